Context: an optimization exercise on an open-source flow, tuned for small area. The choices shown serve that exercise and are no tape-out recipe. In this exercise RTL edits were held to simulation tests only and were not proved equivalent to the original. Runs are listed by start time; runs that overlapped did not see each other's results, and the first one shown may already differ from the original design. Some runs may be left out. An edit can pass the tests and still lose a function that they never use. Power figures rest on the tool's default switching activity, not on a simulated workload.

File: design/flow/config.mk
export PLATFORM = sky130hd
export DESIGN_NAME = top
export DESIGN_NICKNAME = top
export VERILOG_FILES = /design/flow/design.v
export SDC_FILE = /design/flow/constraint.sdc
export NUM_CORES = 4
export LEC_CHECK = 0
export CAP_MARGIN = 20
export CORE_MARGIN = 2
export CORE_UTILIZATION = 35
export GPL_ROUTABILITY_DRIVEN = 1
export PLACE_DENSITY = 0.55
export SLEW_MARGIN = 20
File: design/flow/constraint.sdc
create_clock -name core_clock -period 18.0 [get_ports {sys_clk}]
set_input_delay 3.6000 -clock core_clock [delete_from_list [all_inputs] [get_ports {sys_clk}]]
set_output_delay 3.6000 -clock core_clock [all_outputs]
set_load 0.01 [all_outputs]
File: design/flow/design.v
`timescale 1ns/1ps
module top(
	input		sys_clk,
	input		sys_rst_n,
	input		[9:0]		i_adc,
	input		[9:0]		i_adc_dds,
	output		[9:0]		o_dac,
	output		[9:0]		o_dacP,
	input		phaseUpA,
	input		phaseDownA
);
wire	phaseClrA;
assign phaseClrA =1'b0;
wire	 	[9:0]	adc_data;
wire	 	[9:0]	adc_dds_data;
wire		[9:0]	la_filter_data;
wire		[9:0]	dacP_data;
wire		[9:0]	dacPMM_data;
wire		[63:0]	sum;
adc	adc_dutO(
	.clk			(sys_clk),
	.i_data			(i_adc),
	.o_data			(adc_data)
);
adc	adc_dutDds(
	.clk			(sys_clk),
	.i_data			(i_adc_dds),
	.o_data			(adc_dds_data)
);
dac	dac_dut(
	.clk			(sys_clk),
	.i_data			(la_filter_data),
	.o_data			(o_dac)
);
la_filter la_filter_dut(
	.clk			(sys_clk),
	.sys_rst_n		(sys_rst_n),
	.input_signal	(adc_data),
	.sigmaS_out		(la_filter_data),
	.sum			(sum)
);
dac	dac_dutPhase(
	.clk			(sys_clk),
	.i_data			(dacPMM_data),
	.o_data			(o_dacP)
);
phase_adjust phase_adjust_dut(
	.clk			(sys_clk),
	.sys_rst_n		(sys_rst_n),
	.input_signal	(adc_data),
	.output_signal	(dacP_data),
	.butt_phase_down(phaseUpA),
	.butt_phase_up	(phaseDownA),
	.butt_phase_clr	(phaseClrA)
);
b_rescue b_rescue_dut(
	.clk			(sys_clk),
	.sys_rst_n		(sys_rst_n),
	.rv_signal		(la_filter_data),
	.input_signalA	(dacP_data),
	.dds_input		(adc_dds_data),
	.dds_shift		(dacPMM_data)
);
endmodule
module adc(
	input			clk,
	input	[9:0]	i_data,
	output	[9:0]	o_data
);
parameter	DC_BIAS =10'd380;
assign o_data =i_data -DC_BIAS;
endmodule
module dac(
	input			clk,
	input	[9:0]	i_data,
	output	[9:0]	o_data
);
assign o_data =i_data;
endmodule
module la_filter(
	input			clk,
	input			sys_rst_n,
	input			[9:0]	input_signal,
	output			[9:0]	sigmaS_out,
	output reg		[63:0]	sum
);
reg	[9:0]	xi[0:127];
reg	[31:0]	sum128_to_16[0:15];
reg	[31:0]	sum16_to_4[0:3];
reg	[3:0]	delay_cnt;							 
integer	reg_index;
always @(posedge clk or negedge sys_rst_n)
	if(!sys_rst_n) begin
		for(reg_index =0;reg_index <128;reg_index =reg_index +1) begin
			xi[reg_index] <='d0;
		end
		delay_cnt <=3'd0;
	end
	else begin
		if(delay_cnt ==3'd2) begin
			delay_cnt <=3'd0;
			xi[0] <=input_signal;
			for(reg_index =0;reg_index <127;reg_index =reg_index +1) begin
				xi[reg_index +1] <=xi[reg_index];
			end
		end
		else
			delay_cnt <=delay_cnt +1'b1;
	end
always @(posedge clk or negedge sys_rst_n)		 
	if(!sys_rst_n) begin
		for(reg_index =0;reg_index <16;reg_index =reg_index +1) begin
			sum128_to_16[reg_index] <='d0;
		end
	end
	else begin
		for(reg_index =0;reg_index <16;reg_index =reg_index +1) begin
			sum128_to_16[reg_index] <=xi[reg_index*8]+xi[reg_index*8+1]+xi[reg_index*8+2]+xi[reg_index*8+3]
				+xi[reg_index*8+4]+xi[reg_index*8+5]+xi[reg_index*8+6]+xi[reg_index*8+7];
		end
	end
always @(posedge clk or negedge sys_rst_n)		 
	if(!sys_rst_n) begin
		for(reg_index =0;reg_index <4;reg_index =reg_index +1) begin
			sum16_to_4[reg_index] <='d0;
		end
	end
	else begin
		for(reg_index =0;reg_index <4;reg_index =reg_index +1) begin
			sum16_to_4[reg_index] <=sum128_to_16[4*reg_index] +sum128_to_16[4*reg_index+1] 
				+sum128_to_16[4*reg_index+2] +sum128_to_16[4*reg_index+3];
		end
	end
always @(posedge clk or negedge sys_rst_n)
	if(!sys_rst_n)
		sum <='d0;
	else 
		sum <=sum16_to_4[0]+sum16_to_4[1]+sum16_to_4[2]+sum16_to_4[3];
assign 		sigmaS_out =sum[10:1];				 
endmodule
module phase_adjust(
	input		clk,
	input		sys_rst_n,
	input		[9:0]	input_signal,
	output		[9:0]	output_signal,
	input		butt_phase_down,
	input		butt_phase_up,
	input		butt_phase_clr					 
);
wire	butt_phase_down_o;
wire	butt_phase_up_o;
reg			butt_phase_up_1,butt_phase_up_2;	
reg			butt_phase_down_1,butt_phase_down_2;	
reg	[8:0]		OUTPHASE;
parameter		PHASEFACTER		=16'd365;
integer			index;
reg	[9:0]	signal_shiftR[PHASEFACTER-1:0];
always @(posedge clk or negedge sys_rst_n)
	if(!sys_rst_n) begin
		for(index =0;index <PHASEFACTER;index =index +1) begin
			signal_shiftR[index] <='d0;
		end
	end
	else begin
		signal_shiftR[0] <=input_signal;
		for(index =0;index <PHASEFACTER -1;index =index +1) begin
			signal_shiftR[index +1] <=signal_shiftR[index];
		end
	end
wire	[PHASEFACTER*10-1:0]	signal_flat;
wire	[8:0]	rd_index =OUTPHASE -9'd1;
genvar	gi;
generate
	for(gi =0;gi <PHASEFACTER;gi =gi +1) begin : g_flat
		assign signal_flat[gi*10 +:10] =signal_shiftR[gi];
	end
endgenerate
assign output_signal =(OUTPHASE !=9'd0 &&OUTPHASE <=PHASEFACTER) ?signal_flat[rd_index*10 +:10] :10'd0;
always @(posedge clk or negedge sys_rst_n)
	if(!sys_rst_n) begin
		OUTPHASE <='d256;
	end
	else begin
		if(~butt_phase_down_o &&butt_phase_up_o && !butt_phase_clr)
			OUTPHASE <=OUTPHASE +'d2; 
		else if(butt_phase_down_o &&~butt_phase_up_o && !butt_phase_clr)
			OUTPHASE <=OUTPHASE -'d2;  
		else if (butt_phase_clr)
			OUTPHASE <='d256;
		else begin
			OUTPHASE <=OUTPHASE;
		end
	end
always @(posedge clk or negedge sys_rst_n) 
if(!sys_rst_n)begin
	butt_phase_down_1 <=1'b0;
	butt_phase_down_2 <=1'b0;
	butt_phase_up_1 <=1'b0;
	butt_phase_up_2 <=1'b0;
end
else begin
	butt_phase_down_1 <=butt_phase_down;
	butt_phase_down_2 <=butt_phase_down_1;
	butt_phase_up_1 <=butt_phase_up;
	butt_phase_up_2 <=butt_phase_up_1;
end
assign butt_phase_down_o =(butt_phase_down_2 &&~butt_phase_down_1);
assign butt_phase_up_o =(butt_phase_up_2 &&~butt_phase_up_1);	
endmodule
module b_rescue(
	input		clk,
	input		sys_rst_n,
	input		[9:0]	rv_signal,
	input		[9:0]	input_signalA,
	input		[9:0]	dds_input,
	output		[9:0]	dds_shift
);
reg	[9:0]	dds_input_shift	[255:0];
reg	[7:0]	shift_reg;
reg	[7:0]	tim_delay;
wire	signed [15:0]	R_error;
wire	signed [15:0]	N_error;
wire	signed [15:0]	L_error;
wire	 [15:0]	AbsR_error;
wire	 [15:0]	AbsN_error;
wire	 [15:0]	AbsL_error;
wire	[2559:0]	dds_flat;
wire	[7:0]	shift_up =shift_reg +8'd1;
wire	[7:0]	shift_dn =shift_reg -8'd1;
genvar	gi;
generate
	for(gi =0;gi <256;gi =gi +1) begin : g_flat
		assign dds_flat[gi*10 +:10] =dds_input_shift[gi];
	end
endgenerate
assign R_error =dds_flat[shift_up*10 +:10]+rv_signal		-input_signalA;
assign N_error =dds_flat[shift_reg*10 +:10] +rv_signal		-input_signalA;
assign L_error =dds_flat[shift_dn*10 +:10] +rv_signal  	-input_signalA;
assign AbsR_error=R_error[15] ==1'b1 ?~R_error+1'b1:R_error;
assign AbsN_error=N_error[15] ==1'b1 ?~N_error+1'b1:N_error;
assign AbsL_error=L_error[15] ==1'b1 ?~L_error+1'b1:L_error;
localparam	THOLD	='d11;				 
integer	reg_index;
always @(posedge clk or negedge sys_rst_n)
	if(!sys_rst_n) begin
		for(reg_index =0;reg_index <256;reg_index =reg_index +1) begin
			dds_input_shift[reg_index] <='d0;
		end
	end
	else begin
		dds_input_shift[0] <=dds_input;
		for(reg_index =0;reg_index <255;reg_index =reg_index +1) begin
			dds_input_shift[reg_index +1] <=dds_input_shift[reg_index];
		end
	end
always @(posedge clk or negedge sys_rst_n) 
	if(!sys_rst_n)
		tim_delay <='d0;
	else if(tim_delay !=240) begin
		tim_delay <=tim_delay +1'b1;
	end
	else begin
		tim_delay <=tim_delay;
	end
always @(posedge clk or negedge sys_rst_n) 
	if(!sys_rst_n)
		shift_reg <=8'h00;
	else if(tim_delay ==240) begin
		if(AbsR_error <AbsN_error  &&AbsN_error -AbsR_error >THOLD)
			shift_reg <=shift_reg +'d1;
		else if(AbsL_error <AbsN_error  &&AbsN_error -AbsL_error >THOLD)
			shift_reg <=shift_reg -'d1;
		else begin
			shift_reg <=shift_reg;
		end
	end
	else begin
		shift_reg <=8'h00;
	end
assign dds_shift =dds_flat[shift_reg*10 +:10];
endmodule
File: design/flow/run.sh
#!/bin/bash
# synth_recipe.tcl (not shown) runs the flow's synth.tcl, then flattens the netlist and writes it again
# the make line also repeats each setting of config.mk as NAME=value (left out here)
make -C /OpenROAD-flow-scripts/flow DESIGN_CONFIG=/design/flow/config.mk WORK_HOME=/design/flow/orfs CLKGATE_MAP_FILE= SYNTH_SCRIPT=/design/flow/synth_recipe.tcl finish
==> results of run 1 <==
## cells in the mapped netlist (all sizes together) (12+ instances only)
library cell	number	share of area [%]
dfrtp	7741	60
xnor2	292	0.80
o21a	19	0.045
nor2b	30	0.059
inv	1371	1.6
xor2	88	0.24
nor2	110	0.13
ha	337	1.3
clkbuf	669	0.78
o21bai	50	0.12
nand4	13	0.025
a31oi	14	0.027
o21ai	629	0.98
a21o	67	0.16
nand2b	29	0.057
mux4	3098	22
a211oi	24	0.056
nand2	3018	3.5
fa	1021	6.4
nor3	18	0.028
buf	347	0.50
a21oi	205	0.32
mux2i	27	0.084
nand3	52	0.081
mux2	34	0.12
o211ai	12	0.028
## final cells by class
class	instances	share of cell area, %
clock buffers	1122	6.33
flip-flops and latches	7742	53.3
diodes	7	0.00482
well taps	12200	4.19
repair buffers	312	0.895
inverters	1372	1.42
clock inverters	371	1.44
multi-input cells	9324	32.4
## worst max-delay path: cells and delay by family, from the launching register on
kind	cells	cell delay (ps)
AOI/OAI and AO/OA	12	3040
xor gates and xnor gates	1	130
adders and majority gates	5	2280
buffers and inverters	5	1950
DFF	1	980
muxes	5	2570
and+or+nand+nor	5	1200
## final timing paths
check,from,endpoint,slack [ps],cells past startpoint
worst max-delay path,b_rescue_dut.shift_reg[1],b_rescue_dut.shift_reg[7],5650,33
worst min-delay path,phase_adjust_dut.signal_shiftR[52][3],phase_adjust_dut.signal_shiftR[53][3],220,0
worst max register to register,b_rescue_dut.shift_reg[1],b_rescue_dut.shift_reg[7],5650,33
worst min register to register,phase_adjust_dut.signal_shiftR[52][3],phase_adjust_dut.signal_shiftR[53][3],220,0
max in group asynchronous,sys_rst_n,phase_adjust_dut.signal_shiftR[326][7],11600,5
min in group asynchronous,sys_rst_n,b_rescue_dut.dds_input_shift[253][2],2380,1
## logic make-up after synthesis
family,synth area share [%]
other cells,0.00234
mux,22.0
compound gates,1.92
buf+inv,2.89
xor+xnor,1.04
fa+ha+maj,7.69
flops,60.5
simple gates,4.03
## routing by layer
| layer | track usage [%] | vias to the layer above | wire length, microns |
|---|---|---|---|
| met5 | 0 | - | 69 |
| met4 | 3.28 | 12 | 15700 |
| met3 | 2.23 | 957 | 30100 |
| met2 | 22.7 | 3135 | 310000 |
| met1 | 21.5 | 88500 | 301000 |
| li1 | - | 68700 | - |
## where the power goes
| group | switching (mW) | total (mW) | internal, mW |
|---|---|---|---|
| combinational | 7.49 | 12.2 | 4.67 |
| sequential | 0.255 | 18.0 | 17.7 |
| clock | 7.10 | 17.5 | 10.4 |
| total | 14.8 | 47.6 | 32.8 |
## per-stage QoR
| step | util [%] | hold slack [ps] | instances | setup WS (ps) | total power [mW] |
|---|---|---|---|---|---|
| final | 39.8 | 222 | 32400 | 5650 | 47.6 |
| after global placement | 36.7 | 331 | 30900 | 5070 | 30.5 |
| after CTS | 39.8 | 217 | 32400 | 5180 | 48.3 |
| after floorplan | - | 331 | 19500 | 8090 | 26.6 |
| after global routing | 39.8 | 217 | 32400 | 4590 | 50.2 |
| after detailed placement | 36.7 | 335 | 30900 | 5180 | 30.5 |
==> run notes, run 1 <==
- Fin nets: 20900
- Initial Utilization: 35.1%
- Htree depth: 6
- Maximum VDD drop: 0.510 mV
- # setup viols final: 0
- Critical path class: reg -> reg
- Worst-path maximum fanout: 59
- Flops & latches, synth: 7742
- Vias in the first global route: 176000
- Largest regs: phase_adjust_dut.signal_shiftR (3640), b_rescue_dut.dds_input_shift (2560), la_filter_dut.xi (1280)
- Via count: 161000
- Area growth syn-to-layout: 13.4%
- Port buffer count: 43
- Setup crit end kind: flop
- Worst skew pair latency: 1170 ps
- CP peak stage delay: 980 ps
- Netlist cell types: 72
- Initial antenna violation count: 29
- Slew margin rel.: 22.9%
- Number of synthesized flops with an enable pin: 0
- CP max stage cell: dfrtp_4
- Startpoint Class: flop
- I/O pin total: 44
- Pwr/cell area: 131 mW/mm^2
- Fin Setup TNS: 0 ps
- Design Area, Final: 0.364 sq mm
- Largest net degree at the start of global routing: 231
- Fillers: 82400
- WP data required: 19010 ps
- Fin crit period: 12350 ps
- Ys flop type: dfrtp_1
- Reg area: 0.194 sq mm
- TritonCTS clock tree: done
- Commonest non-fill, non-tap cells in the layout: dfrtp_1, mux4_2, nand2_1, inv_1, fa_1
- Clock Root Buffer: clkbuf_16
- Maxcap violations: 0
- Number of CTS-inserted buffers: 795
- First-pass GRT wire length: 1070000 microns
- Asr flop ratio synth: 100%
- Layout cells sized above 1: 23.7%
- Max Slew Vio Count: 0
- Core Footprint: 0.913 sq mm
- Routed wire length: 658000 microns
- Layout Skew: 129 ps
- Drt pass-1 iters: 6
- Drt via density: 4.97
- Status: complete, no violations
- PostCTS Resize Cnt: 0
- Die X: 961 microns
- Initial drt markers: 11400
- Setup bufs post-CTS: 0
- Max Freq: 0.0809 GHz
- DR DRC count: 0
- Average size of a mapped cell: 16.5 sq um
- Clock Path Buffers: 4
- RSZ-0062 raised after global routing: no
- Lkg Pwr: 164 nW
- CTS Hold Bufs: 0
- Final ANT Viol Nets: 0
- Reg with most FFs: phase_adjust_dut.signal_shiftR
- CTS sink count: 7742
- Post-Synthesis Cells: 19400
- Worst slew pin tran: 1150 ps
- Most common cell after layout, fill and taps aside: dfrtp_1
- HPWL after DPL: 399000 microns
- Row count: 351
- Die ar.: 0.923 sq mm
- Max FFs per register: 3640
- DP Area: 0.335 sq mm
- Height of the die: 961 microns
- Critical path arrival: 13360 ps
- Gp weighted congestion: 0.791
- Grt ovf: 0
- Seq/Total Area, Yosys: 60.5%
- Clock-pin slew of the registers on the worst-case setup and hold paths: 60 ps
- Synthesized cell area: 0.320 sq mm
- Final hold violation count: 0
- Fin crit share: 68.6%
- Syn. warnings: 8
- GRT Overall Usage: 14.5%
- Post-DR wirelength/cell: 20.3 microns
- Critical Path Most Common Cell: mux4_2
- HP Class: reg -> reg
- Area of the multi-input gates: 0.118 sq mm
==> run 2, diff against run 1 <==
==> design/flow/design.v (replaced) <==
`timescale 1ns/1ps
module top(
	input		sys_clk,
	input		sys_rst_n,
	input		[9:0]		i_adc,
	input		[9:0]		i_adc_dds,
	output		[9:0]		o_dac,
	output		[9:0]		o_dacP,
	input		phaseUpA,
	input		phaseDownA
);
wire	[9:0]	adc_data;
wire	[9:0]	adc_dds_data;
wire	[9:0]	la_filter_data;
wire	[9:0]	dacP_data;
wire	[9:0]	dacPMM_data;
wire	[9:0]	tap2;		 
wire	[9:0]	tap_tail;	 
reg		[8:0]	cnt;
reg		[1:0]	dcnt;
always @(posedge sys_clk or negedge sys_rst_n)
	if(!sys_rst_n) begin
		cnt  <=9'd0;
		dcnt <=2'd0;
	end
	else begin
		if(cnt !=9'd511)
			cnt <=cnt +9'd1;
		dcnt <=(dcnt ==2'd2) ?2'd0 :dcnt +2'd1;
	end
adc	adc_dutO(
	.clk			(sys_clk),
	.i_data			(i_adc),
	.o_data			(adc_data)
);
adc	adc_dutDds(
	.clk			(sys_clk),
	.i_data			(i_adc_dds),
	.o_data			(adc_dds_data)
);
dac	dac_dut(
	.clk			(sys_clk),
	.i_data			(la_filter_data),
	.o_data			(o_dac)
);
phase_adjust phase_adjust_dut(
	.clk			(sys_clk),
	.sys_rst_n		(sys_rst_n),
	.cnt			(cnt),
	.input_signal	(adc_data),
	.output_signal	(dacP_data),
	.tap2			(tap2),
	.tap_tail		(tap_tail),
	.butt_phase_down(phaseUpA),
	.butt_phase_up	(phaseDownA)
);
la_filter la_filter_dut(
	.clk			(sys_clk),
	.sys_rst_n		(sys_rst_n),
	.cnt			(cnt),
	.dcnt			(dcnt),
	.tap2			(tap2),
	.tap_tail		(tap_tail),
	.sigmaS_out		(la_filter_data)
);
dac	dac_dutPhase(
	.clk			(sys_clk),
	.i_data			(dacPMM_data),
	.o_data			(o_dacP)
);
b_rescue b_rescue_dut(
	.clk			(sys_clk),
	.sys_rst_n		(sys_rst_n),
	.cnt			(cnt),
	.rv_signal		(la_filter_data),
	.input_signalA	(dacP_data),
	.dds_input		(adc_dds_data),
	.dds_shift		(dacPMM_data)
);
endmodule
module adc(
	input			clk,
	input	[9:0]	i_data,
	output	[9:0]	o_data
);
parameter	DC_BIAS =10'd380;
assign o_data =i_data -DC_BIAS;
endmodule
module dac(
	input			clk,
	input	[9:0]	i_data,
	output	[9:0]	o_data
);
assign o_data =i_data;
endmodule
module la_filter(
	input			clk,
	input			sys_rst_n,
	input			[8:0]	cnt,
	input			[1:0]	dcnt,
	input			[9:0]	tap2,
	input			[9:0]	tap_tail,
	output			[9:0]	sigmaS_out
);
reg		[79:0]	tail;
always @(posedge clk)
	if(dcnt ==2'd0)
		tail <={tail[69:0],tap_tail};
wire	[9:0]	x_in  =(cnt >9'd2)   ?tap2 :10'd0;
wire	[9:0]	x_out =(cnt >9'd386) ?tail[79:70] :10'd0;
reg		[10:0]	sum;
always @(posedge clk or negedge sys_rst_n)
	if(!sys_rst_n)
		sum <=11'd0;
	else if(dcnt ==2'd2)
		sum <=sum +{1'b0,x_in} -{1'b0,x_out};
assign 		sigmaS_out =sum[10:1];
endmodule
module phase_adjust(
	input		clk,
	input		sys_rst_n,
	input		[8:0]	cnt,
	input		[9:0]	input_signal,
	output	reg	[9:0]	output_signal,
	output		[9:0]	tap2,
	output		[9:0]	tap_tail,
	input		butt_phase_down,
	input		butt_phase_up
);
localparam	LEN	=364;
reg		[LEN*10-1:0]	sr;
always @(posedge clk)
	sr <={sr[LEN*10-11:0],input_signal};
assign tap2     =sr[2*10 +:10];
assign tap_tail =sr[(LEN-1)*10 +:10];
reg			butt_phase_up_1,butt_phase_up_2;
reg			butt_phase_down_1,butt_phase_down_2;
wire		butt_phase_down_o =butt_phase_down_2 &~butt_phase_down_1;
wire		butt_phase_up_o   =butt_phase_up_2 &~butt_phase_up_1;
reg		[7:0]	ph;
always @(posedge clk or negedge sys_rst_n)
	if(!sys_rst_n) begin
		butt_phase_down_1 <=1'b0;
		butt_phase_down_2 <=1'b0;
		butt_phase_up_1 <=1'b0;
		butt_phase_up_2 <=1'b0;
		ph <=8'd128;
	end
	else begin
		butt_phase_down_1 <=butt_phase_down;
		butt_phase_down_2 <=butt_phase_down_1;
		butt_phase_up_1 <=butt_phase_up;
		butt_phase_up_2 <=butt_phase_up_1;
		if(~butt_phase_down_o &butt_phase_up_o)
			ph <=ph +8'd1;
		else if(butt_phase_down_o &~butt_phase_up_o)
			ph <=ph -8'd1;
	end
wire	rd_ok =(ph !=8'd0) &&(ph <=8'd182) &&({ph,1'b0} <=cnt);
integer	k;
always @* begin
	output_signal =10'd0;
	for(k =0;k <182;k =k +1)
		output_signal =output_signal |({10{rd_ok &&(ph ==k+1)}} &sr[(2*k+1)*10 +:10]);
end
endmodule
module b_rescue(
	input		clk,
	input		sys_rst_n,
	input		[8:0]	cnt,
	input		[9:0]	rv_signal,
	input		[9:0]	input_signalA,
	input		[9:0]	dds_input,
	output		[9:0]	dds_shift
);
localparam	THOLD	=11;
reg		[2559:0]	dl;
always @(posedge clk)
	dl <={dl[2549:0],dds_input};
reg		[7:0]	shift_reg;
reg		[9:0]	w_l,w_n,w_r;
wire	[12:0]	b   ={3'b0,rv_signal} -{3'b0,input_signalA};
wire	[12:0]	e_r ={3'b0,w_r} +b;
wire	[12:0]	e_n ={3'b0,w_n} +b;
wire	[12:0]	e_l ={3'b0,w_l} +b;
wire	[11:0]	abs_r =e_r[12] ?-e_r[11:0] :e_r[11:0];
wire	[11:0]	abs_n =e_n[12] ?-e_n[11:0] :e_n[11:0];
wire	[11:0]	abs_l =e_l[12] ?-e_l[11:0] :e_l[11:0];
wire	run =(cnt >=9'd240);
wire	up  =run &&({1'b0,abs_n} >{1'b0,abs_r} +13'd11);
wire	dn  =run &&!up &&({1'b0,abs_n} >{1'b0,abs_l} +13'd11);
wire	[7:0]	i2 =shift_reg -8'd2;
wire	[7:0]	i3 =shift_reg -8'd3;
wire	[6:0]	ke =shift_reg[7:1] -7'd1;
wire	[6:0]	ko =shift_reg[0] ?ke :ke -7'd1;
reg		[9:0]	rd_e,rd_o;
integer	k;
always @* begin
	rd_e =10'd0;
	rd_o =10'd0;
	for(k =0;k <128;k =k +1) begin
		rd_e =rd_e |({10{ke ==k}} &dl[(2*k)*10 +:10]);
		rd_o =rd_o |({10{ko ==k}} &dl[(2*k+1)*10 +:10]);
	end
end
wire	[9:0]	x2 =({1'b0,i2} <cnt) ?(shift_reg[0] ?rd_o :rd_e) :10'd0;
wire	[9:0]	x3 =({1'b0,i3} <cnt) ?(shift_reg[0] ?rd_e :rd_o) :10'd0;
wire	[7:0]	s_nx =up ?shift_reg +8'd1 :dn ?shift_reg -8'd1 :shift_reg;
wire	[9:0]	nx_r =(s_nx ==8'd255) ?dds_input :up ?w_r :dn ?w_l :w_n;
wire	[9:0]	nx_n =(s_nx ==8'd0)   ?dds_input :up ?w_n :dn ?x2  :w_l;
wire	[9:0]	nx_l =(s_nx ==8'd1)   ?dds_input :up ?w_l :dn ?x3  :x2;
always @(posedge clk or negedge sys_rst_n)
	if(!sys_rst_n) begin
		shift_reg <=8'd0;
		w_l <=10'd0;
		w_n <=10'd0;
		w_r <=10'd0;
	end
	else begin
		shift_reg <=s_nx;
		w_l <=nx_l;
		w_n <=nx_n;
		w_r <=nx_r;
	end
assign dds_shift =w_n;
endmodule
==> run 2 against run 1 <==
  * Still clean on timing, DRC and antenna
  * Non-clock buffer count up 218
  * Count of clock-buffer cells in the layout down 300
  * Clock skew down 82 ps
  * Setup slack worse by 2000 ps
  * Critical path depth up 10
  * Fmax down 14%
  * First-iteration DRC count up 92%
  * Register-to-register slack worse by 2000 ps
  * Via count down 24%
  * Worst hold slack better by 82 ps
  * Flip-flop and latch count down 1390
  * Critical path type unchanged
  * Critical endpoint is now b_rescue_dut.w_n[6]
  * Largest cell class unchanged
  * Largest power group unchanged
==> run notes, run 2 <==
- Status: complete, no violations
- Dpl cells: 18700
- Average size of a mapped cell: 13.5 sq um
- Clock-pin slew of the registers on the worst-case setup and hold paths: 60 ps
- DP Area: 0.179 sq mm
- Initial drt markers: 21900
- Reg with most FFs: phase_adjust_dut.sr
- Htree depth: 6
- Fillers: 44300
- Height of the die: 696 microns
- Fin crit share: 79.5%
- Vias in the first global route: 112000
- Worst-path maximum fanout: 21
- Grt ovf: 0
- Setup crit end kind: flop
- Maxcap violations: 0
- Die ar.: 0.485 sq mm
- Max Slew Vio Count: 0
- Layout cells sized above 1: 12.9%
- Area share of the largest cell type after synthesis: 74.0%
- Worst skew pair latency: 1130 ps
- Critical path class: reg -> reg
- CP max stage cell: dfrtp_1
- Number of synthesized flops with an enable pin: 80
- CTS Hold Bufs: 0
- Fin crit period: 14310 ps
- Core Footprint: 0.478 sq mm
- Final ANT Viol Nets: 0
- Worst slack, placed: 3960 ps
- Synthesized cell area: 0.168 sq mm
- Netlist cell types: 103
- Slew margin rel.: 8.62%
- Die X: 696 microns
- Layout Skew: 46.5 ps
- Clock Root Buffer: clkbuf_16
- Max Freq: 0.0699 GHz
- Routed wire length: 830000 microns
- Initial antenna violation count: 135
- CTS sink count: 6352
- CP peak stage delay: 1010 ps
- Post-synth top area cell: dfxtp_1
- Fin nets: 13100
- Critical path arrival: 15280 ps
- Port buffer count: 43
- Flops & latches, synth: 6352
- Final cell count without fillers: 19900
- Area growth syn-to-layout: 18.5%
- Crit-path leading delay family: simple AND/OR/NAND/NOR gates
- DR DRC count: 0
- Max FFs per register: 3640
- PostCTS Resize Cnt: 0
- Pwr/cell area: 160 mW/mm^2
- Drt via density: 6.12
- Final hold violation count: 0
- Worst Hold Margin: 304 ps
- Clock Path Buffers: 4
- Setup bufs post-CTS: 0
- TritonCTS clock tree: done
- Initial Utilization: 35.1%
- Maximum VDD drop: 0.145 mV
- Via count: 122000
- Fin Setup TNS: 0 ps
- Post-DR wirelength/cell: 41.7 microns
- Startpoint Class: flop
- Ys flop type: dfxtp_1
- Lkg Pwr: 74.4 nW
- Seq/Total Area, Yosys: 76.5%
- Row count: 254
- Final worst slack: 3690 ps
- Asr flop ratio synth: 1.13%
- RSZ-0062 raised after global routing: no
- GRT Overall Usage: 33.2%
- Worst slew pin tran: 1370 ps
- First-pass GRT wire length: 1070000 microns
- Largest net degree at the start of global routing: 92
- Final core area utilization: 41.6%
- Commonest non-fill, non-tap cells in the layout: dfxtp_1, a22oi_1, clkbuf_16, nand3_1, buf_4
- Most common cell in the netlist: dfxtp_1
- Post-Synthesis Cells: 12400
- Largest regs: phase_adjust_dut.sr (3640), b_rescue_dut.dl (2560), la_filter_dut.tail (80)
- Design Area, Final: 0.199 sq mm
- Gp weighted congestion: 1.05
- I/O pin total: 44
- HPWL after DPL: 570000 microns
- # setup viols final: 0
- Drt pass-1 iters: 10
- HP Class: reg -> reg
- Area contributors post-synth: dfxtp_1, a22oi_1, nand3_1, a32oi_1, edfxtp_1
- Overall Power: 31.8 mW
- Syn. warnings: 4
- Buf/Inv on CP: 1
- Most common cell after layout, fill and taps aside: dfxtp_1
- Number of CTS-inserted buffers: 578
- WP data required: 18970 ps
- Post-synth top cells: dfxtp_1, a22oi_1, nand3_1, clkbuf_1, nand2_1
## run 2: cell types whose count changed in the layout (fill, tap and decap cells not counted), moves of 212 or more
cell / before / now
dfrtp_1: 7733 / 68
dfxtp_1: 0 / 6200
mux4_2: 3098 / 0
nand2_1: 3018 / 425
inv_1: 1371 / 89
fa_1: 1021 / 14
a22oi_1: 2 / 826
nand3_1: 52 / 582
o21ai_0: 627 / 178
a32oi_1: 0 / 283
buf_4: 205 / 469
a22o_1: 0 / 223
ha_1: 335 / 120
clkbuf_16: 802 / 590
## run 2: cells by family (layout without fill, tap and decap cells)
group | Yosys count | after routing | share of synthesized area, %
simple gates | 2150 | 2150 | 6.55
other cells | 0 | 171 | 0
flops | 6352 | 6352 | 76.5
buf+inv | 753 | 1652 | 1.75
xor+xnor | 130 | 130 | 0.688
mux | 72 | 72 | 0.452
fa+ha+maj | 135 | 135 | 1.07
compound gates | 2851 | 2851 | 13.0
## run 2: final timing paths
| kind | endpoint | start | cells past startpoint | slack (ps) |
|---|---|---|---|---|
| setup reg to reg | b_rescue_dut.w_n[6] | phase_adjust_dut.ph[6] | 43 | 3690 |
| hold reg to reg | phase_adjust_dut.sr[2818] | phase_adjust_dut.sr[2808] | 0 | 300 |
| hold / removal | phase_adjust_dut.sr[2818] | phase_adjust_dut.sr[2808] | 0 | 300 |
| min in group asynchronous | b_rescue_dut.w_n[8] | sys_rst_n | 1 | 2560 |
| max in group asynchronous | phase_adjust_dut.ph[5] | sys_rst_n | 2 | 14290 |
| setup / recovery | b_rescue_dut.w_n[6] | phase_adjust_dut.ph[6] | 43 | 3690 |
## run 2: worst register-to-register path: cells and delay by family (launching register included)
| family | cells | cell delay [ps] |
|---|---|---|
| AO/OA/AOI/OAI | 16 | 4500 |
| XOR/XNOR | 3 | 700 |
| adder cells (fa/ha/maj) | 6 | 2280 |
| buffers and inverters | 1 | 650 |
| flip-flops | 1 | 1010 |
| AND/OR/NAND/NOR | 17 | 5010 |
## run 2: where the power goes
part           internal (mW)  leakage [nW]  total, mW  switching, mW
registers               14.3          51.9       14.5          0.231
clock network           7.10          9.55       12.6           5.55
logic                   1.41          12.9       4.64           3.24
total                   22.8          74.4       31.8           9.02
## run 2: final cells by class
type / instances / area [sq um] / area share (%)
Multi-Input combinational cell: 5338 / 37900 / 19.1
Clock inverter: 204 / 2600 / 1.31
Tap cell: 6400 / 8010 / 4.03
Antenna cell: 171 / 428 / 0.215
Timing Repair Buffer: 530 / 4300 / 2.16
Clock buffer: 822 / 16900 / 8.49
Sequential cell: 6352 / 128000 / 64.5
Inverter: 96 / 360 / 0.181
## run 2: routing by layer
layer  track usage, %  wire length, microns  up-vias
met4             29.8                 92000       44
met2             46.0                331000    11500
met3             12.7                107000     3867
met5           0.0693                   351        -
met1             39.6                300000    59600
li1                 -                     -    46900
==> run 3: too many edits to list; what changed since run 2 <==
design/flow/design.v: 226 -> 1837 lines; modules unchanged: 4
  c_aoi222: new, 3 lines
  c_nand4: new, 3 lines
  c_nand3: new, 3 lines
  c_nand2: new, 3 lines
  c_nor2: new, 3 lines
  c_inv: new, 3 lines
  phase_adjust: edited, 48 -> 64 lines
  rdmux_182: new, 906 lines, shown in part
  b_rescue: edited, 60 -> 75 lines
  rdmux_128: new, 656 lines, not shown
==> module c_aoi222 as of run 3 <==
module c_aoi222(input a1,a2,b1,b2,c1,c2, output y);
assign y =~((a1&a2)|(b1&b2)|(c1&c2));
endmodule
==> module c_nand4 as of run 3 <==
module c_nand4(input a,b,c,d, output y);
assign y =~(a&b&c&d);
endmodule
==> module c_nand3 as of run 3 <==
module c_nand3(input a,b,c, output y);
assign y =~(a&b&c);
endmodule
==> module c_nand2 as of run 3 <==
module c_nand2(input a,b, output y);
assign y =~(a&b);
endmodule
==> module c_nor2 as of run 3 <==
module c_nor2(input a,b, output y);
assign y =~(a|b);
endmodule
==> module c_inv as of run 3 <==
module c_inv(input a, output y);
assign y =~a;
endmodule
==> module phase_adjust, changes in run 3 <==
@@ -3,7 +3,7 @@
 	input		sys_rst_n,
 	input		[8:0]	cnt,
 	input		[9:0]	input_signal,
-	output	reg	[9:0]	output_signal,
+	output		[9:0]	output_signal,
 	output		[9:0]	tap2,
 	output		[9:0]	tap_tail,
 	input		butt_phase_down,
@@ -38,11 +38,27 @@
 		else if(butt_phase_down_o &~butt_phase_up_o)
 			ph <=ph -8'd1;
 	end
-wire	rd_ok =(ph !=8'd0) &&(ph <=8'd182) &&({ph,1'b0} <=cnt);
-integer	k;
-always @* begin
-	output_signal =10'd0;
-	for(k =0;k <182;k =k +1)
-		output_signal =output_signal |({10{rd_ok &&(ph ==k+1)}} &sr[(2*k+1)*10 +:10]);
-end
+wire	rd_en =({ph,1'b0} <=cnt);
+wire	[22:0]	hi_n;
+wire	[7:0]	lo_n;
+wire	[181:0]	sel;
+wire	[1819:0]	odd;
+genvar	gi;
+generate
+	for(gi =0;gi <23;gi =gi +1) begin : g_hi
+		assign hi_n[gi] =~(rd_en &&(ph[7:3] ==gi));
+	end
+	for(gi =0;gi <8;gi =gi +1) begin : g_lo
+		assign lo_n[gi] =~(ph[2:0] ==gi);
+	end
+	for(gi =0;gi <182;gi =gi +1) begin : g_sel
+		c_nor2 u_sel(.a(hi_n[(gi+1)>>3]),.b(lo_n[(gi+1)&7]),.y(sel[gi]));
+		assign odd[gi*10 +:10] =sr[(2*gi+1)*10 +:10];
+	end
+endgenerate
+rdmux_182 u_rd(
+	.data	(odd),
+	.sel	(sel),
+	.q		(output_signal)
+);
 endmodule
==> module rdmux_182 as of run 3, first 18 of 906 lines <==
module rdmux_182(
	input	[1819:0]	data,
	input	[181:0]	sel,
	output	[9:0]	q
);
	wire b0_p0; c_aoi222 b0_p0_u(.a1(sel[0]),.a2(data[0]),.b1(sel[1]),.b2(data[10]),.c1(sel[2]),.c2(data[20]),.y(b0_p0));
	wire b0_p1; c_aoi222 b0_p1_u(.a1(sel[3]),.a2(data[30]),.b1(sel[4]),.b2(data[40]),.c1(sel[5]),.c2(data[50]),.y(b0_p1));
	wire b0_p2; c_aoi222 b0_p2_u(.a1(sel[6]),.a2(data[60]),.b1(sel[7]),.b2(data[70]),.c1(sel[8]),.c2(data[80]),.y(b0_p2));
	wire b0_p3; c_aoi222 b0_p3_u(.a1(sel[9]),.a2(data[90]),.b1(sel[10]),.b2(data[100]),.c1(sel[11]),.c2(data[110]),.y(b0_p3));
	wire b0_p4; c_aoi222 b0_p4_u(.a1(sel[12]),.a2(data[120]),.b1(sel[13]),.b2(data[130]),.c1(sel[14]),.c2(data[140]),.y(b0_p4));
	wire b0_p5; c_aoi222 b0_p5_u(.a1(sel[15]),.a2(data[150]),.b1(sel[16]),.b2(data[160]),.c1(sel[17]),.c2(data[170]),.y(b0_p5));
	wire b0_p6; c_aoi222 b0_p6_u(.a1(sel[18]),.a2(data[180]),.b1(sel[19]),.b2(data[190]),.c1(sel[20]),.c2(data[200]),.y(b0_p6));
	wire b0_p7; c_aoi222 b0_p7_u(.a1(sel[21]),.a2(data[210]),.b1(sel[22]),.b2(data[220]),.c1(sel[23]),.c2(data[230]),.y(b0_p7));
	wire b0_p8; c_aoi222 b0_p8_u(.a1(sel[24]),.a2(data[240]),.b1(sel[25]),.b2(data[250]),.c1(sel[26]),.c2(data[260]),.y(b0_p8));
	wire b0_p9; c_aoi222 b0_p9_u(.a1(sel[27]),.a2(data[270]),.b1(sel[28]),.b2(data[280]),.c1(sel[29]),.c2(data[290]),.y(b0_p9));
	wire b0_p10; c_aoi222 b0_p10_u(.a1(sel[30]),.a2(data[300]),.b1(sel[31]),.b2(data[310]),.c1(sel[32]),.c2(data[320]),.y(b0_p10));
	wire b0_p11; c_aoi222 b0_p11_u(.a1(sel[33]),.a2(data[330]),.b1(sel[34]),.b2(data[340]),.c1(sel[35]),.c2(data[350]),.y(b0_p11));
	wire b0_p12; c_aoi222 b0_p12_u(.a1(sel[36]),.a2(data[360]),.b1(sel[37]),.b2(data[370]),.c1(sel[38]),.c2(data[380]),.y(b0_p12));
==> module b_rescue as of run 3 <==
module b_rescue(
	input		clk,
	input		sys_rst_n,
	input		[8:0]	cnt,
	input		[9:0]	rv_signal,
	input		[9:0]	input_signalA,
	input		[9:0]	dds_input,
	output		[9:0]	dds_shift
);
reg		[2559:0]	dl;
always @(posedge clk)
	dl <={dl[2549:0],dds_input};
reg		[7:0]	shift_reg;
reg		[9:0]	w_l,w_n,w_r;
wire	[12:0]	b   ={3'b0,rv_signal} -{3'b0,input_signalA};
wire	[12:0]	e_r ={3'b0,w_r} +b;
wire	[12:0]	e_n ={3'b0,w_n} +b;
wire	[12:0]	e_l ={3'b0,w_l} +b;
wire	[11:0]	abs_r =e_r[12] ?-e_r[11:0] :e_r[11:0];
wire	[11:0]	abs_n =e_n[12] ?-e_n[11:0] :e_n[11:0];
wire	[11:0]	abs_l =e_l[12] ?-e_l[11:0] :e_l[11:0];
wire	run =(cnt >=9'd240);
wire	up  =run &&({1'b0,abs_n} >{1'b0,abs_r} +13'd11);
wire	dn  =run &&!up &&({1'b0,abs_n} >{1'b0,abs_l} +13'd11);
wire	[7:0]	i2 =shift_reg -8'd2;
wire	[7:0]	i3 =shift_reg -8'd3;
wire	[6:0]	ke =i2[7:1];
wire	[6:0]	ko =i3[7:1];
wire	en_e =({1'b0,ke,1'b0} <cnt);
wire	en_o =({1'b0,ko,1'b1} <cnt);
wire	[15:0]	hie_n,hio_n;
wire	[7:0]	loe_n,loo_n;
wire	[127:0]	sel_e,sel_o;
wire	[1279:0]	d_e,d_o;
genvar	gi;
generate
	for(gi =0;gi <16;gi =gi +1) begin : g_hi
		assign hie_n[gi] =~(en_e &&(ke[6:3] ==gi));
		assign hio_n[gi] =~(en_o &&(ko[6:3] ==gi));
	end
	for(gi =0;gi <8;gi =gi +1) begin : g_lo
		assign loe_n[gi] =~(ke[2:0] ==gi);
		assign loo_n[gi] =~(ko[2:0] ==gi);
	end
	for(gi =0;gi <128;gi =gi +1) begin : g_sel
		c_nor2 u_sele(.a(hie_n[gi>>3]),.b(loe_n[gi&7]),.y(sel_e[gi]));
		c_nor2 u_selo(.a(hio_n[gi>>3]),.b(loo_n[gi&7]),.y(sel_o[gi]));
		assign d_e[gi*10 +:10] =dl[(2*gi)*10 +:10];
		assign d_o[gi*10 +:10] =dl[(2*gi+1)*10 +:10];
	end
endgenerate
wire	[9:0]	rd_e,rd_o;
rdmux_128 u_rde(.data(d_e),.sel(sel_e),.q(rd_e));
rdmux_128 u_rdo(.data(d_o),.sel(sel_o),.q(rd_o));
wire	[9:0]	x2 =shift_reg[0] ?rd_o :rd_e;
wire	[9:0]	x3 =shift_reg[0] ?rd_e :rd_o;
wire	[7:0]	s_nx =up ?shift_reg +8'd1 :dn ?shift_reg -8'd1 :shift_reg;
wire	[9:0]	nx_r =(s_nx ==8'd255) ?dds_input :up ?w_r :dn ?w_l :w_n;
wire	[9:0]	nx_n =(s_nx ==8'd0)   ?dds_input :up ?w_n :dn ?x2  :w_l;
wire	[9:0]	nx_l =(s_nx ==8'd1)   ?dds_input :up ?w_l :dn ?x3  :x2;
always @(posedge clk or negedge sys_rst_n)
	if(!sys_rst_n) begin
		shift_reg <=8'd0;
		w_l <=10'd0;
		w_n <=10'd0;
		w_r <=10'd0;
	end
	else begin
		shift_reg <=s_nx;
		w_l <=nx_l;
		w_n <=nx_n;
		w_r <=nx_r;
	end
assign dds_shift =w_n;
endmodule
--- a/design/flow/config.mk
+++ b/design/flow/config.mk
@@ -7,7 +7,12 @@
 export LEC_CHECK = 0
 export CAP_MARGIN = 20
 export CORE_MARGIN = 2
-export CORE_UTILIZATION = 35
+export CORE_UTILIZATION = 60
+export CTS_BUF_LIST = sky130_fd_sc_hd__clkbuf_8 sky130_fd_sc_hd__clkbuf_16
+export CTS_CLUSTER_DIAMETER = 60
+export CTS_CLUSTER_SIZE = 30
 export GPL_ROUTABILITY_DRIVEN = 1
-export PLACE_DENSITY = 0.55
+export PLACE_DENSITY = 0.7
 export SLEW_MARGIN = 20
+export SYNTH_HIERARCHICAL = 1
+export SYNTH_MINIMUM_KEEP_SIZE = 0
==> run 3 against run 2 <==
  * Highest routed layer unchanged
  * First-iteration DRC count is 31% lower
  * Flip-flop and latch count stayed put
  * Routed wire length is 53% lower
  * Core utilization is 24 points higher
  * Total power is 15% lower
  * Cell area is 14% lower
==> run notes, run 3 <==
- Startpoint Class: flop
- Clock Root Buffer: clkbuf_16
- First-pass GRT wire length: 568000 microns
- Worst r2r path cells: 51
- Die ar.: 0.267 sq mm
- Gp weighted congestion: 1.01
- Fin nets: 10800
- Setup crit end kind: flop
- Post-synth top area cell: dfxtp_1
- Final worst slack: 3900 ps
- Worst slack, placed: 3880 ps
- Max FFs per register: 3640
- Area growth syn-to-layout: 8.86%
- Fin crit share: 78.3%
- Final cell count without fillers: 14300
- DP Area: 0.162 sq mm
- GRT Overall Usage: 28.4%
- Main combinational cell family by area after synthesis: compound AO/OA/AOI/OAI gates
- Dpl cells: 13800
- Asr flop ratio synth: 1.13%
- Clock Path Buffers: 4
- TritonCTS clock tree: done
- CP peak stage delay: 770 ps
- Most common cell in the netlist: dfxtp_1
- Drt via density: 6.22
- Layout cells sized above 1: 5.64%
- Slew margin rel.: 14.8%
- Maximum VDD drop: 0.201 mV
- Critical path arrival: 14900 ps
- Compound-Gate Fraction of Synth Area: 10.8%
- Final ANT Viol Nets: 0
- Area share of the largest cell type after synthesis: 78.8%
- Largest net degree at the start of global routing: 81
- Final hold violation count: 0
- Post-synthesis mux area share: 0.380%
- Max Freq: 0.0709 GHz
- Synthesized cell area: 0.157 sq mm
- Design Area, Final: 0.171 sq mm
- Worst skew pair latency: 970 ps
- Hold path depth: 0
- Initial drt markers: 15200
- Row count: 188
- CTS sink count: 6352
- CTS Hold Bufs: 0
- DR DRC count: 0
- Lkg Pwr: 65.0 nW
- Drt pass-1 iters: 12
- Fillers: 18400
- Status: complete, no violations
- Most common cell after layout, fill and taps aside: dfxtp_1
- Largest regs: phase_adjust_dut.sr (3640), b_rescue_dut.dl (2560), la_filter_dut.tail (80)
- Worst-path maximum fanout: 23
- Die X: 516 microns
- Pwr/cell area: 157 mW/mm^2
- # setup viols final: 0
- Commonest non-fill, non-tap cells in the layout: dfxtp_1, a222oi_1, nor2_1, nand4_1, clkbuf_16
- Post-Synth Adder-Cell Area: 1.14%
- Fin Setup TNS: 0 ps
- Final core area utilization: 65.5%
- Area contributors post-synth: dfxtp_1, a222oi_1, nor2_1, nand4_1, edfxtp_1
- Number of CTS-inserted buffers: 290
- Average size of a mapped cell: 15.4 sq um
- Worst Hold Margin: 309 ps
- Ys flop type: dfxtp_1
- Max Slew Vio Count: 0
- Post-synth top cells: dfxtp_1, a222oi_1, nor2_1, nand4_1, nand2_1
- Reg with most FFs: phase_adjust_dut.sr
- Post-Synth Simple-Gate Area: 4.68%
- Routed wire length: 391000 microns
- Initial antenna violation count: 10
- Netlist cell types: 98
- Post-DR wirelength/cell: 27.4 microns
- Port buffer count: 43
- Initial Utilization: 60.2%
- Worst slew pin tran: 1270 ps
- Post-synthesis xor/xnor area fraction: 0.594%
- Height of the die: 516 microns
- CP max stage cell: and4b_1
- Maxcap violations: 0
- Vias in the first global route: 86600
- HPWL after DPL: 270000 microns
- HP Class: reg -> reg
- Htree depth: 5
- Layout Skew: 80.3 ps
- Syn. warnings: 10
- Flops & latches, synth: 6352
- PostCTS Resize Cnt: 0
- WP data required: 18800 ps
- Via count: 88700
- Number of synthesized flops with an enable pin: 80
- Post-Synthesis Cells: 10300
- Core Footprint: 0.262 sq mm
- Overall Power: 26.9 mW
- Seq/Total Area, Yosys: 81.5%
- I/O pin total: 44
- Clock-pin slew of the registers on the worst-case setup and hold paths: 110 ps
- Critical path class: reg -> reg
- Setup bufs post-CTS: 0
- RSZ-0062 raised after global routing: no
- Fin crit period: 14100 ps
- Grt ovf: 0
run 3: layer usage:
metal / wire length [microns] / global-route usage (%) / share of wire (%)
met1: 160000 / 38.1 / 41
met2: 177000 / 44.9 / 45
met3: 31700 / 4.97 / 8.1
met4: 21500 / 13.9 / 5.5
met5: 7 / 0 / 0.0018
run 3: critical path: cells and delay by family, from the launching register on:
family | cells | cell delay [ps]
buf+inv | 4 | 680
compound gates | 22 | 5380
mux | 1 | 350
fa+ha+maj | 5 | 1490
simple gates | 17 | 4970
xor+xnor | 2 | 500
flops | 1 | 500
run 3: worst paths after layout:
check	to	start	slack, ps
worst min-delay path	phase_adjust_dut.sr[2776]	phase_adjust_dut.sr[2766]	310
min in group asynchronous	phase_adjust_dut.butt_phase_down_1	sys_rst_n	2670
max in group asynchronous	b_rescue_dut.shift_reg[5]	sys_rst_n	14670
worst max-delay path	b_rescue_dut.w_n[4]	cnt[4]	3900
worst max register to register	b_rescue_dut.w_n[4]	cnt[4]	3900
worst min register to register	phase_adjust_dut.sr[2776]	phase_adjust_dut.sr[2766]	310
run 3: cells by family after synthesis:
family	count (synthesis)
AOI/OAI and AO/OA	1793
and+or+nand+nor	1532
xor gates and xnor gates	106
buffers and inverters	284
other	4
adders and majority gates	135
DFF	6352
muxes	52
run 3: cell type report:
class / count / area, sq um / area share [%]
flip-flops and latches: 6352 / 128000 / 74.8
multi-input cells: 3680 / 28100 / 16.4
clock buffers: 305 / 7550 / 4.41
well taps: 3515 / 4400 / 2.57
clock inverters: 115 / 1380 / 0.803
repair buffers: 136 / 1130 / 0.658
inverters: 151 / 567 / 0.331
diodes: 3 / 7.51 / 0.00438
run 3: power by group:
part / total, mW / switching (mW) / internal, mW
registers: 14.5 / 0.193 / 14.3
logic: 4.83 / 3.11 / 1.72
clock network: 7.58 / 4.32 / 3.26
run 3: per-module statistics from Yosys, one instance, submodules excluded:
module,cell area (sq um),flip-flops and latches,copies in the design,cells inside
c_nand3,5.00,0,20,1
c_nor2,3.75,0,648,1
c_inv,3.75,0,60,1
adc,164,0,2,23
rdmux_182,78.8,0,1,11
rdmux_128,78.8,0,2,11
la_filter,3770,91,1,246
c_nand4,6.26,0,390,1
c_nand2,3.75,0,20,1
c_aoi222,10.0,0,1470,1
phase_adjust,74300,3652,1,3811
dac,75.1,0,2,10
top,468,11,1,36
b_rescue,58300,2598,1,3458
==> run 4, diff against run 3 <==
--- a/design/flow/config.mk
+++ b/design/flow/config.mk
@@ -8,8 +8,8 @@
 export CAP_MARGIN = 20
 export CORE_MARGIN = 2
 export CORE_UTILIZATION = 60
-export CTS_BUF_LIST = sky130_fd_sc_hd__clkbuf_8 sky130_fd_sc_hd__clkbuf_16
-export CTS_CLUSTER_DIAMETER = 60
+export CTS_BUF_LIST = sky130_fd_sc_hd__clkbuf_16
+export CTS_CLUSTER_DIAMETER = 80
 export CTS_CLUSTER_SIZE = 30
 export GPL_ROUTABILITY_DRIVEN = 1
 export PLACE_DENSITY = 0.7
==> run 4 against run 3 <==
  * Clock skew up 21 ps
  * Synthesized cell count stayed put
  * Largest power group unchanged
  * Fmax decreased by 0.96%
  * Sequential share of layout area is 1.1 points higher
  * Non-clock buffer count unchanged
  * Area after synthesis is the same
  * Clock power decreased by 15%
  * Critical path depth decreased by 4
  * Register-to-register slack worse by 140 ps
  * Worst hold slack worse by 31 ps
  * Global-route usage fell by 0.22 points
  * Count of clock-buffer cells in the layout shrank 60
  * Highest routed layer unchanged
==> run notes, run 4 <==
- Post-DR wirelength/cell: 27.5 microns
- Synthesized cell area: 0.157 sq mm
- HPWL after DPL: 270000 microns
- Final ANT Viol Nets: 0
- Post-synthesis xor/xnor area fraction: 0.594%
- Die X: 516 microns
- Netlist cell types: 98
- Worst-path maximum fanout: 23
- Critical path arrival: 15010 ps
- Setup bufs post-CTS: 0
- Final hold violation count: 0
- Area share of the largest cell type after synthesis: 78.8%
- HP Class: reg -> reg
- Row count: 188
- Lkg Pwr: 63.7 nW
- Grt ovf: 0
- RSZ-0062 raised after global routing: no
- Maxcap violations: 0
- Layout cells sized above 1: 4.47%
- Seq/Total Area, Yosys: 81.5%
- Most common cell in the netlist: dfxtp_1
- Design Area, Final: 0.169 sq mm
- Final worst slack: 3760 ps
- I/O pin total: 44
- Dpl cells: 13800
- Buf/Inv on CP: 4
- Initial drt markers: 15300
- Routed wire length: 388000 microns
- Flops & latches, synth: 6352
- Number of synthesized flops with an enable pin: 80
- Fin crit period: 14240 ps
- Fin Setup TNS: 0 ps
- Post-Synthesis Cells: 10300
- Flop pwr share: 56.2%
- Largest regs: phase_adjust_dut.sr (3640), b_rescue_dut.dl (2560), la_filter_dut.tail (80)
- Number of CTS-inserted buffers: 243
- Clock-pin slew of the registers on the worst-case setup and hold paths: 110 ps
- Asr flop ratio synth: 1.13%
- Max Slew Vio Count: 0
- Via count: 88000
- DR DRC count: 0
- Compound-Gate Fraction of Synth Area: 10.8%
- Area growth syn-to-layout: 7.30%
- CTS Hold Bufs: 0
- Port buffer count: 43
- Die ar.: 0.267 sq mm
- Int Pwr: 18.5 mW
- Area contributors post-synth: dfxtp_1, a222oi_1, nor2_1, nand4_1, edfxtp_1
- Largest net degree at the start of global routing: 81
- CP peak stage delay: 790 ps
- Status: complete, no violations
- Max Freq: 0.0702 GHz
- GRT Overall Usage: 28.2%
- Initial antenna violation count: 13
- Clock Path Buffers: 4
- CTS sink count: 6352
- Final core area utilization: 64.5%
- Sw Ratio: 28.2%
- TritonCTS clock tree: done
- Average size of a mapped cell: 15.4 sq um
- Fin nets: 10700
- Layout Skew: 101 ps
- WP data required: 18770 ps
- Post-Synth Simple-Gate Area: 4.68%
- Crit-path leading delay family: simple AND/OR/NAND/NOR gates
- Combinational Power Share: 18.7%
- Core Footprint: 0.262 sq mm
- Vias in the first global route: 86000
- Overall Power: 25.8 mW
- # setup viols final: 0
- Clock power frac: 25.0%
- Critical path class: reg -> reg
- Syn. warnings: 10
- Worst slack, placed: 3880 ps
- Commonest non-fill, non-tap cells in the layout: dfxtp_1, a222oi_1, nor2_1, nand4_1, clkbuf_16
- Max FFs per register: 3640
- Fin crit share: 79.1%
- Reg with most FFs: phase_adjust_dut.sr
- Main combinational cell family by area after synthesis: compound AO/OA/AOI/OAI gates
- Post-synth top cells: dfxtp_1, a222oi_1, nor2_1, nand4_1, nand2_1
- CP max stage cell: and4b_1
- Slew margin rel.: 16.4%
- Ys flop type: dfxtp_1
- Htree depth: 4
- Initial Utilization: 60.2%
- NetSw: 7.28 mW
- Final cell count without fillers: 14100
- Pwr/cell area: 153 mW/mm^2
- Clock Root Buffer: clkbuf_16
- Post-Synth Adder-Cell Area: 1.14%
- PostCTS Resize Cnt: 0
- Maximum VDD drop: 0.203 mV
- Drt pass-1 iters: 11
- Worst slew pin tran: 1250 ps
- Drt via density: 6.23
- Startpoint Class: flop
- First-pass GRT wire length: 565000 microns
- Height of the die: 516 microns
- Setup crit end kind: flop
- Worst Hold Margin: 278 ps
- Worst skew pair latency: 980 ps
- Post-synth top area cell: dfxtp_1
- Most common cell after layout, fill and taps aside: dfxtp_1
- Gp weighted congestion: 1.01
- Post-synthesis mux area share: 0.380%
- DP Area: 0.162 sq mm
[run 4: per-layer routing]
metal / vias to the layer above / track usage [%] / wire, microns
li1: 39200 / - / -
met1: 43600 / 38.0 / 160000
met2: 4326 / 44.3 / 175000
met3: 882 / 4.99 / 31200
met4: 4 / 13.6 / 21500
met5: - / 0 / 42
[run 4: cells by family after synthesis]
group	Yosys count
fa+ha+maj	135
other cells	4
compound gates	1793
mux	52
flops	6352
buf+inv	284
xor+xnor	106
simple gates	1532
[run 4: final cells by class]
cell class              count  area [sq um]
inverters                 151           567
clock buffers             245          6130
multi-input cells        3680         28100
well taps                3515          4400
clock inverters            34           324
diodes                      8          20.0
flip-flops and latches   6352        128000
repair buffers            136          1130
fillers                 18700         92800
[run 4: power groups by stage]
stage | combinational [mW] | sequential (mW) | clock, mW
detailed placement | 4.77 | 14.8 | 0
global placement | 4.77 | 14.8 | 0
finish | 4.83 | 14.5 | 6.46
floorplan | 3.40 | 14.7 | 0
global route | 5.31 | 14.5 | 6.99
CTS | 4.80 | 14.5 | 6.52
[run 4: Yosys stat by module, one instance, submodules excluded, excerpt]
module        area [sq um]  cells inside  flip-flops and latches
c_nor2                3.75             1                       0
c_nand3               5.00             1                       0
phase_adjust         74300          3811                    3652
adc                    164            23                       0
c_inv                 3.75             1                       0
c_nand2               3.75             1                       0
top                    468            36                      11
[run 4: worst paths after layout]
kind	cells past startpoint	from	end	slack, ps
max in group asynchronous	1	sys_rst_n	b_rescue_dut.shift_reg[5]	14670
worst min register to register	0	phase_adjust_dut.sr[2540]	phase_adjust_dut.sr[2550]	280
worst min-delay path	0	phase_adjust_dut.sr[2540]	phase_adjust_dut.sr[2550]	280
worst max register to register	47	cnt[4]	b_rescue_dut.w_n[4]	3760
worst max-delay path	47	cnt[4]	b_rescue_dut.w_n[4]	3760
min in group asynchronous	1	sys_rst_n	la_filter_dut.sum[3]	2670
==> run 5, diff against run 4 <==
--- a/design/flow/design.v
+++ b/design/flow/design.v
@@ -192,16 +192,18 @@
 		assign odd[gi*10 +:10] =sr[(2*gi+1)*10 +:10];
 	end
 endgenerate
+wire	[9:0]	rd_n;
 rdmux_182 u_rd(
 	.data	(odd),
 	.sel	(sel),
-	.q		(output_signal)
+	.q_n	(rd_n)
 );
+assign output_signal =~rd_n;
 endmodule
 module rdmux_182(
 	input	[1819:0]	data,
 	input	[181:0]	sel,
-	output	[9:0]	q
+	output	[9:0]	q_n
 );
 	wire b0_p0; c_aoi222 b0_p0_u(.a1(sel[0]),.a2(data[0]),.b1(sel[1]),.b2(data[10]),.c1(sel[2]),.c2(data[20]),.y(b0_p0));
 	wire b0_p1; c_aoi222 b0_p1_u(.a1(sel[3]),.a2(data[30]),.b1(sel[4]),.b2(data[40]),.c1(sel[5]),.c2(data[50]),.y(b0_p1));
@@ -263,7 +265,7 @@
 	wire b0_p57; c_aoi222 b0_p57_u(.a1(sel[171]),.a2(data[1710]),.b1(sel[172]),.b2(data[1720]),.c1(sel[173]),.c2(data[1730]),.y(b0_p57));
 	wire b0_p58; c_aoi222 b0_p58_u(.a1(sel[174]),.a2(data[1740]),.b1(sel[175]),.b2(data[1750]),.c1(sel[176]),.c2(data[1760]),.y(b0_p58));
 	wire b0_p59; c_aoi222 b0_p59_u(.a1(sel[177]),.a2(data[1770]),.b1(sel[178]),.b2(data[1780]),.c1(sel[179]),.c2(data[1790]),.y(b0_p59));
-	wire b0_p60; c_aoi222 b0_p60_u(.a1(sel[180]),.a2(data[1800]),.b1(sel[181]),.b2(data[1810]),.c1(1'b0),.c2(1'b0),.y(b0_p60));
+	wire b0_p60; c_aoi222 b0_p60_u(.a1(sel[180]),.a2(data[1800]),.b1(sel[181]),.b2(data[1810]),.c1(sel[180]),.c2(data[1800]),.y(b0_p60));
 	wire b0_l0_0; c_nand4 b0_l0_0_u(.a(b0_p0),.b(b0_p1),.c(b0_p2),.d(b0_p3),.y(b0_l0_0));
 	wire b0_l0_1; c_nand4 b0_l0_1_u(.a(b0_p4),.b(b0_p5),.c(b0_p6),.d(b0_p7),.y(b0_l0_1));
 	wire b0_l0_2; c_nand4 b0_l0_2_u(.a(b0_p8),.b(b0_p9),.c(b0_p10),.d(b0_p11),.y(b0_l0_2));
@@ -278,8 +280,8 @@
 	wire b0_l0_11; c_nand4 b0_l0_11_u(.a(b0_p44),.b(b0_p45),.c(b0_p46),.d(b0_p47),.y(b0_l0_11));
 	wire b0_l0_12; c_nand4 b0_l0_12_u(.a(b0_p48),.b(b0_p49),.c(b0_p50),.d(b0_p51),.y(b0_l0_12));
 	wire b0_l0_13; c_nand4 b0_l0_13_u(.a(b0_p52),.b(b0_p53),.c(b0_p54),.d(b0_p55),.y(b0_l0_13));
-	wire b0_l0_14; c_nand4 b0_l0_14_u(.a(b0_p56),.b(b0_p57),.c(b0_p58),.d(b0_p59),.y(b0_l0_14));
-	wire b0_l0_15; c_inv b0_l0_15_u(.a(b0_p60),.y(b0_l0_15));
+	wire b0_l0_14; c_nand3 b0_l0_14_u(.a(b0_p56),.b(b0_p57),.c(b0_p58),.y(b0_l0_14));
+	wire b0_l0_15; c_nand2 b0_l0_15_u(.a(b0_p59),.b(b0_p60),.y(b0_l0_15));
 	wire b0_l1_0; c_nor2 b0_l1_0_u(.a(b0_l0_0),.b(b0_l0_1),.y(b0_l1_0));
 	wire b0_l1_1; c_nor2 b0_l1_1_u(.a(b0_l0_2),.b(b0_l0_3),.y(b0_l1_1));
 	wire b0_l1_2; c_nor2 b0_l1_2_u(.a(b0_l0_4),.b(b0_l0_5),.y(b0_l1_2));
@@ -291,8 +293,7 @@
 	wire b0_l2_0; c_nand4 b0_l2_0_u(.a(b0_l1_0),.b(b0_l1_1),.c(b0_l1_2),.d(b0_l1_3),.y(b0_l2_0));
 	wire b0_l2_1; c_nand4 b0_l2_1_u(.a(b0_l1_4),.b(b0_l1_5),.c(b0_l1_6),.d(b0_l1_7),.y(b0_l2_1));
 	wire b0_l3_0; c_nor2 b0_l3_0_u(.a(b0_l2_0),.b(b0_l2_1),.y(b0_l3_0));
-	wire b0_o; c_inv b0_iv(.a(b0_l3_0),.y(b0_o));
-	assign q[0] =b0_o;
+	assign q_n[0] =b0_l3_0;
 	wire b1_p0; c_aoi222 b1_p0_u(.a1(sel[0]),.a2(data[1]),.b1(sel[1]),.b2(data[11]),.c1(sel[2]),.c2(data[21]),.y(b1_p0));
 	wire b1_p1; c_aoi222 b1_p1_u(.a1(sel[3]),.a2(data[31]),.b1(sel[4]),.b2(data[41]),.c1(sel[5]),.c2(data[51]),.y(b1_p1));
 	wire b1_p2; c_aoi222 b1_p2_u(.a1(sel[6]),.a2(data[61]),.b1(sel[7]),.b2(data[71]),.c1(sel[8]),.c2(data[81]),.y(b1_p2));
@@ -353,7 +354,7 @@
 	wire b1_p57; c_aoi222 b1_p57_u(.a1(sel[171]),.a2(data[1711]),.b1(sel[172]),.b2(data[1721]),.c1(sel[173]),.c2(data[1731]),.y(b1_p57));
 	wire b1_p58; c_aoi222 b1_p58_u(.a1(sel[174]),.a2(data[1741]),.b1(sel[175]),.b2(data[1751]),.c1(sel[176]),.c2(data[1761]),.y(b1_p58));
 	wire b1_p59; c_aoi222 b1_p59_u(.a1(sel[177]),.a2(data[1771]),.b1(sel[178]),.b2(data[1781]),.c1(sel[179]),.c2(data[1791]),.y(b1_p59));
-	wire b1_p60; c_aoi222 b1_p60_u(.a1(sel[180]),.a2(data[1801]),.b1(sel[181]),.b2(data[1811]),.c1(1'b0),.c2(1'b0),.y(b1_p60));
+	wire b1_p60; c_aoi222 b1_p60_u(.a1(sel[180]),.a2(data[1801]),.b1(sel[181]),.b2(data[1811]),.c1(sel[180]),.c2(data[1801]),.y(b1_p60));
 	wire b1_l0_0; c_nand4 b1_l0_0_u(.a(b1_p0),.b(b1_p1),.c(b1_p2),.d(b1_p3),.y(b1_l0_0));
 	wire b1_l0_1; c_nand4 b1_l0_1_u(.a(b1_p4),.b(b1_p5),.c(b1_p6),.d(b1_p7),.y(b1_l0_1));
 	wire b1_l0_2; c_nand4 b1_l0_2_u(.a(b1_p8),.b(b1_p9),.c(b1_p10),.d(b1_p11),.y(b1_l0_2));
@@ -368,8 +369,8 @@
 	wire b1_l0_11; c_nand4 b1_l0_11_u(.a(b1_p44),.b(b1_p45),.c(b1_p46),.d(b1_p47),.y(b1_l0_11));
 	wire b1_l0_12; c_nand4 b1_l0_12_u(.a(b1_p48),.b(b1_p49),.c(b1_p50),.d(b1_p51),.y(b1_l0_12));
 	wire b1_l0_13; c_nand4 b1_l0_13_u(.a(b1_p52),.b(b1_p53),.c(b1_p54),.d(b1_p55),.y(b1_l0_13));
-	wire b1_l0_14; c_nand4 b1_l0_14_u(.a(b1_p56),.b(b1_p57),.c(b1_p58),.d(b1_p59),.y(b1_l0_14));
-	wire b1_l0_15; c_inv b1_l0_15_u(.a(b1_p60),.y(b1_l0_15));
+	wire b1_l0_14; c_nand3 b1_l0_14_u(.a(b1_p56),.b(b1_p57),.c(b1_p58),.y(b1_l0_14));
+	wire b1_l0_15; c_nand2 b1_l0_15_u(.a(b1_p59),.b(b1_p60),.y(b1_l0_15));
 	wire b1_l1_0; c_nor2 b1_l1_0_u(.a(b1_l0_0),.b(b1_l0_1),.y(b1_l1_0));
 	wire b1_l1_1; c_nor2 b1_l1_1_u(.a(b1_l0_2),.b(b1_l0_3),.y(b1_l1_1));
 	wire b1_l1_2; c_nor2 b1_l1_2_u(.a(b1_l0_4),.b(b1_l0_5),.y(b1_l1_2));
@@ -381,8 +382,7 @@
 	wire b1_l2_0; c_nand4 b1_l2_0_u(.a(b1_l1_0),.b(b1_l1_1),.c(b1_l1_2),.d(b1_l1_3),.y(b1_l2_0));
 	wire b1_l2_1; c_nand4 b1_l2_1_u(.a(b1_l1_4),.b(b1_l1_5),.c(b1_l1_6),.d(b1_l1_7),.y(b1_l2_1));
 	wire b1_l3_0; c_nor2 b1_l3_0_u(.a(b1_l2_0),.b(b1_l2_1),.y(b1_l3_0));
-	wire b1_o; c_inv b1_iv(.a(b1_l3_0),.y(b1_o));
-	assign q[1] =b1_o;
+	assign q_n[1] =b1_l3_0;
 	wire b2_p0; c_aoi222 b2_p0_u(.a1(sel[0]),.a2(data[2]),.b1(sel[1]),.b2(data[12]),.c1(sel[2]),.c2(data[22]),.y(b2_p0));
 	wire b2_p1; c_aoi222 b2_p1_u(.a1(sel[3]),.a2(data[32]),.b1(sel[4]),.b2(data[42]),.c1(sel[5]),.c2(data[52]),.y(b2_p1));
 	wire b2_p2; c_aoi222 b2_p2_u(.a1(sel[6]),.a2(data[62]),.b1(sel[7]),.b2(data[72]),.c1(sel[8]),.c2(data[82]),.y(b2_p2));
@@ -443,7 +443,7 @@
 	wire b2_p57; c_aoi222 b2_p57_u(.a1(sel[171]),.a2(data[1712]),.b1(sel[172]),.b2(data[1722]),.c1(sel[173]),.c2(data[1732]),.y(b2_p57));
 	wire b2_p58; c_aoi222 b2_p58_u(.a1(sel[174]),.a2(data[1742]),.b1(sel[175]),.b2(data[1752]),.c1(sel[176]),.c2(data[1762]),.y(b2_p58));
 	wire b2_p59; c_aoi222 b2_p59_u(.a1(sel[177]),.a2(data[1772]),.b1(sel[178]),.b2(data[1782]),.c1(sel[179]),.c2(data[1792]),.y(b2_p59));
-	wire b2_p60; c_aoi222 b2_p60_u(.a1(sel[180]),.a2(data[1802]),.b1(sel[181]),.b2(data[1812]),.c1(1'b0),.c2(1'b0),.y(b2_p60));
+	wire b2_p60; c_aoi222 b2_p60_u(.a1(sel[180]),.a2(data[1802]),.b1(sel[181]),.b2(data[1812]),.c1(sel[180]),.c2(data[1802]),.y(b2_p60));
 	wire b2_l0_0; c_nand4 b2_l0_0_u(.a(b2_p0),.b(b2_p1),.c(b2_p2),.d(b2_p3),.y(b2_l0_0));
 	wire b2_l0_1; c_nand4 b2_l0_1_u(.a(b2_p4),.b(b2_p5),.c(b2_p6),.d(b2_p7),.y(b2_l0_1));
 	wire b2_l0_2; c_nand4 b2_l0_2_u(.a(b2_p8),.b(b2_p9),.c(b2_p10),.d(b2_p11),.y(b2_l0_2));
@@ -458,8 +458,8 @@
 	wire b2_l0_11; c_nand4 b2_l0_11_u(.a(b2_p44),.b(b2_p45),.c(b2_p46),.d(b2_p47),.y(b2_l0_11));
 	wire b2_l0_12; c_nand4 b2_l0_12_u(.a(b2_p48),.b(b2_p49),.c(b2_p50),.d(b2_p51),.y(b2_l0_12));
 	wire b2_l0_13; c_nand4 b2_l0_13_u(.a(b2_p52),.b(b2_p53),.c(b2_p54),.d(b2_p55),.y(b2_l0_13));
-	wire b2_l0_14; c_nand4 b2_l0_14_u(.a(b2_p56),.b(b2_p57),.c(b2_p58),.d(b2_p59),.y(b2_l0_14));
-	wire b2_l0_15; c_inv b2_l0_15_u(.a(b2_p60),.y(b2_l0_15));
+	wire b2_l0_14; c_nand3 b2_l0_14_u(.a(b2_p56),.b(b2_p57),.c(b2_p58),.y(b2_l0_14));
+	wire b2_l0_15; c_nand2 b2_l0_15_u(.a(b2_p59),.b(b2_p60),.y(b2_l0_15));
 	wire b2_l1_0; c_nor2 b2_l1_0_u(.a(b2_l0_0),.b(b2_l0_1),.y(b2_l1_0));
 	wire b2_l1_1; c_nor2 b2_l1_1_u(.a(b2_l0_2),.b(b2_l0_3),.y(b2_l1_1));
 	wire b2_l1_2; c_nor2 b2_l1_2_u(.a(b2_l0_4),.b(b2_l0_5),.y(b2_l1_2));
@@ -471,8 +471,7 @@
 	wire b2_l2_0; c_nand4 b2_l2_0_u(.a(b2_l1_0),.b(b2_l1_1),.c(b2_l1_2),.d(b2_l1_3),.y(b2_l2_0));
 	wire b2_l2_1; c_nand4 b2_l2_1_u(.a(b2_l1_4),.b(b2_l1_5),.c(b2_l1_6),.d(b2_l1_7),.y(b2_l2_1));
 	wire b2_l3_0; c_nor2 b2_l3_0_u(.a(b2_l2_0),.b(b2_l2_1),.y(b2_l3_0));
-	wire b2_o; c_inv b2_iv(.a(b2_l3_0),.y(b2_o));
-	assign q[2] =b2_o;
+	assign q_n[2] =b2_l3_0;
 	wire b3_p0; c_aoi222 b3_p0_u(.a1(sel[0]),.a2(data[3]),.b1(sel[1]),.b2(data[13]),.c1(sel[2]),.c2(data[23]),.y(b3_p0));
 	wire b3_p1; c_aoi222 b3_p1_u(.a1(sel[3]),.a2(data[33]),.b1(sel[4]),.b2(data[43]),.c1(sel[5]),.c2(data[53]),.y(b3_p1));
 	wire b3_p2; c_aoi222 b3_p2_u(.a1(sel[6]),.a2(data[63]),.b1(sel[7]),.b2(data[73]),.c1(sel[8]),.c2(data[83]),.y(b3_p2));
@@ -533,7 +532,7 @@
 	wire b3_p57; c_aoi222 b3_p57_u(.a1(sel[171]),.a2(data[1713]),.b1(sel[172]),.b2(data[1723]),.c1(sel[173]),.c2(data[1733]),.y(b3_p57));
 	wire b3_p58; c_aoi222 b3_p58_u(.a1(sel[174]),.a2(data[1743]),.b1(sel[175]),.b2(data[1753]),.c1(sel[176]),.c2(data[1763]),.y(b3_p58));
 	wire b3_p59; c_aoi222 b3_p59_u(.a1(sel[177]),.a2(data[1773]),.b1(sel[178]),.b2(data[1783]),.c1(sel[179]),.c2(data[1793]),.y(b3_p59));
-	wire b3_p60; c_aoi222 b3_p60_u(.a1(sel[180]),.a2(data[1803]),.b1(sel[181]),.b2(data[1813]),.c1(1'b0),.c2(1'b0),.y(b3_p60));
+	wire b3_p60; c_aoi222 b3_p60_u(.a1(sel[180]),.a2(data[1803]),.b1(sel[181]),.b2(data[1813]),.c1(sel[180]),.c2(data[1803]),.y(b3_p60));
 	wire b3_l0_0; c_nand4 b3_l0_0_u(.a(b3_p0),.b(b3_p1),.c(b3_p2),.d(b3_p3),.y(b3_l0_0));
 	wire b3_l0_1; c_nand4 b3_l0_1_u(.a(b3_p4),.b(b3_p5),.c(b3_p6),.d(b3_p7),.y(b3_l0_1));
 	wire b3_l0_2; c_nand4 b3_l0_2_u(.a(b3_p8),.b(b3_p9),.c(b3_p10),.d(b3_p11),.y(b3_l0_2));
@@ -548,8 +547,8 @@
 	wire b3_l0_11; c_nand4 b3_l0_11_u(.a(b3_p44),.b(b3_p45),.c(b3_p46),.d(b3_p47),.y(b3_l0_11));
 	wire b3_l0_12; c_nand4 b3_l0_12_u(.a(b3_p48),.b(b3_p49),.c(b3_p50),.d(b3_p51),.y(b3_l0_12));
 	wire b3_l0_13; c_nand4 b3_l0_13_u(.a(b3_p52),.b(b3_p53),.c(b3_p54),.d(b3_p55),.y(b3_l0_13));
-	wire b3_l0_14; c_nand4 b3_l0_14_u(.a(b3_p56),.b(b3_p57),.c(b3_p58),.d(b3_p59),.y(b3_l0_14));
-	wire b3_l0_15; c_inv b3_l0_15_u(.a(b3_p60),.y(b3_l0_15));
+	wire b3_l0_14; c_nand3 b3_l0_14_u(.a(b3_p56),.b(b3_p57),.c(b3_p58),.y(b3_l0_14));
+	wire b3_l0_15; c_nand2 b3_l0_15_u(.a(b3_p59),.b(b3_p60),.y(b3_l0_15));
 	wire b3_l1_0; c_nor2 b3_l1_0_u(.a(b3_l0_0),.b(b3_l0_1),.y(b3_l1_0));
 	wire b3_l1_1; c_nor2 b3_l1_1_u(.a(b3_l0_2),.b(b3_l0_3),.y(b3_l1_1));
 	wire b3_l1_2; c_nor2 b3_l1_2_u(.a(b3_l0_4),.b(b3_l0_5),.y(b3_l1_2));
@@ -561,8 +560,7 @@
 	wire b3_l2_0; c_nand4 b3_l2_0_u(.a(b3_l1_0),.b(b3_l1_1),.c(b3_l1_2),.d(b3_l1_3),.y(b3_l2_0));
 	wire b3_l2_1; c_nand4 b3_l2_1_u(.a(b3_l1_4),.b(b3_l1_5),.c(b3_l1_6),.d(b3_l1_7),.y(b3_l2_1));
 	wire b3_l3_0; c_nor2 b3_l3_0_u(.a(b3_l2_0),.b(b3_l2_1),.y(b3_l3_0));
-	wire b3_o; c_inv b3_iv(.a(b3_l3_0),.y(b3_o));
-	assign q[3] =b3_o;
+	assign q_n[3] =b3_l3_0;
 	wire b4_p0; c_aoi222 b4_p0_u(.a1(sel[0]),.a2(data[4]),.b1(sel[1]),.b2(data[14]),.c1(sel[2]),.c2(data[24]),.y(b4_p0));
 	wire b4_p1; c_aoi222 b4_p1_u(.a1(sel[3]),.a2(data[34]),.b1(sel[4]),.b2(data[44]),.c1(sel[5]),.c2(data[54]),.y(b4_p1));
 	wire b4_p2; c_aoi222 b4_p2_u(.a1(sel[6]),.a2(data[64]),.b1(sel[7]),.b2(data[74]),.c1(sel[8]),.c2(data[84]),.y(b4_p2));
@@ -623,7 +621,7 @@
 	wire b4_p57; c_aoi222 b4_p57_u(.a1(sel[171]),.a2(data[1714]),.b1(sel[172]),.b2(data[1724]),.c1(sel[173]),.c2(data[1734]),.y(b4_p57));
 	wire b4_p58; c_aoi222 b4_p58_u(.a1(sel[174]),.a2(data[1744]),.b1(sel[175]),.b2(data[1754]),.c1(sel[176]),.c2(data[1764]),.y(b4_p58));
 	wire b4_p59; c_aoi222 b4_p59_u(.a1(sel[177]),.a2(data[1774]),.b1(sel[178]),.b2(data[1784]),.c1(sel[179]),.c2(data[1794]),.y(b4_p59));
-	wire b4_p60; c_aoi222 b4_p60_u(.a1(sel[180]),.a2(data[1804]),.b1(sel[181]),.b2(data[1814]),.c1(1'b0),.c2(1'b0),.y(b4_p60));
+	wire b4_p60; c_aoi222 b4_p60_u(.a1(sel[180]),.a2(data[1804]),.b1(sel[181]),.b2(data[1814]),.c1(sel[180]),.c2(data[1804]),.y(b4_p60));
 	wire b4_l0_0; c_nand4 b4_l0_0_u(.a(b4_p0),.b(b4_p1),.c(b4_p2),.d(b4_p3),.y(b4_l0_0));
 	wire b4_l0_1; c_nand4 b4_l0_1_u(.a(b4_p4),.b(b4_p5),.c(b4_p6),.d(b4_p7),.y(b4_l0_1));
 	wire b4_l0_2; c_nand4 b4_l0_2_u(.a(b4_p8),.b(b4_p9),.c(b4_p10),.d(b4_p11),.y(b4_l0_2));
@@ -638,8 +636,8 @@
 	wire b4_l0_11; c_nand4 b4_l0_11_u(.a(b4_p44),.b(b4_p45),.c(b4_p46),.d(b4_p47),.y(b4_l0_11));
 	wire b4_l0_12; c_nand4 b4_l0_12_u(.a(b4_p48),.b(b4_p49),.c(b4_p50),.d(b4_p51),.y(b4_l0_12));
 	wire b4_l0_13; c_nand4 b4_l0_13_u(.a(b4_p52),.b(b4_p53),.c(b4_p54),.d(b4_p55),.y(b4_l0_13));
-	wire b4_l0_14; c_nand4 b4_l0_14_u(.a(b4_p56),.b(b4_p57),.c(b4_p58),.d(b4_p59),.y(b4_l0_14));
-	wire b4_l0_15; c_inv b4_l0_15_u(.a(b4_p60),.y(b4_l0_15));
+	wire b4_l0_14; c_nand3 b4_l0_14_u(.a(b4_p56),.b(b4_p57),.c(b4_p58),.y(b4_l0_14));
+	wire b4_l0_15; c_nand2 b4_l0_15_u(.a(b4_p59),.b(b4_p60),.y(b4_l0_15));
 	wire b4_l1_0; c_nor2 b4_l1_0_u(.a(b4_l0_0),.b(b4_l0_1),.y(b4_l1_0));
 	wire b4_l1_1; c_nor2 b4_l1_1_u(.a(b4_l0_2),.b(b4_l0_3),.y(b4_l1_1));
 	wire b4_l1_2; c_nor2 b4_l1_2_u(.a(b4_l0_4),.b(b4_l0_5),.y(b4_l1_2));
@@ -651,8 +649,7 @@
 	wire b4_l2_0; c_nand4 b4_l2_0_u(.a(b4_l1_0),.b(b4_l1_1),.c(b4_l1_2),.d(b4_l1_3),.y(b4_l2_0));
 	wire b4_l2_1; c_nand4 b4_l2_1_u(.a(b4_l1_4),.b(b4_l1_5),.c(b4_l1_6),.d(b4_l1_7),.y(b4_l2_1));
 	wire b4_l3_0; c_nor2 b4_l3_0_u(.a(b4_l2_0),.b(b4_l2_1),.y(b4_l3_0));
-	wire b4_o; c_inv b4_iv(.a(b4_l3_0),.y(b4_o));
-	assign q[4] =b4_o;
+	assign q_n[4] =b4_l3_0;
 	wire b5_p0; c_aoi222 b5_p0_u(.a1(sel[0]),.a2(data[5]),.b1(sel[1]),.b2(data[15]),.c1(sel[2]),.c2(data[25]),.y(b5_p0));
 	wire b5_p1; c_aoi222 b5_p1_u(.a1(sel[3]),.a2(data[35]),.b1(sel[4]),.b2(data[45]),.c1(sel[5]),.c2(data[55]),.y(b5_p1));
 	wire b5_p2; c_aoi222 b5_p2_u(.a1(sel[6]),.a2(data[65]),.b1(sel[7]),.b2(data[75]),.c1(sel[8]),.c2(data[85]),.y(b5_p2));
@@ -713,7 +710,7 @@
 	wire b5_p57; c_aoi222 b5_p57_u(.a1(sel[171]),.a2(data[1715]),.b1(sel[172]),.b2(data[1725]),.c1(sel[173]),.c2(data[1735]),.y(b5_p57));
 	wire b5_p58; c_aoi222 b5_p58_u(.a1(sel[174]),.a2(data[1745]),.b1(sel[175]),.b2(data[1755]),.c1(sel[176]),.c2(data[1765]),.y(b5_p58));
 	wire b5_p59; c_aoi222 b5_p59_u(.a1(sel[177]),.a2(data[1775]),.b1(sel[178]),.b2(data[1785]),.c1(sel[179]),.c2(data[1795]),.y(b5_p59));
-	wire b5_p60; c_aoi222 b5_p60_u(.a1(sel[180]),.a2(data[1805]),.b1(sel[181]),.b2(data[1815]),.c1(1'b0),.c2(1'b0),.y(b5_p60));
+	wire b5_p60; c_aoi222 b5_p60_u(.a1(sel[180]),.a2(data[1805]),.b1(sel[181]),.b2(data[1815]),.c1(sel[180]),.c2(data[1805]),.y(b5_p60));
 	wire b5_l0_0; c_nand4 b5_l0_0_u(.a(b5_p0),.b(b5_p1),.c(b5_p2),.d(b5_p3),.y(b5_l0_0));
 	wire b5_l0_1; c_nand4 b5_l0_1_u(.a(b5_p4),.b(b5_p5),.c(b5_p6),.d(b5_p7),.y(b5_l0_1));
 	wire b5_l0_2; c_nand4 b5_l0_2_u(.a(b5_p8),.b(b5_p9),.c(b5_p10),.d(b5_p11),.y(b5_l0_2));
@@ -728,8 +725,8 @@
 	wire b5_l0_11; c_nand4 b5_l0_11_u(.a(b5_p44),.b(b5_p45),.c(b5_p46),.d(b5_p47),.y(b5_l0_11));
 	wire b5_l0_12; c_nand4 b5_l0_12_u(.a(b5_p48),.b(b5_p49),.c(b5_p50),.d(b5_p51),.y(b5_l0_12));
 	wire b5_l0_13; c_nand4 b5_l0_13_u(.a(b5_p52),.b(b5_p53),.c(b5_p54),.d(b5_p55),.y(b5_l0_13));
-	wire b5_l0_14; c_nand4 b5_l0_14_u(.a(b5_p56),.b(b5_p57),.c(b5_p58),.d(b5_p59),.y(b5_l0_14));
-	wire b5_l0_15; c_inv b5_l0_15_u(.a(b5_p60),.y(b5_l0_15));
+	wire b5_l0_14; c_nand3 b5_l0_14_u(.a(b5_p56),.b(b5_p57),.c(b5_p58),.y(b5_l0_14));
+	wire b5_l0_15; c_nand2 b5_l0_15_u(.a(b5_p59),.b(b5_p60),.y(b5_l0_15));
 	wire b5_l1_0; c_nor2 b5_l1_0_u(.a(b5_l0_0),.b(b5_l0_1),.y(b5_l1_0));
 	wire b5_l1_1; c_nor2 b5_l1_1_u(.a(b5_l0_2),.b(b5_l0_3),.y(b5_l1_1));
 	wire b5_l1_2; c_nor2 b5_l1_2_u(.a(b5_l0_4),.b(b5_l0_5),.y(b5_l1_2));
@@ -741,8 +738,7 @@
 	wire b5_l2_0; c_nand4 b5_l2_0_u(.a(b5_l1_0),.b(b5_l1_1),.c(b5_l1_2),.d(b5_l1_3),.y(b5_l2_0));
 	wire b5_l2_1; c_nand4 b5_l2_1_u(.a(b5_l1_4),.b(b5_l1_5),.c(b5_l1_6),.d(b5_l1_7),.y(b5_l2_1));
 	wire b5_l3_0; c_nor2 b5_l3_0_u(.a(b5_l2_0),.b(b5_l2_1),.y(b5_l3_0));
-	wire b5_o; c_inv b5_iv(.a(b5_l3_0),.y(b5_o));
-	assign q[5] =b5_o;
+	assign q_n[5] =b5_l3_0;
 	wire b6_p0; c_aoi222 b6_p0_u(.a1(sel[0]),.a2(data[6]),.b1(sel[1]),.b2(data[16]),.c1(sel[2]),.c2(data[26]),.y(b6_p0));
 	wire b6_p1; c_aoi222 b6_p1_u(.a1(sel[3]),.a2(data[36]),.b1(sel[4]),.b2(data[46]),.c1(sel[5]),.c2(data[56]),.y(b6_p1));
 	wire b6_p2; c_aoi222 b6_p2_u(.a1(sel[6]),.a2(data[66]),.b1(sel[7]),.b2(data[76]),.c1(sel[8]),.c2(data[86]),.y(b6_p2));
@@ -803,7 +799,7 @@
 	wire b6_p57; c_aoi222 b6_p57_u(.a1(sel[171]),.a2(data[1716]),.b1(sel[172]),.b2(data[1726]),.c1(sel[173]),.c2(data[1736]),.y(b6_p57));
 	wire b6_p58; c_aoi222 b6_p58_u(.a1(sel[174]),.a2(data[1746]),.b1(sel[175]),.b2(data[1756]),.c1(sel[176]),.c2(data[1766]),.y(b6_p58));
 	wire b6_p59; c_aoi222 b6_p59_u(.a1(sel[177]),.a2(data[1776]),.b1(sel[178]),.b2(data[1786]),.c1(sel[179]),.c2(data[1796]),.y(b6_p59));
-	wire b6_p60; c_aoi222 b6_p60_u(.a1(sel[180]),.a2(data[1806]),.b1(sel[181]),.b2(data[1816]),.c1(1'b0),.c2(1'b0),.y(b6_p60));
+	wire b6_p60; c_aoi222 b6_p60_u(.a1(sel[180]),.a2(data[1806]),.b1(sel[181]),.b2(data[1816]),.c1(sel[180]),.c2(data[1806]),.y(b6_p60));
 	wire b6_l0_0; c_nand4 b6_l0_0_u(.a(b6_p0),.b(b6_p1),.c(b6_p2),.d(b6_p3),.y(b6_l0_0));
 	wire b6_l0_1; c_nand4 b6_l0_1_u(.a(b6_p4),.b(b6_p5),.c(b6_p6),.d(b6_p7),.y(b6_l0_1));
 	wire b6_l0_2; c_nand4 b6_l0_2_u(.a(b6_p8),.b(b6_p9),.c(b6_p10),.d(b6_p11),.y(b6_l0_2));
@@ -818,8 +814,8 @@
 	wire b6_l0_11; c_nand4 b6_l0_11_u(.a(b6_p44),.b(b6_p45),.c(b6_p46),.d(b6_p47),.y(b6_l0_11));
 	wire b6_l0_12; c_nand4 b6_l0_12_u(.a(b6_p48),.b(b6_p49),.c(b6_p50),.d(b6_p51),.y(b6_l0_12));
 	wire b6_l0_13; c_nand4 b6_l0_13_u(.a(b6_p52),.b(b6_p53),.c(b6_p54),.d(b6_p55),.y(b6_l0_13));
-	wire b6_l0_14; c_nand4 b6_l0_14_u(.a(b6_p56),.b(b6_p57),.c(b6_p58),.d(b6_p59),.y(b6_l0_14));
-	wire b6_l0_15; c_inv b6_l0_15_u(.a(b6_p60),.y(b6_l0_15));
+	wire b6_l0_14; c_nand3 b6_l0_14_u(.a(b6_p56),.b(b6_p57),.c(b6_p58),.y(b6_l0_14));
+	wire b6_l0_15; c_nand2 b6_l0_15_u(.a(b6_p59),.b(b6_p60),.y(b6_l0_15));
 	wire b6_l1_0; c_nor2 b6_l1_0_u(.a(b6_l0_0),.b(b6_l0_1),.y(b6_l1_0));
 	wire b6_l1_1; c_nor2 b6_l1_1_u(.a(b6_l0_2),.b(b6_l0_3),.y(b6_l1_1));
 	wire b6_l1_2; c_nor2 b6_l1_2_u(.a(b6_l0_4),.b(b6_l0_5),.y(b6_l1_2));
@@ -831,8 +827,7 @@
 	wire b6_l2_0; c_nand4 b6_l2_0_u(.a(b6_l1_0),.b(b6_l1_1),.c(b6_l1_2),.d(b6_l1_3),.y(b6_l2_0));
 	wire b6_l2_1; c_nand4 b6_l2_1_u(.a(b6_l1_4),.b(b6_l1_5),.c(b6_l1_6),.d(b6_l1_7),.y(b6_l2_1));
 	wire b6_l3_0; c_nor2 b6_l3_0_u(.a(b6_l2_0),.b(b6_l2_1),.y(b6_l3_0));
-	wire b6_o; c_inv b6_iv(.a(b6_l3_0),.y(b6_o));
-	assign q[6] =b6_o;
+	assign q_n[6] =b6_l3_0;
 	wire b7_p0; c_aoi222 b7_p0_u(.a1(sel[0]),.a2(data[7]),.b1(sel[1]),.b2(data[17]),.c1(sel[2]),.c2(data[27]),.y(b7_p0));
 	wire b7_p1; c_aoi222 b7_p1_u(.a1(sel[3]),.a2(data[37]),.b1(sel[4]),.b2(data[47]),.c1(sel[5]),.c2(data[57]),.y(b7_p1));
 	wire b7_p2; c_aoi222 b7_p2_u(.a1(sel[6]),.a2(data[67]),.b1(sel[7]),.b2(data[77]),.c1(sel[8]),.c2(data[87]),.y(b7_p2));
@@ -893,7 +888,7 @@
 	wire b7_p57; c_aoi222 b7_p57_u(.a1(sel[171]),.a2(data[1717]),.b1(sel[172]),.b2(data[1727]),.c1(sel[173]),.c2(data[1737]),.y(b7_p57));
 	wire b7_p58; c_aoi222 b7_p58_u(.a1(sel[174]),.a2(data[1747]),.b1(sel[175]),.b2(data[1757]),.c1(sel[176]),.c2(data[1767]),.y(b7_p58));
 	wire b7_p59; c_aoi222 b7_p59_u(.a1(sel[177]),.a2(data[1777]),.b1(sel[178]),.b2(data[1787]),.c1(sel[179]),.c2(data[1797]),.y(b7_p59));
-	wire b7_p60; c_aoi222 b7_p60_u(.a1(sel[180]),.a2(data[1807]),.b1(sel[181]),.b2(data[1817]),.c1(1'b0),.c2(1'b0),.y(b7_p60));
+	wire b7_p60; c_aoi222 b7_p60_u(.a1(sel[180]),.a2(data[1807]),.b1(sel[181]),.b2(data[1817]),.c1(sel[180]),.c2(data[1807]),.y(b7_p60));
 	wire b7_l0_0; c_nand4 b7_l0_0_u(.a(b7_p0),.b(b7_p1),.c(b7_p2),.d(b7_p3),.y(b7_l0_0));
 	wire b7_l0_1; c_nand4 b7_l0_1_u(.a(b7_p4),.b(b7_p5),.c(b7_p6),.d(b7_p7),.y(b7_l0_1));
 	wire b7_l0_2; c_nand4 b7_l0_2_u(.a(b7_p8),.b(b7_p9),.c(b7_p10),.d(b7_p11),.y(b7_l0_2));
@@ -908,8 +903,8 @@
 	wire b7_l0_11; c_nand4 b7_l0_11_u(.a(b7_p44),.b(b7_p45),.c(b7_p46),.d(b7_p47),.y(b7_l0_11));
 	wire b7_l0_12; c_nand4 b7_l0_12_u(.a(b7_p48),.b(b7_p49),.c(b7_p50),.d(b7_p51),.y(b7_l0_12));
 	wire b7_l0_13; c_nand4 b7_l0_13_u(.a(b7_p52),.b(b7_p53),.c(b7_p54),.d(b7_p55),.y(b7_l0_13));
-	wire b7_l0_14; c_nand4 b7_l0_14_u(.a(b7_p56),.b(b7_p57),.c(b7_p58),.d(b7_p59),.y(b7_l0_14));
-	wire b7_l0_15; c_inv b7_l0_15_u(.a(b7_p60),.y(b7_l0_15));
+	wire b7_l0_14; c_nand3 b7_l0_14_u(.a(b7_p56),.b(b7_p57),.c(b7_p58),.y(b7_l0_14));
+	wire b7_l0_15; c_nand2 b7_l0_15_u(.a(b7_p59),.b(b7_p60),.y(b7_l0_15));
 	wire b7_l1_0; c_nor2 b7_l1_0_u(.a(b7_l0_0),.b(b7_l0_1),.y(b7_l1_0));
 	wire b7_l1_1; c_nor2 b7_l1_1_u(.a(b7_l0_2),.b(b7_l0_3),.y(b7_l1_1));
 	wire b7_l1_2; c_nor2 b7_l1_2_u(.a(b7_l0_4),.b(b7_l0_5),.y(b7_l1_2));
@@ -921,8 +916,7 @@
 	wire b7_l2_0; c_nand4 b7_l2_0_u(.a(b7_l1_0),.b(b7_l1_1),.c(b7_l1_2),.d(b7_l1_3),.y(b7_l2_0));
 	wire b7_l2_1; c_nand4 b7_l2_1_u(.a(b7_l1_4),.b(b7_l1_5),.c(b7_l1_6),.d(b7_l1_7),.y(b7_l2_1));
 	wire b7_l3_0; c_nor2 b7_l3_0_u(.a(b7_l2_0),.b(b7_l2_1),.y(b7_l3_0));
-	wire b7_o; c_inv b7_iv(.a(b7_l3_0),.y(b7_o));
-	assign q[7] =b7_o;
+	assign q_n[7] =b7_l3_0;
 	wire b8_p0; c_aoi222 b8_p0_u(.a1(sel[0]),.a2(data[8]),.b1(sel[1]),.b2(data[18]),.c1(sel[2]),.c2(data[28]),.y(b8_p0));
 	wire b8_p1; c_aoi222 b8_p1_u(.a1(sel[3]),.a2(data[38]),.b1(sel[4]),.b2(data[48]),.c1(sel[5]),.c2(data[58]),.y(b8_p1));
 	wire b8_p2; c_aoi222 b8_p2_u(.a1(sel[6]),.a2(data[68]),.b1(sel[7]),.b2(data[78]),.c1(sel[8]),.c2(data[88]),.y(b8_p2));
@@ -983,7 +977,7 @@
 	wire b8_p57; c_aoi222 b8_p57_u(.a1(sel[171]),.a2(data[1718]),.b1(sel[172]),.b2(data[1728]),.c1(sel[173]),.c2(data[1738]),.y(b8_p57));
 	wire b8_p58; c_aoi222 b8_p58_u(.a1(sel[174]),.a2(data[1748]),.b1(sel[175]),.b2(data[1758]),.c1(sel[176]),.c2(data[1768]),.y(b8_p58));
 	wire b8_p59; c_aoi222 b8_p59_u(.a1(sel[177]),.a2(data[1778]),.b1(sel[178]),.b2(data[1788]),.c1(sel[179]),.c2(data[1798]),.y(b8_p59));
-	wire b8_p60; c_aoi222 b8_p60_u(.a1(sel[180]),.a2(data[1808]),.b1(sel[181]),.b2(data[1818]),.c1(1'b0),.c2(1'b0),.y(b8_p60));
+	wire b8_p60; c_aoi222 b8_p60_u(.a1(sel[180]),.a2(data[1808]),.b1(sel[181]),.b2(data[1818]),.c1(sel[180]),.c2(data[1808]),.y(b8_p60));
 	wire b8_l0_0; c_nand4 b8_l0_0_u(.a(b8_p0),.b(b8_p1),.c(b8_p2),.d(b8_p3),.y(b8_l0_0));
 	wire b8_l0_1; c_nand4 b8_l0_1_u(.a(b8_p4),.b(b8_p5),.c(b8_p6),.d(b8_p7),.y(b8_l0_1));
 	wire b8_l0_2; c_nand4 b8_l0_2_u(.a(b8_p8),.b(b8_p9),.c(b8_p10),.d(b8_p11),.y(b8_l0_2));
@@ -998,8 +992,8 @@
 	wire b8_l0_11; c_nand4 b8_l0_11_u(.a(b8_p44),.b(b8_p45),.c(b8_p46),.d(b8_p47),.y(b8_l0_11));
 	wire b8_l0_12; c_nand4 b8_l0_12_u(.a(b8_p48),.b(b8_p49),.c(b8_p50),.d(b8_p51),.y(b8_l0_12));
 	wire b8_l0_13; c_nand4 b8_l0_13_u(.a(b8_p52),.b(b8_p53),.c(b8_p54),.d(b8_p55),.y(b8_l0_13));
-	wire b8_l0_14; c_nand4 b8_l0_14_u(.a(b8_p56),.b(b8_p57),.c(b8_p58),.d(b8_p59),.y(b8_l0_14));
-	wire b8_l0_15; c_inv b8_l0_15_u(.a(b8_p60),.y(b8_l0_15));
+	wire b8_l0_14; c_nand3 b8_l0_14_u(.a(b8_p56),.b(b8_p57),.c(b8_p58),.y(b8_l0_14));
+	wire b8_l0_15; c_nand2 b8_l0_15_u(.a(b8_p59),.b(b8_p60),.y(b8_l0_15));
 	wire b8_l1_0; c_nor2 b8_l1_0_u(.a(b8_l0_0),.b(b8_l0_1),.y(b8_l1_0));
 	wire b8_l1_1; c_nor2 b8_l1_1_u(.a(b8_l0_2),.b(b8_l0_3),.y(b8_l1_1));
 	wire b8_l1_2; c_nor2 b8_l1_2_u(.a(b8_l0_4),.b(b8_l0_5),.y(b8_l1_2));
@@ -1011,8 +1005,7 @@
 	wire b8_l2_0; c_nand4 b8_l2_0_u(.a(b8_l1_0),.b(b8_l1_1),.c(b8_l1_2),.d(b8_l1_3),.y(b8_l2_0));
 	wire b8_l2_1; c_nand4 b8_l2_1_u(.a(b8_l1_4),.b(b8_l1_5),.c(b8_l1_6),.d(b8_l1_7),.y(b8_l2_1));
 	wire b8_l3_0; c_nor2 b8_l3_0_u(.a(b8_l2_0),.b(b8_l2_1),.y(b8_l3_0));
-	wire b8_o; c_inv b8_iv(.a(b8_l3_0),.y(b8_o));
-	assign q[8] =b8_o;
+	assign q_n[8] =b8_l3_0;
 	wire b9_p0; c_aoi222 b9_p0_u(.a1(sel[0]),.a2(data[9]),.b1(sel[1]),.b2(data[19]),.c1(sel[2]),.c2(data[29]),.y(b9_p0));
 	wire b9_p1; c_aoi222 b9_p1_u(.a1(sel[3]),.a2(data[39]),.b1(sel[4]),.b2(data[49]),.c1(sel[5]),.c2(data[59]),.y(b9_p1));
 	wire b9_p2; c_aoi222 b9_p2_u(.a1(sel[6]),.a2(data[69]),.b1(sel[7]),.b2(data[79]),.c1(sel[8]),.c2(data[89]),.y(b9_p2));
@@ -1073,7 +1066,7 @@
 	wire b9_p57; c_aoi222 b9_p57_u(.a1(sel[171]),.a2(data[1719]),.b1(sel[172]),.b2(data[1729]),.c1(sel[173]),.c2(data[1739]),.y(b9_p57));
 	wire b9_p58; c_aoi222 b9_p58_u(.a1(sel[174]),.a2(data[1749]),.b1(sel[175]),.b2(data[1759]),.c1(sel[176]),.c2(data[1769]),.y(b9_p58));
 	wire b9_p59; c_aoi222 b9_p59_u(.a1(sel[177]),.a2(data[1779]),.b1(sel[178]),.b2(data[1789]),.c1(sel[179]),.c2(data[1799]),.y(b9_p59));
-	wire b9_p60; c_aoi222 b9_p60_u(.a1(sel[180]),.a2(data[1809]),.b1(sel[181]),.b2(data[1819]),.c1(1'b0),.c2(1'b0),.y(b9_p60));
+	wire b9_p60; c_aoi222 b9_p60_u(.a1(sel[180]),.a2(data[1809]),.b1(sel[181]),.b2(data[1819]),.c1(sel[180]),.c2(data[1809]),.y(b9_p60));
 	wire b9_l0_0; c_nand4 b9_l0_0_u(.a(b9_p0),.b(b9_p1),.c(b9_p2),.d(b9_p3),.y(b9_l0_0));
 	wire b9_l0_1; c_nand4 b9_l0_1_u(.a(b9_p4),.b(b9_p5),.c(b9_p6),.d(b9_p7),.y(b9_l0_1));
 	wire b9_l0_2; c_nand4 b9_l0_2_u(.a(b9_p8),.b(b9_p9),.c(b9_p10),.d(b9_p11),.y(b9_l0_2));
@@ -1088,8 +1081,8 @@
 	wire b9_l0_11; c_nand4 b9_l0_11_u(.a(b9_p44),.b(b9_p45),.c(b9_p46),.d(b9_p47),.y(b9_l0_11));
 	wire b9_l0_12; c_nand4 b9_l0_12_u(.a(b9_p48),.b(b9_p49),.c(b9_p50),.d(b9_p51),.y(b9_l0_12));
 	wire b9_l0_13; c_nand4 b9_l0_13_u(.a(b9_p52),.b(b9_p53),.c(b9_p54),.d(b9_p55),.y(b9_l0_13));
-	wire b9_l0_14; c_nand4 b9_l0_14_u(.a(b9_p56),.b(b9_p57),.c(b9_p58),.d(b9_p59),.y(b9_l0_14));
-	wire b9_l0_15; c_inv b9_l0_15_u(.a(b9_p60),.y(b9_l0_15));
+	wire b9_l0_14; c_nand3 b9_l0_14_u(.a(b9_p56),.b(b9_p57),.c(b9_p58),.y(b9_l0_14));
+	wire b9_l0_15; c_nand2 b9_l0_15_u(.a(b9_p59),.b(b9_p60),.y(b9_l0_15));
 	wire b9_l1_0; c_nor2 b9_l1_0_u(.a(b9_l0_0),.b(b9_l0_1),.y(b9_l1_0));
 	wire b9_l1_1; c_nor2 b9_l1_1_u(.a(b9_l0_2),.b(b9_l0_3),.y(b9_l1_1));
 	wire b9_l1_2; c_nor2 b9_l1_2_u(.a(b9_l0_4),.b(b9_l0_5),.y(b9_l1_2));
@@ -1101,8 +1094,7 @@
 	wire b9_l2_0; c_nand4 b9_l2_0_u(.a(b9_l1_0),.b(b9_l1_1),.c(b9_l1_2),.d(b9_l1_3),.y(b9_l2_0));
 	wire b9_l2_1; c_nand4 b9_l2_1_u(.a(b9_l1_4),.b(b9_l1_5),.c(b9_l1_6),.d(b9_l1_7),.y(b9_l2_1));
 	wire b9_l3_0; c_nor2 b9_l3_0_u(.a(b9_l2_0),.b(b9_l2_1),.y(b9_l3_0));
-	wire b9_o; c_inv b9_iv(.a(b9_l3_0),.y(b9_o));
-	assign q[9] =b9_o;
+	assign q_n[9] =b9_l3_0;
 endmodule
 module b_rescue(
 	input		clk,
@@ -1155,9 +1147,11 @@
 		assign d_o[gi*10 +:10] =dl[(2*gi+1)*10 +:10];
 	end
 endgenerate
-wire	[9:0]	rd_e,rd_o;
-rdmux_128 u_rde(.data(d_e),.sel(sel_e),.q(rd_e));
-rdmux_128 u_rdo(.data(d_o),.sel(sel_o),.q(rd_o));
+wire	[9:0]	rde_n,rdo_n;
+rdmux_128 u_rde(.data(d_e),.sel(sel_e),.q_n(rde_n));
+rdmux_128 u_rdo(.data(d_o),.sel(sel_o),.q_n(rdo_n));
+wire	[9:0]	rd_e =~rde_n;
+wire	[9:0]	rd_o =~rdo_n;
 wire	[9:0]	x2 =shift_reg[0] ?rd_o :rd_e;
 wire	[9:0]	x3 =shift_reg[0] ?rd_e :rd_o;
 wire	[7:0]	s_nx =up ?shift_reg +8'd1 :dn ?shift_reg -8'd1 :shift_reg;
@@ -1182,7 +1176,7 @@
 module rdmux_128(
 	input	[1279:0]	data,
 	input	[127:0]	sel,
-	output	[9:0]	q
+	output	[9:0]	q_n
 );
 	wire b0_p0; c_aoi222 b0_p0_u(.a1(sel[0]),.a2(data[0]),.b1(sel[1]),.b2(data[10]),.c1(sel[2]),.c2(data[20]),.y(b0_p0));
 	wire b0_p1; c_aoi222 b0_p1_u(.a1(sel[3]),.a2(data[30]),.b1(sel[4]),.b2(data[40]),.c1(sel[5]),.c2(data[50]),.y(b0_p1));
@@ -1226,7 +1220,7 @@
 	wire b0_p39; c_aoi222 b0_p39_u(.a1(sel[117]),.a2(data[1170]),.b1(sel[118]),.b2(data[1180]),.c1(sel[119]),.c2(data[1190]),.y(b0_p39));
 	wire b0_p40; c_aoi222 b0_p40_u(.a1(sel[120]),.a2(data[1200]),.b1(sel[121]),.b2(data[1210]),.c1(sel[122]),.c2(data[1220]),.y(b0_p40));
 	wire b0_p41; c_aoi222 b0_p41_u(.a1(sel[123]),.a2(data[1230]),.b1(sel[124]),.b2(data[1240]),.c1(sel[125]),.c2(data[1250]),.y(b0_p41));
-	wire b0_p42; c_aoi222 b0_p42_u(.a1(sel[126]),.a2(data[1260]),.b1(sel[127]),.b2(data[1270]),.c1(1'b0),.c2(1'b0),.y(b0_p42));
+	wire b0_p42; c_aoi222 b0_p42_u(.a1(sel[126]),.a2(data[1260]),.b1(sel[127]),.b2(data[1270]),.c1(sel[126]),.c2(data[1260]),.y(b0_p42));
 	wire b0_l0_0; c_nand4 b0_l0_0_u(.a(b0_p0),.b(b0_p1),.c(b0_p2),.d(b0_p3),.y(b0_l0_0));
 	wire b0_l0_1; c_nand4 b0_l0_1_u(.a(b0_p4),.b(b0_p5),.c(b0_p6),.d(b0_p7),.y(b0_l0_1));
 	wire b0_l0_2; c_nand4 b0_l0_2_u(.a(b0_p8),.b(b0_p9),.c(b0_p10),.d(b0_p11),.y(b0_l0_2));
@@ -1247,8 +1241,7 @@
 	wire b0_l2_0; c_nand4 b0_l2_0_u(.a(b0_l1_0),.b(b0_l1_1),.c(b0_l1_2),.d(b0_l1_3),.y(b0_l2_0));
 	wire b0_l2_1; c_nand2 b0_l2_1_u(.a(b0_l1_4),.b(b0_l1_5),.y(b0_l2_1));
 	wire b0_l3_0; c_nor2 b0_l3_0_u(.a(b0_l2_0),.b(b0_l2_1),.y(b0_l3_0));
-	wire b0_o; c_inv b0_iv(.a(b0_l3_0),.y(b0_o));
-	assign q[0] =b0_o;
+	assign q_n[0] =b0_l3_0;
 	wire b1_p0; c_aoi222 b1_p0_u(.a1(sel[0]),.a2(data[1]),.b1(sel[1]),.b2(data[11]),.c1(sel[2]),.c2(data[21]),.y(b1_p0));
 	wire b1_p1; c_aoi222 b1_p1_u(.a1(sel[3]),.a2(data[31]),.b1(sel[4]),.b2(data[41]),.c1(sel[5]),.c2(data[51]),.y(b1_p1));
 	wire b1_p2; c_aoi222 b1_p2_u(.a1(sel[6]),.a2(data[61]),.b1(sel[7]),.b2(data[71]),.c1(sel[8]),.c2(data[81]),.y(b1_p2));
@@ -1291,7 +1284,7 @@
 	wire b1_p39; c_aoi222 b1_p39_u(.a1(sel[117]),.a2(data[1171]),.b1(sel[118]),.b2(data[1181]),.c1(sel[119]),.c2(data[1191]),.y(b1_p39));
 	wire b1_p40; c_aoi222 b1_p40_u(.a1(sel[120]),.a2(data[1201]),.b1(sel[121]),.b2(data[1211]),.c1(sel[122]),.c2(data[1221]),.y(b1_p40));
 	wire b1_p41; c_aoi222 b1_p41_u(.a1(sel[123]),.a2(data[1231]),.b1(sel[124]),.b2(data[1241]),.c1(sel[125]),.c2(data[1251]),.y(b1_p41));
-	wire b1_p42; c_aoi222 b1_p42_u(.a1(sel[126]),.a2(data[1261]),.b1(sel[127]),.b2(data[1271]),.c1(1'b0),.c2(1'b0),.y(b1_p42));
+	wire b1_p42; c_aoi222 b1_p42_u(.a1(sel[126]),.a2(data[1261]),.b1(sel[127]),.b2(data[1271]),.c1(sel[126]),.c2(data[1261]),.y(b1_p42));
 	wire b1_l0_0; c_nand4 b1_l0_0_u(.a(b1_p0),.b(b1_p1),.c(b1_p2),.d(b1_p3),.y(b1_l0_0));
 	wire b1_l0_1; c_nand4 b1_l0_1_u(.a(b1_p4),.b(b1_p5),.c(b1_p6),.d(b1_p7),.y(b1_l0_1));
 	wire b1_l0_2; c_nand4 b1_l0_2_u(.a(b1_p8),.b(b1_p9),.c(b1_p10),.d(b1_p11),.y(b1_l0_2));
@@ -1312,8 +1305,7 @@
 	wire b1_l2_0; c_nand4 b1_l2_0_u(.a(b1_l1_0),.b(b1_l1_1),.c(b1_l1_2),.d(b1_l1_3),.y(b1_l2_0));
 	wire b1_l2_1; c_nand2 b1_l2_1_u(.a(b1_l1_4),.b(b1_l1_5),.y(b1_l2_1));
 	wire b1_l3_0; c_nor2 b1_l3_0_u(.a(b1_l2_0),.b(b1_l2_1),.y(b1_l3_0));
-	wire b1_o; c_inv b1_iv(.a(b1_l3_0),.y(b1_o));
-	assign q[1] =b1_o;
+	assign q_n[1] =b1_l3_0;
 	wire b2_p0; c_aoi222 b2_p0_u(.a1(sel[0]),.a2(data[2]),.b1(sel[1]),.b2(data[12]),.c1(sel[2]),.c2(data[22]),.y(b2_p0));
 	wire b2_p1; c_aoi222 b2_p1_u(.a1(sel[3]),.a2(data[32]),.b1(sel[4]),.b2(data[42]),.c1(sel[5]),.c2(data[52]),.y(b2_p1));
 	wire b2_p2; c_aoi222 b2_p2_u(.a1(sel[6]),.a2(data[62]),.b1(sel[7]),.b2(data[72]),.c1(sel[8]),.c2(data[82]),.y(b2_p2));
@@ -1356,7 +1348,7 @@
 	wire b2_p39; c_aoi222 b2_p39_u(.a1(sel[117]),.a2(data[1172]),.b1(sel[118]),.b2(data[1182]),.c1(sel[119]),.c2(data[1192]),.y(b2_p39));
 	wire b2_p40; c_aoi222 b2_p40_u(.a1(sel[120]),.a2(data[1202]),.b1(sel[121]),.b2(data[1212]),.c1(sel[122]),.c2(data[1222]),.y(b2_p40));
 	wire b2_p41; c_aoi222 b2_p41_u(.a1(sel[123]),.a2(data[1232]),.b1(sel[124]),.b2(data[1242]),.c1(sel[125]),.c2(data[1252]),.y(b2_p41));
-	wire b2_p42; c_aoi222 b2_p42_u(.a1(sel[126]),.a2(data[1262]),.b1(sel[127]),.b2(data[1272]),.c1(1'b0),.c2(1'b0),.y(b2_p42));
+	wire b2_p42; c_aoi222 b2_p42_u(.a1(sel[126]),.a2(data[1262]),.b1(sel[127]),.b2(data[1272]),.c1(sel[126]),.c2(data[1262]),.y(b2_p42));
 	wire b2_l0_0; c_nand4 b2_l0_0_u(.a(b2_p0),.b(b2_p1),.c(b2_p2),.d(b2_p3),.y(b2_l0_0));
 	wire b2_l0_1; c_nand4 b2_l0_1_u(.a(b2_p4),.b(b2_p5),.c(b2_p6),.d(b2_p7),.y(b2_l0_1));
 	wire b2_l0_2; c_nand4 b2_l0_2_u(.a(b2_p8),.b(b2_p9),.c(b2_p10),.d(b2_p11),.y(b2_l0_2));
@@ -1377,8 +1369,7 @@
 	wire b2_l2_0; c_nand4 b2_l2_0_u(.a(b2_l1_0),.b(b2_l1_1),.c(b2_l1_2),.d(b2_l1_3),.y(b2_l2_0));
 	wire b2_l2_1; c_nand2 b2_l2_1_u(.a(b2_l1_4),.b(b2_l1_5),.y(b2_l2_1));
 	wire b2_l3_0; c_nor2 b2_l3_0_u(.a(b2_l2_0),.b(b2_l2_1),.y(b2_l3_0));
-	wire b2_o; c_inv b2_iv(.a(b2_l3_0),.y(b2_o));
-	assign q[2] =b2_o;
+	assign q_n[2] =b2_l3_0;
 	wire b3_p0; c_aoi222 b3_p0_u(.a1(sel[0]),.a2(data[3]),.b1(sel[1]),.b2(data[13]),.c1(sel[2]),.c2(data[23]),.y(b3_p0));
 	wire b3_p1; c_aoi222 b3_p1_u(.a1(sel[3]),.a2(data[33]),.b1(sel[4]),.b2(data[43]),.c1(sel[5]),.c2(data[53]),.y(b3_p1));
 	wire b3_p2; c_aoi222 b3_p2_u(.a1(sel[6]),.a2(data[63]),.b1(sel[7]),.b2(data[73]),.c1(sel[8]),.c2(data[83]),.y(b3_p2));
@@ -1421,7 +1412,7 @@
 	wire b3_p39; c_aoi222 b3_p39_u(.a1(sel[117]),.a2(data[1173]),.b1(sel[118]),.b2(data[1183]),.c1(sel[119]),.c2(data[1193]),.y(b3_p39));
 	wire b3_p40; c_aoi222 b3_p40_u(.a1(sel[120]),.a2(data[1203]),.b1(sel[121]),.b2(data[1213]),.c1(sel[122]),.c2(data[1223]),.y(b3_p40));
 	wire b3_p41; c_aoi222 b3_p41_u(.a1(sel[123]),.a2(data[1233]),.b1(sel[124]),.b2(data[1243]),.c1(sel[125]),.c2(data[1253]),.y(b3_p41));
-	wire b3_p42; c_aoi222 b3_p42_u(.a1(sel[126]),.a2(data[1263]),.b1(sel[127]),.b2(data[1273]),.c1(1'b0),.c2(1'b0),.y(b3_p42));
+	wire b3_p42; c_aoi222 b3_p42_u(.a1(sel[126]),.a2(data[1263]),.b1(sel[127]),.b2(data[1273]),.c1(sel[126]),.c2(data[1263]),.y(b3_p42));
 	wire b3_l0_0; c_nand4 b3_l0_0_u(.a(b3_p0),.b(b3_p1),.c(b3_p2),.d(b3_p3),.y(b3_l0_0));
 	wire b3_l0_1; c_nand4 b3_l0_1_u(.a(b3_p4),.b(b3_p5),.c(b3_p6),.d(b3_p7),.y(b3_l0_1));
 	wire b3_l0_2; c_nand4 b3_l0_2_u(.a(b3_p8),.b(b3_p9),.c(b3_p10),.d(b3_p11),.y(b3_l0_2));
@@ -1442,8 +1433,7 @@
 	wire b3_l2_0; c_nand4 b3_l2_0_u(.a(b3_l1_0),.b(b3_l1_1),.c(b3_l1_2),.d(b3_l1_3),.y(b3_l2_0));
 	wire b3_l2_1; c_nand2 b3_l2_1_u(.a(b3_l1_4),.b(b3_l1_5),.y(b3_l2_1));
 	wire b3_l3_0; c_nor2 b3_l3_0_u(.a(b3_l2_0),.b(b3_l2_1),.y(b3_l3_0));
-	wire b3_o; c_inv b3_iv(.a(b3_l3_0),.y(b3_o));
-	assign q[3] =b3_o;
+	assign q_n[3] =b3_l3_0;
 	wire b4_p0; c_aoi222 b4_p0_u(.a1(sel[0]),.a2(data[4]),.b1(sel[1]),.b2(data[14]),.c1(sel[2]),.c2(data[24]),.y(b4_p0));
 	wire b4_p1; c_aoi222 b4_p1_u(.a1(sel[3]),.a2(data[34]),.b1(sel[4]),.b2(data[44]),.c1(sel[5]),.c2(data[54]),.y(b4_p1));
 	wire b4_p2; c_aoi222 b4_p2_u(.a1(sel[6]),.a2(data[64]),.b1(sel[7]),.b2(data[74]),.c1(sel[8]),.c2(data[84]),.y(b4_p2));
@@ -1486,7 +1476,7 @@
 	wire b4_p39; c_aoi222 b4_p39_u(.a1(sel[117]),.a2(data[1174]),.b1(sel[118]),.b2(data[1184]),.c1(sel[119]),.c2(data[1194]),.y(b4_p39));
 	wire b4_p40; c_aoi222 b4_p40_u(.a1(sel[120]),.a2(data[1204]),.b1(sel[121]),.b2(data[1214]),.c1(sel[122]),.c2(data[1224]),.y(b4_p40));
 	wire b4_p41; c_aoi222 b4_p41_u(.a1(sel[123]),.a2(data[1234]),.b1(sel[124]),.b2(data[1244]),.c1(sel[125]),.c2(data[1254]),.y(b4_p41));
-	wire b4_p42; c_aoi222 b4_p42_u(.a1(sel[126]),.a2(data[1264]),.b1(sel[127]),.b2(data[1274]),.c1(1'b0),.c2(1'b0),.y(b4_p42));
+	wire b4_p42; c_aoi222 b4_p42_u(.a1(sel[126]),.a2(data[1264]),.b1(sel[127]),.b2(data[1274]),.c1(sel[126]),.c2(data[1264]),.y(b4_p42));
 	wire b4_l0_0; c_nand4 b4_l0_0_u(.a(b4_p0),.b(b4_p1),.c(b4_p2),.d(b4_p3),.y(b4_l0_0));
 	wire b4_l0_1; c_nand4 b4_l0_1_u(.a(b4_p4),.b(b4_p5),.c(b4_p6),.d(b4_p7),.y(b4_l0_1));
 	wire b4_l0_2; c_nand4 b4_l0_2_u(.a(b4_p8),.b(b4_p9),.c(b4_p10),.d(b4_p11),.y(b4_l0_2));
@@ -1507,8 +1497,7 @@
 	wire b4_l2_0; c_nand4 b4_l2_0_u(.a(b4_l1_0),.b(b4_l1_1),.c(b4_l1_2),.d(b4_l1_3),.y(b4_l2_0));
 	wire b4_l2_1; c_nand2 b4_l2_1_u(.a(b4_l1_4),.b(b4_l1_5),.y(b4_l2_1));
 	wire b4_l3_0; c_nor2 b4_l3_0_u(.a(b4_l2_0),.b(b4_l2_1),.y(b4_l3_0));
-	wire b4_o; c_inv b4_iv(.a(b4_l3_0),.y(b4_o));
-	assign q[4] =b4_o;
+	assign q_n[4] =b4_l3_0;
 	wire b5_p0; c_aoi222 b5_p0_u(.a1(sel[0]),.a2(data[5]),.b1(sel[1]),.b2(data[15]),.c1(sel[2]),.c2(data[25]),.y(b5_p0));
 	wire b5_p1; c_aoi222 b5_p1_u(.a1(sel[3]),.a2(data[35]),.b1(sel[4]),.b2(data[45]),.c1(sel[5]),.c2(data[55]),.y(b5_p1));
 	wire b5_p2; c_aoi222 b5_p2_u(.a1(sel[6]),.a2(data[65]),.b1(sel[7]),.b2(data[75]),.c1(sel[8]),.c2(data[85]),.y(b5_p2));
@@ -1551,7 +1540,7 @@
 	wire b5_p39; c_aoi222 b5_p39_u(.a1(sel[117]),.a2(data[1175]),.b1(sel[118]),.b2(data[1185]),.c1(sel[119]),.c2(data[1195]),.y(b5_p39));
 	wire b5_p40; c_aoi222 b5_p40_u(.a1(sel[120]),.a2(data[1205]),.b1(sel[121]),.b2(data[1215]),.c1(sel[122]),.c2(data[1225]),.y(b5_p40));
 	wire b5_p41; c_aoi222 b5_p41_u(.a1(sel[123]),.a2(data[1235]),.b1(sel[124]),.b2(data[1245]),.c1(sel[125]),.c2(data[1255]),.y(b5_p41));
-	wire b5_p42; c_aoi222 b5_p42_u(.a1(sel[126]),.a2(data[1265]),.b1(sel[127]),.b2(data[1275]),.c1(1'b0),.c2(1'b0),.y(b5_p42));
+	wire b5_p42; c_aoi222 b5_p42_u(.a1(sel[126]),.a2(data[1265]),.b1(sel[127]),.b2(data[1275]),.c1(sel[126]),.c2(data[1265]),.y(b5_p42));
 	wire b5_l0_0; c_nand4 b5_l0_0_u(.a(b5_p0),.b(b5_p1),.c(b5_p2),.d(b5_p3),.y(b5_l0_0));
 	wire b5_l0_1; c_nand4 b5_l0_1_u(.a(b5_p4),.b(b5_p5),.c(b5_p6),.d(b5_p7),.y(b5_l0_1));
 	wire b5_l0_2; c_nand4 b5_l0_2_u(.a(b5_p8),.b(b5_p9),.c(b5_p10),.d(b5_p11),.y(b5_l0_2));
@@ -1572,8 +1561,7 @@
 	wire b5_l2_0; c_nand4 b5_l2_0_u(.a(b5_l1_0),.b(b5_l1_1),.c(b5_l1_2),.d(b5_l1_3),.y(b5_l2_0));
 	wire b5_l2_1; c_nand2 b5_l2_1_u(.a(b5_l1_4),.b(b5_l1_5),.y(b5_l2_1));
 	wire b5_l3_0; c_nor2 b5_l3_0_u(.a(b5_l2_0),.b(b5_l2_1),.y(b5_l3_0));
-	wire b5_o; c_inv b5_iv(.a(b5_l3_0),.y(b5_o));
-	assign q[5] =b5_o;
+	assign q_n[5] =b5_l3_0;
 	wire b6_p0; c_aoi222 b6_p0_u(.a1(sel[0]),.a2(data[6]),.b1(sel[1]),.b2(data[16]),.c1(sel[2]),.c2(data[26]),.y(b6_p0));
 	wire b6_p1; c_aoi222 b6_p1_u(.a1(sel[3]),.a2(data[36]),.b1(sel[4]),.b2(data[46]),.c1(sel[5]),.c2(data[56]),.y(b6_p1));
 	wire b6_p2; c_aoi222 b6_p2_u(.a1(sel[6]),.a2(data[66]),.b1(sel[7]),.b2(data[76]),.c1(sel[8]),.c2(data[86]),.y(b6_p2));
@@ -1616,7 +1604,7 @@
 	wire b6_p39; c_aoi222 b6_p39_u(.a1(sel[117]),.a2(data[1176]),.b1(sel[118]),.b2(data[1186]),.c1(sel[119]),.c2(data[1196]),.y(b6_p39));
 	wire b6_p40; c_aoi222 b6_p40_u(.a1(sel[120]),.a2(data[1206]),.b1(sel[121]),.b2(data[1216]),.c1(sel[122]),.c2(data[1226]),.y(b6_p40));
 	wire b6_p41; c_aoi222 b6_p41_u(.a1(sel[123]),.a2(data[1236]),.b1(sel[124]),.b2(data[1246]),.c1(sel[125]),.c2(data[1256]),.y(b6_p41));
-	wire b6_p42; c_aoi222 b6_p42_u(.a1(sel[126]),.a2(data[1266]),.b1(sel[127]),.b2(data[1276]),.c1(1'b0),.c2(1'b0),.y(b6_p42));
+	wire b6_p42; c_aoi222 b6_p42_u(.a1(sel[126]),.a2(data[1266]),.b1(sel[127]),.b2(data[1276]),.c1(sel[126]),.c2(data[1266]),.y(b6_p42));
 	wire b6_l0_0; c_nand4 b6_l0_0_u(.a(b6_p0),.b(b6_p1),.c(b6_p2),.d(b6_p3),.y(b6_l0_0));
 	wire b6_l0_1; c_nand4 b6_l0_1_u(.a(b6_p4),.b(b6_p5),.c(b6_p6),.d(b6_p7),.y(b6_l0_1));
 	wire b6_l0_2; c_nand4 b6_l0_2_u(.a(b6_p8),.b(b6_p9),.c(b6_p10),.d(b6_p11),.y(b6_l0_2));
@@ -1637,8 +1625,7 @@
 	wire b6_l2_0; c_nand4 b6_l2_0_u(.a(b6_l1_0),.b(b6_l1_1),.c(b6_l1_2),.d(b6_l1_3),.y(b6_l2_0));
 	wire b6_l2_1; c_nand2 b6_l2_1_u(.a(b6_l1_4),.b(b6_l1_5),.y(b6_l2_1));
 	wire b6_l3_0; c_nor2 b6_l3_0_u(.a(b6_l2_0),.b(b6_l2_1),.y(b6_l3_0));
-	wire b6_o; c_inv b6_iv(.a(b6_l3_0),.y(b6_o));
-	assign q[6] =b6_o;
+	assign q_n[6] =b6_l3_0;
 	wire b7_p0; c_aoi222 b7_p0_u(.a1(sel[0]),.a2(data[7]),.b1(sel[1]),.b2(data[17]),.c1(sel[2]),.c2(data[27]),.y(b7_p0));
 	wire b7_p1; c_aoi222 b7_p1_u(.a1(sel[3]),.a2(data[37]),.b1(sel[4]),.b2(data[47]),.c1(sel[5]),.c2(data[57]),.y(b7_p1));
 	wire b7_p2; c_aoi222 b7_p2_u(.a1(sel[6]),.a2(data[67]),.b1(sel[7]),.b2(data[77]),.c1(sel[8]),.c2(data[87]),.y(b7_p2));
@@ -1681,7 +1668,7 @@
 	wire b7_p39; c_aoi222 b7_p39_u(.a1(sel[117]),.a2(data[1177]),.b1(sel[118]),.b2(data[1187]),.c1(sel[119]),.c2(data[1197]),.y(b7_p39));
 	wire b7_p40; c_aoi222 b7_p40_u(.a1(sel[120]),.a2(data[1207]),.b1(sel[121]),.b2(data[1217]),.c1(sel[122]),.c2(data[1227]),.y(b7_p40));
 	wire b7_p41; c_aoi222 b7_p41_u(.a1(sel[123]),.a2(data[1237]),.b1(sel[124]),.b2(data[1247]),.c1(sel[125]),.c2(data[1257]),.y(b7_p41));
-	wire b7_p42; c_aoi222 b7_p42_u(.a1(sel[126]),.a2(data[1267]),.b1(sel[127]),.b2(data[1277]),.c1(1'b0),.c2(1'b0),.y(b7_p42));
+	wire b7_p42; c_aoi222 b7_p42_u(.a1(sel[126]),.a2(data[1267]),.b1(sel[127]),.b2(data[1277]),.c1(sel[126]),.c2(data[1267]),.y(b7_p42));
 	wire b7_l0_0; c_nand4 b7_l0_0_u(.a(b7_p0),.b(b7_p1),.c(b7_p2),.d(b7_p3),.y(b7_l0_0));
 	wire b7_l0_1; c_nand4 b7_l0_1_u(.a(b7_p4),.b(b7_p5),.c(b7_p6),.d(b7_p7),.y(b7_l0_1));
 	wire b7_l0_2; c_nand4 b7_l0_2_u(.a(b7_p8),.b(b7_p9),.c(b7_p10),.d(b7_p11),.y(b7_l0_2));
@@ -1702,8 +1689,7 @@
 	wire b7_l2_0; c_nand4 b7_l2_0_u(.a(b7_l1_0),.b(b7_l1_1),.c(b7_l1_2),.d(b7_l1_3),.y(b7_l2_0));
 	wire b7_l2_1; c_nand2 b7_l2_1_u(.a(b7_l1_4),.b(b7_l1_5),.y(b7_l2_1));
 	wire b7_l3_0; c_nor2 b7_l3_0_u(.a(b7_l2_0),.b(b7_l2_1),.y(b7_l3_0));
-	wire b7_o; c_inv b7_iv(.a(b7_l3_0),.y(b7_o));
-	assign q[7] =b7_o;
+	assign q_n[7] =b7_l3_0;
 	wire b8_p0; c_aoi222 b8_p0_u(.a1(sel[0]),.a2(data[8]),.b1(sel[1]),.b2(data[18]),.c1(sel[2]),.c2(data[28]),.y(b8_p0));
 	wire b8_p1; c_aoi222 b8_p1_u(.a1(sel[3]),.a2(data[38]),.b1(sel[4]),.b2(data[48]),.c1(sel[5]),.c2(data[58]),.y(b8_p1));
 	wire b8_p2; c_aoi222 b8_p2_u(.a1(sel[6]),.a2(data[68]),.b1(sel[7]),.b2(data[78]),.c1(sel[8]),.c2(data[88]),.y(b8_p2));
@@ -1746,7 +1732,7 @@
 	wire b8_p39; c_aoi222 b8_p39_u(.a1(sel[117]),.a2(data[1178]),.b1(sel[118]),.b2(data[1188]),.c1(sel[119]),.c2(data[1198]),.y(b8_p39));
 	wire b8_p40; c_aoi222 b8_p40_u(.a1(sel[120]),.a2(data[1208]),.b1(sel[121]),.b2(data[1218]),.c1(sel[122]),.c2(data[1228]),.y(b8_p40));
 	wire b8_p41; c_aoi222 b8_p41_u(.a1(sel[123]),.a2(data[1238]),.b1(sel[124]),.b2(data[1248]),.c1(sel[125]),.c2(data[1258]),.y(b8_p41));
-	wire b8_p42; c_aoi222 b8_p42_u(.a1(sel[126]),.a2(data[1268]),.b1(sel[127]),.b2(data[1278]),.c1(1'b0),.c2(1'b0),.y(b8_p42));
+	wire b8_p42; c_aoi222 b8_p42_u(.a1(sel[126]),.a2(data[1268]),.b1(sel[127]),.b2(data[1278]),.c1(sel[126]),.c2(data[1268]),.y(b8_p42));
 	wire b8_l0_0; c_nand4 b8_l0_0_u(.a(b8_p0),.b(b8_p1),.c(b8_p2),.d(b8_p3),.y(b8_l0_0));
 	wire b8_l0_1; c_nand4 b8_l0_1_u(.a(b8_p4),.b(b8_p5),.c(b8_p6),.d(b8_p7),.y(b8_l0_1));
 	wire b8_l0_2; c_nand4 b8_l0_2_u(.a(b8_p8),.b(b8_p9),.c(b8_p10),.d(b8_p11),.y(b8_l0_2));
@@ -1767,8 +1753,7 @@
 	wire b8_l2_0; c_nand4 b8_l2_0_u(.a(b8_l1_0),.b(b8_l1_1),.c(b8_l1_2),.d(b8_l1_3),.y(b8_l2_0));
 	wire b8_l2_1; c_nand2 b8_l2_1_u(.a(b8_l1_4),.b(b8_l1_5),.y(b8_l2_1));
 	wire b8_l3_0; c_nor2 b8_l3_0_u(.a(b8_l2_0),.b(b8_l2_1),.y(b8_l3_0));
-	wire b8_o; c_inv b8_iv(.a(b8_l3_0),.y(b8_o));
-	assign q[8] =b8_o;
+	assign q_n[8] =b8_l3_0;
 	wire b9_p0; c_aoi222 b9_p0_u(.a1(sel[0]),.a2(data[9]),.b1(sel[1]),.b2(data[19]),.c1(sel[2]),.c2(data[29]),.y(b9_p0));
 	wire b9_p1; c_aoi222 b9_p1_u(.a1(sel[3]),.a2(data[39]),.b1(sel[4]),.b2(data[49]),.c1(sel[5]),.c2(data[59]),.y(b9_p1));
 	wire b9_p2; c_aoi222 b9_p2_u(.a1(sel[6]),.a2(data[69]),.b1(sel[7]),.b2(data[79]),.c1(sel[8]),.c2(data[89]),.y(b9_p2));
@@ -1811,7 +1796,7 @@
 	wire b9_p39; c_aoi222 b9_p39_u(.a1(sel[117]),.a2(data[1179]),.b1(sel[118]),.b2(data[1189]),.c1(sel[119]),.c2(data[1199]),.y(b9_p39));
 	wire b9_p40; c_aoi222 b9_p40_u(.a1(sel[120]),.a2(data[1209]),.b1(sel[121]),.b2(data[1219]),.c1(sel[122]),.c2(data[1229]),.y(b9_p40));
 	wire b9_p41; c_aoi222 b9_p41_u(.a1(sel[123]),.a2(data[1239]),.b1(sel[124]),.b2(data[1249]),.c1(sel[125]),.c2(data[1259]),.y(b9_p41));
-	wire b9_p42; c_aoi222 b9_p42_u(.a1(sel[126]),.a2(data[1269]),.b1(sel[127]),.b2(data[1279]),.c1(1'b0),.c2(1'b0),.y(b9_p42));
+	wire b9_p42; c_aoi222 b9_p42_u(.a1(sel[126]),.a2(data[1269]),.b1(sel[127]),.b2(data[1279]),.c1(sel[126]),.c2(data[1269]),.y(b9_p42));
 	wire b9_l0_0; c_nand4 b9_l0_0_u(.a(b9_p0),.b(b9_p1),.c(b9_p2),.d(b9_p3),.y(b9_l0_0));
 	wire b9_l0_1; c_nand4 b9_l0_1_u(.a(b9_p4),.b(b9_p5),.c(b9_p6),.d(b9_p7),.y(b9_l0_1));
 	wire b9_l0_2; c_nand4 b9_l0_2_u(.a(b9_p8),.b(b9_p9),.c(b9_p10),.d(b9_p11),.y(b9_l0_2));
@@ -1832,6 +1817,5 @@
 	wire b9_l2_0; c_nand4 b9_l2_0_u(.a(b9_l1_0),.b(b9_l1_1),.c(b9_l1_2),.d(b9_l1_3),.y(b9_l2_0));
 	wire b9_l2_1; c_nand2 b9_l2_1_u(.a(b9_l1_4),.b(b9_l1_5),.y(b9_l2_1));
 	wire b9_l3_0; c_nor2 b9_l3_0_u(.a(b9_l2_0),.b(b9_l2_1),.y(b9_l3_0));
-	wire b9_o; c_inv b9_iv(.a(b9_l3_0),.y(b9_o));
-	assign q[9] =b9_o;
+	assign q_n[9] =b9_l3_0;
 endmodule
==> run 5 against run 4 <==
  * Still clean on timing, DRC and antenna
  * Cell count is 0.94% lower
  * Combinational power fell by 43%
  * First-iteration DRC count decreased by 1.8%
  * Clock skew fell by 3.7 ps
  * Fmax is 3.3% higher
  * Clock power hardly changed
  * Via count decreased by 0.48%
  * Critical path depth is 3 higher
  * Worst hold slack lost 10 ps
  * Sequential share of layout area is 0.26 points higher
  * Largest power group unchanged
==> run notes, run 5 <==
- Clock Path Buffers: 3
- CP peak stage delay: 740 ps
- Vias in the first global route: 86200
- Flop pwr share: 61.1%
- Int Pwr: 17.7 mW
- Gp weighted congestion: 0.960
- First-pass GRT wire length: 556000 microns
- Layout cells sized above 1: 3.97%
- HP Class: reg -> reg
- I/O pin total: 44
- # setup viols final: 0
- Critical path class: reg -> reg
- Most common cell in the netlist: dfxtp_1
- HPWL after DPL: 261000 microns
- R2r startpoint: phase_adjust_dut.ph[3]
- Fillers: 18700
- Syn. warnings: 10
- RSZ-0062 raised after global routing: no
- TritonCTS clock tree: done
- Combinational Power Share: 11.6%
- CTS sink count: 6352
- Final hold violation count: 0
- Most common cell after layout, fill and taps aside: dfxtp_1
- Setup bufs post-CTS: 0
- CP max stage cell: and4b_1
- Seq/Total Area, Yosys: 81.6%
- Largest net degree at the start of global routing: 81
- WP data required: 18770 ps
- Row count: 188
- Average size of a mapped cell: 15.4 sq um
- Setup crit end kind: flop
- Largest regs: phase_adjust_dut.sr (3640), b_rescue_dut.dl (2560), la_filter_dut.tail (80)
- Final core area utilization: 64.4%
- Post-synth top cells: dfxtp_1, a222oi_1, nor2_1, nand4_1, nand2_1
- Area share of the largest cell type after synthesis: 78.9%
- Max FFs per register: 3640
- Die ar.: 0.266 sq mm
- Number of synthesized flops with an enable pin: 80
- Fin nets: 10600
- Pwr/cell area: 140 mW/mm^2
- Max Freq: 0.0726 GHz
- Lkg Pwr: 63.3 nW
- Sw Ratio: 25.2%
- Worst skew pair latency: 970 ps
- Fin crit period: 13780 ps
- Netlist cell types: 96
- CTS Hold Bufs: 0
- Status: complete, no violations
- Startpoint Class: flop
- Critical Path Most Common Cell: o21ai_0
- Drt via density: 6.26
- Maximum VDD drop: 0.124 mV
- Worst-path maximum fanout: 32
- Max Slew Vio Count: 0
- Maxcap violations: 0
- Commonest non-fill, non-tap cells in the layout: dfxtp_1, a222oi_1, nor2_1, nand4_1, clkbuf_16
- Layout Skew: 97.5 ps
- Crit-path leading delay family: simple AND/OR/NAND/NOR gates
- Final ANT Viol Nets: 0
- Initial Utilization: 60.2%
- Clock Root Buffer: clkbuf_16
- Die X: 516 microns
- Htree depth: 4
- Worst Setup SP: phase_adjust_dut.ph[3]
- NetSw: 5.95 mW
- Critical path arrival: 14550 ps
- Reg with most FFs: phase_adjust_dut.sr
- Port buffer count: 43
- Area growth syn-to-layout: 7.04%
- Drt pass-1 iters: 11
- Flops & latches, synth: 6352
- Asr flop ratio synth: 1.13%
- Hold Crit Start: phase_adjust_dut.sr[2786]
- Area of the multi-input gates: 0.0278 sq mm
- GRT Overall Usage: 27.6%
- Grt ovf: 0
- Post-Synthesis Cells: 10200
- Initial antenna violation count: 9
- Routed wire length: 378000 microns
- Height of the die: 516 microns
- Clock power frac: 27.3%
- Ys flop type: dfxtp_1
- Area contributors post-synth: dfxtp_1, a222oi_1, nor2_1, nand4_1, edfxtp_1
- Fin Setup TNS: 0 ps
- Post-synth top area cell: dfxtp_1
- Buf/Inv on CP: 3
- Synthesized cell area: 0.157 sq mm
- Dpl cells: 13700
- PostCTS Resize Cnt: 0
- Final cell count without fillers: 14000
- Clock-pin slew of the registers on the worst-case setup and hold paths: 110 ps
- Fin crit share: 76.6%
- Initial drt markers: 15000
- Via count: 87600
- DR DRC count: 0
- Reg area: 0.128 sq mm
- Worst slew pin tran: 1340 ps
- Number of CTS-inserted buffers: 235
- Core Footprint: 0.262 sq mm
- Slew margin rel.: 10.4%
- Post-DR wirelength/cell: 27.0 microns
run 5: cell types whose count changed in the layout (fill, tap and decap cells not counted), moves of 11 or more:
cell	previous run	this run
clkinv_16	1	13
conb_1	62	2
inv_1	164	132
o221ai_1	1	22
a221oi_1	21	0
buf_4	92	51
a211oi_1	12	23
nand4_1	407	395
a22o_1	0	12
nor2_2	26	9
mux2i_1	17	5
run 5: final timing paths:
check | to | slack, ps | cells past startpoint
setup / recovery | b_rescue_dut.w_n[7] | 4220 | 50
hold / removal | phase_adjust_dut.sr[2796] | 270 | 0
setup reg to reg | b_rescue_dut.w_n[7] | 4220 | 50
hold reg to reg | phase_adjust_dut.sr[2796] | 270 | 0
max in group asynchronous | la_filter_dut.sum[8] | 14360 | 2
min in group asynchronous | b_rescue_dut.w_n[3] | 2600 | 1
run 5: cell families after synthesis:
family                   share of synthesized area, %
flip-flops                                       81.6
other                                         0.00238
XOR/XNOR                                        0.590
buffers and inverters                           0.823
multiplexers                                    0.323
AO/OA/AOI/OAI                                    10.9
adder cells (fa/ha/maj)                          1.15
AND/OR/NAND/NOR                                  4.69
run 5: power by group through the flow:
stage          Clock, mW  Combinational (mW)  Sequential [mW]
6_report            6.45                2.73             14.5
5_1_grt             7.01                3.01             14.5
4_1_cts             6.53                2.71             14.5
3_5_place_dp           0                2.70             14.8
3_3_place_gp           0                2.67             14.8
2_1_floorplan          0                1.93             14.7
run 5: through the flow:
stage / cell area [sq um] / total power [mW] / worst slack [ps] / hold WS (ps)
floorplan: 157000 / 16.6 / 7640 / 310
global placement: 162000 / 17.4 / 4350 / 310
detailed placement: 162000 / 17.5 / 4340 / 312
CTS: 168000 / 23.7 / 4180 / 265
global route: 168000 / 24.5 / 3440 / 278
finish: 168000 / 23.6 / 4220 / 267
run 5: cell type report:
type / count / area share, %
tap: 3515 / 2.61
clock inverter: 41 / 0.396
antenna: 7 / 0.0104
clock buffer: 236 / 3.51
sequential: 6352 / 76.2
inverter: 121 / 0.270
timing repair buffer: 94 / 0.484
multi-input combinational: 3622 / 16.5
run 5: layer usage:
layer,up-vias,track usage (%),part of all wire (%),wire length (microns)
met5,-,0,0.012,47
met4,8,14.5,6.0,22600
met3,912,5.12,8.2,31000
met2,4221,42.1,44,166000
met1,43500,37.8,42,158000
li1,39000,-,-,-
run 5: per-module statistics from Yosys (local to each module, per instance), a selection:
| module | flops+latches | copies in the design | cells |
|---|---|---|---|
| c_nor2 | 0 | 648 | 1 |
| c_nand4 | 0 | 380 | 1 |
| c_aoi222 | 0 | 1470 | 1 |
| adc | 0 | 2 | 23 |
| top | 11 | 1 | 36 |
| rdmux_128 | 0 | 2 | 10 |
| b_rescue | 2598 | 1 | 3445 |

what the ideal ports hide:
How much do the figures lean on ideal ports? The routed layouts below were timed once more, with nothing changed but the port constraints. Step 1 sets driving cells, clkbuf_16 on the clock port and buf_2 on the other inputs (assumed; they add their load-dependent delay and slew). Step 2 times the ports against the registers' clock, not the clock port: input delays grow and output delays shrink by t, the midpoint of the rising clock arrivals with the driver on. Slacks: no drivers / after step 1 / after step 2; pairs: no drivers / after step 1.
run	t (ns)	slack for setup (ns)	latest minus earliest clock arrival (ns)	pins driven straight from the clock port
run 1	1.248	5.646 / 5.646 / 5.646	0.149 / 0.150	1
run 2	1.228	3.692 / 3.692 / 3.692	0.052 / 0.052	1
run 3	1.024	3.901 / 3.901 / 3.901	0.085 / 0.084	1
run 4	1.024	3.764 / 3.764 / 3.764	0.101 / 0.101	1
run 5	1.022	4.217 / 4.217 / 4.217	0.097 / 0.097	1
After both steps every run listed still meets setup and hold.
